Source: an optimization exercise on an open RTL-to-GDS flow (aim: small area). Production flows keep margins and buffers that such runs may drop.
RTL that was checked went through simulation tests only; none was proved equivalent to the original.
Runs are listed by start time; runs that overlapped did not see each other's results, and the first one shown may already differ from the original design.
The series may have gaps, and a smaller design here may also do less where the tests do not look.
Function not checked in runs 1, 5, 8 and 14: the RTL went through the layout flow alone.
No activity file was given, so power comes from the tool's default toggle rates.

==> flow/run.sh <==
#!/bin/bash
# synth_recipe.tcl (not shown) runs the flow's synth.tcl, then flattens the netlist and writes it again
# the make line also repeats each setting of config.mk as NAME=value (left out here)
make -C /OpenROAD-flow-scripts/flow DESIGN_CONFIG=/design/flow/config.mk WORK_HOME=/design/flow/orfs CLKGATE_MAP_FILE= SYNTH_SCRIPT=/design/flow/synth_recipe.tcl finish
==> flow/config.mk <==
export PLATFORM = sky130hd
export DESIGN_NAME = crtc
export DESIGN_NICKNAME = crtc
export VERILOG_FILES = /design/flow/design.v
export SDC_FILE = /design/flow/constraint.sdc
export NUM_CORES = 4
export LEC_CHECK = 0
export CAP_MARGIN = 20
export CORE_MARGIN = 2
export CORE_UTILIZATION = 40
export SETUP_SLACK_MARGIN = 0.2
export SLEW_MARGIN = 20
==> flow/constraint.sdc <==
create_clock -name core_clock -period 5.0 [get_ports {clk}]
set_input_delay 1.0000 -clock core_clock [delete_from_list [all_inputs] [get_ports {clk}]]
set_output_delay 1.0000 -clock core_clock [all_outputs]
set_load 0.01 [all_outputs]
==> flow/design.v <==
module jtframe_frac_cen #(parameter W=2)(
    input         clk,
    input         rst,
    input         cen_in,
    input   [9:0] n,          
    input   [9:0] m,          
    output reg [W-1:0] cen,
    output reg [W-1:0] cenb  
);
wire [10:0] step={1'b0,n};
wire [10:0] lim ={1'b0,m};
wire [10:0] absmax = lim+step;
reg  [10:0] cencnt;
reg  [10:0] next;
reg  [10:0] next2;
always @(*) begin
    next  = cencnt+step;
    next2 = next-lim;
end
reg  half;
wire over    = next>=lim;
wire halfway = next >= (lim>>1)  && !half;
reg  [W-1:0] edgecnt;
wire [W-1:0] next_edgecnt = edgecnt + 1'b1;
wire [W-1:0] toggle = next_edgecnt & ~edgecnt;
always @(posedge clk) begin
    cen  <= {W{1'b0}};
    cenb <= {W{1'b0}};
    if (rst) begin
        cencnt  <= 11'd0;
        half    <= 1'b0;
        edgecnt <= {W{1'b0}};
    end else if (cen_in) begin
        if( cencnt >= absmax ) begin
            cencnt <= 11'd0;
        end else
        if( halfway ) begin
            half <= 1'b1;
            cenb[0] <= 1'b1;
        end
        if( over ) begin
            cencnt <= next2;
            half <= 1'b0;
            edgecnt <= next_edgecnt;
            cen <= { toggle[W-2:0], 1'b1 };
        end else begin
            cencnt <= next;
        end
    end
end
endmodule
module crtc(
    input clk,
    input reset,
    output ce_pixel,
    input [1:0] wr,
    input [4:0] address,
    input [15:0] din,
    output [15:0] dout,
    output hsync,
    output hblank,
    output [11:0] hcnt,
    output vsync,
    output vblank,
    output [11:0] vcnt,
    output [11:0] arx,
    output [11:0] ary,
	output [5:0] pll_addr,
	output [31:0] pll_value,
	output reg pll_write,
	input      pll_busy
);
reg [15:0] ctrl[32];
wire [9:0] ce_num = ctrl[0][9:0];
wire [9:0] ce_denom = ctrl[1][9:0];
wire [11:0] hact = ctrl[2][11:0];
wire [11:0] hfp = ctrl[3][11:0];
wire [11:0] hs = ctrl[4][11:0];
wire [11:0] hbp = ctrl[5][11:0];
wire [11:0] vact = ctrl[6][11:0];
wire [11:0] vfp = ctrl[7][11:0];
wire [11:0] vs = ctrl[8][11:0];
wire [11:0] vbp = ctrl[9][11:0];
assign arx = ctrl[10][11:0];
assign ary = ctrl[11][11:0];
assign pll_addr = ctrl[14][5:0];
assign pll_value = {ctrl[12], ctrl[13]};
localparam PLL_IO_REG = 15;
localparam HCNT_REG = 16;
localparam VCNT_REG = 17;
assign hcnt = ctrl[HCNT_REG][11:0];
assign vcnt = ctrl[VCNT_REG][11:0];
wire ce_pixel2;  
jtframe_frac_cen ce_pix_frac(
    .clk(clk),
    .rst(reset),
    .cen_in(1'b1),
    .n(ce_num),
    .m(ce_denom),
    .cen({ce_pixel2, ce_pixel}),
    .cenb()
);
reg [11:0] hb_start, vb_start;
reg [11:0] hs_start, vs_start;
reg [11:0] hs_end, vs_end;
assign hblank = hcnt >= hb_start || hcnt < hbp;
assign hsync = hcnt >= hs_start && hcnt < hs_end;
assign vblank = vcnt >= vb_start || vcnt < vbp;
assign vsync = vcnt >= vs_start && vcnt < vs_end;
assign dout = address == PLL_IO_REG ? {16{pll_busy}} : ctrl[address];
wire pll_io_req = wr[0] && address == PLL_IO_REG;
reg pll_io_req_prev;
integer i;
always_ff @(posedge clk) begin
    if (reset) begin
        for (i = 0; i < 32; i = i + 1) ctrl[i] <= 16'd0;
        pll_io_req_prev <= 1'b0;
        pll_write <= 1'b0;
        hb_start <= 12'd0;
        vb_start <= 12'd0;
        hs_start <= 12'd0;
        vs_start <= 12'd0;
        hs_end <= 12'd0;
        vs_end <= 12'd0;
    end else begin
    if (wr[0]) ctrl[address][7:0] <= din[7:0];
    if (wr[1]) ctrl[address][15:8] <= din[15:8];
    pll_io_req_prev <= pll_io_req;
    pll_write <= pll_io_req & ~pll_io_req_prev;
    hb_start <= hact + hbp;
    vb_start <= vact + vbp;
    hs_start <= hb_start + hfp;
    vs_start <= vb_start + vfp;
    hs_end <= hs_start + hs;
    vs_end <= vs_start + vs;
    if (ce_pixel) begin
        ctrl[HCNT_REG] <= hcnt + 12'd1;
        if (hcnt >= (hs_end - 1)) begin
            ctrl[HCNT_REG] <= 16'd0;
            ctrl[VCNT_REG] <= vcnt + 12'd1;
            if (vcnt >= (vs_end - 1)) begin
                ctrl[VCNT_REG] <= 16'd0;
            end
        end
    end
    end
end
endmodule
==> results of run 1 <==
cell usage in the layout (no fill, tap or decap), types with 31 or more instances in the layout:
| master | count |
|---|---|
| dfxtp_1 | 86 |
| a31oi_1 | 40 |
| mux4_2 | 117 |
| xor2_1 | 46 |
| xnor2_1 | 60 |
| nor3_1 | 487 |
| buf_4 | 126 |
| o21ai_0 | 125 |
| ha_1 | 208 |
| a21oi_1 | 58 |
| nand2_1 | 167 |
| nand3_1 | 31 |
| edfxtp_1 | 499 |
| inv_1 | 140 |
| clkbuf_16 | 68 |
| clkdlybuf4s50_1 | 130 |
| a21o_1 | 32 |
| nor2_1 | 136 |
worst max-delay path, cell delays in order:
cell and delay [ns]:
clkbuf_8 0.48, buf_4 0.33, mux4_2 0.22, mux2i_1 0.06, o21ai_0 0.42, o21ai_0 0.15, a31oi_1 0.41, clkdlybuf4s50_1 0.63
cell families (layout without fill, tap and decap cells):
kind of cell,after synthesis,after routing,share of synthesized area
AND/OR/NAND/NOR,988,988,0.147
multiplexers,145,145,0.0886
other,0,4,0
AO/OA/AOI/OAI,447,447,0.0896
buffers and inverters,383,529,0.0587
flip-flops,585,585,0.505
adder cells (fa/ha/maj),216,216,0.0835
XOR/XNOR,106,106,0.0281
routing by layer:
layer	part of all wire	up-vias	GRT usage
met4	0.039	6	0.110
met5	0.00034	-	0
met3	0.13	262	0.0778
li1	-	11000	-
met1	0.39	12600	0.375
met2	0.44	1730	0.424
sequential cells by signal (all words and copies together) (netlist names):
register	flops
hb_start	12
ctrl	499
vs_end	12
vs_start	12
pll_write	1
hs_start	12
ce_pix_frac.cencnt	11
ce_pix_frac.cen	1
hs_end	12
vb_start	12
pll_io_req_prev	1
stage by stage:
step	total power, uW	util
2_1_floorplan	8860	-
3_3_place_gp	10300	0.433
3_5_place_dp	10400	0.433
4_1_cts	15100	0.458
5_1_grt	15700	0.459
6_report	15100	0.459
what timing repair did:
| action | in CTS | in global routing |
|---|---|---|
| endpoints found under the setup margin | 1 | 12 |
| resized for setup | 1 | 4 |
| endpoints found under the hold margin | 0 | 0 |
worst min-delay path by stage:
stage                                           from                   end  cells after the start
after floorplan           pll_io_req_prev$_SDFF_PP0_  pll_write$_SDFF_PP0_                      1
after global placement    pll_io_req_prev$_SDFF_PP0_  pll_write$_SDFF_PP0_                      1
after detailed placement  pll_io_req_prev$_SDFF_PP0_  pll_write$_SDFF_PP0_                      1
after CTS                 pll_io_req_prev$_SDFF_PP0_  pll_write$_SDFF_PP0_                      1
after global routing      pll_io_req_prev$_SDFF_PP0_  pll_write$_SDFF_PP0_                      1
final                     pll_io_req_prev$_SDFF_PP0_  pll_write$_SDFF_PP0_                      1
report_power, final:
| group | total, uW | switching, uW | leakage, uW | internal, uW |
|---|---|---|---|---|
| Clock | 4710 | 2110 | 0.000982 | 2600 |
| Sequential | 6110 | 431 | 0.00586 | 5680 |
| Combinational | 4300 | 2570 | 0.00666 | 1730 |
cell type report:
class,count,area (um2),area share
Inverter,143,537,0.0143
Multi-Input combinational cell,1902,14500,0.386
Clock inverter,29,264,0.00702
Antenna cell,4,10.0,0.000266
Timing Repair Buffer,268,2470,0.0656
Sequential cell,585,16700,0.444
Tap cell,1070,1340,0.0356
Clock buffer,89,1790,0.0476
==> notes.md, run 1 <==
antenna viol nets, final=0; syn avg cell area=11.5 um2; Post-Route WL=120 mm; Buffers on Ports=133; first-pass GRT wire length=173 mm; RSZ-0062 raised after global routing=yes; critical path type=input port to output port; hold buffers post-CTS=0; synthesis-to-finish area growth=13.7%; Initial Utilization=0.404; Max Cap Violations=0; asr flop ratio synth=0; DIE WIDTH=292 um; Yosys warning count=2; Pins Over Slew Limit=0; largest net degree at the start of global routing=138; Fmax=0.209 GHz; placed cell area=35500 um2; cell taking the most area after synthesis=edfxtp_1; Hold Vio Cnt, Final=0; FP Rows=105; average wire per standard cell=29.3 um; pre-CTS WS=0.261 ns; Least-Margin Pin Slew=1.05 ns; R2R depth=13; fin area=37600 um2; CP Max Fanout=55; Seq/Total Area, Yosys=0.505; Tmin final=4.77 ns; Final setup viols=0; Chip Height=292 um; peak supply drop=0.229 mV; CTS Buf Count=67; Boundary Pins=134; Clock Pin Slew Worst Setup and Hold Paths=0.06 ns; required time of the critical path=4.00 ns; via count=25600; total grt overflow=0; synth top area cells=edfxtp_1, mux4_2, ha_1; setup TNS=0 ns; crit path to=dout[8]; clk_skew=0.0275 ns; PnR worst setup slack=0.227 ns; Layout Cells excl Fill=4090; H-tree depth=3; Worst-Skew Late Latency=0.62 ns; Placer Congestion=1.01; headroom to the max-slew limit=0.301; share of cells above drive strength 1=0.136; CTS tree=yes; 1st-pass router iterations=6; Final Net Count=3209; top cell type's share of synthesized area=0.453; Tcrit/Tclk final=0.955; placed insts=3967; Reg-to-Reg Start=hs_end[5]$_SDFF_PP0_; Critical Path AT=3.77 ns; detailed router's first-iteration violation count=3626; worst hold-check path type=flip-flop to flip-flop; core area=82000 um2; Synth Register Bits=585; Total Routing Usage GR=0.278; Crit. End Element=output port; Power Dens Cells=402 nW/um2; fillers=7556; status=no timing/DRC/antenna violations; Post-Syn Instances=2870; vias in the first global route=25000; HPWL after DPL=87.4 mm; Post-synth top cells=edfxtp_1, nor3_1, ha_1, nand2_1, inv_1; Leak=0.0135 uW; most common flop cell mapped by yosys=edfxtp_1; worst reg2reg endpoint=ctrl[14][0]$_SDFFCE_PN0P_; Fin Hold WS=0.422 ns; synth unique cells=75; Root Buffer=clkbuf_16; # Post-CTS Setup Buffers=0; die area=85000 um2; initial antenna violation count=11; Post-synth EDFFs=499; # clock sinks=585; most common cell in the netlist=edfxtp_1; mapped cell area=33100 um2; DRC errors left=0; Max Root-Sink Buffers=3; Vias/cell=6.26; CP Launch Type=input port; R2R setup slack=0.85 ns; CP startpoint=address[1]
==> run 2, diff against run 1 <==
==> flow/design.v (replaced) <==
module jtframe_frac_cen(
    input         clk,
    input         rst,
    input   [9:0] n,          
    input   [9:0] m,          
    output reg    cen
);
reg  [10:0] cencnt;
wire [10:0] next  = cencnt + {1'b0, n};
wire        over  = next >= {1'b0, m};
wire [10:0] next2 = next - {1'b0, m};
always @(posedge clk) begin
    if (rst) begin
        cencnt <= 11'd0;
        cen    <= 1'b0;
    end else begin
        cencnt <= over ? next2 : next;
        cen    <= over;
    end
end
endmodule
module crtc(
    input clk,
    input reset,
    output ce_pixel,
    input [1:0] wr,
    input [4:0] address,
    input [15:0] din,
    output [15:0] dout,
    output hsync,
    output hblank,
    output [11:0] hcnt,
    output vsync,
    output vblank,
    output [11:0] vcnt,
    output [11:0] arx,
    output [11:0] ary,
	output [5:0] pll_addr,
	output [31:0] pll_value,
	output reg pll_write,
	input      pll_busy
);
localparam PLL_IO_REG = 15;
localparam HCNT_REG = 16;
localparam VCNT_REG = 17;
wire [15:0] wd = din & {16{~reset}};
wire [31:0] sel = 32'd1 << address;
wire [15:0] ctrl [0:31];
genvar k;
generate
for (k = 0; k < 32; k = k + 1) begin : g_reg
    if (k == PLL_IO_REG) begin : g_io
        assign ctrl[k] = 16'd0;
    end else if (k != HCNT_REG && k != VCNT_REG) begin : g_plain
        reg [15:0] q;
        wire en_lo = reset | (wr[0] & sel[k]);
        wire en_hi = reset | (wr[1] & sel[k]);
        always @(posedge clk) begin
            if (en_lo) q[7:0] <= wd[7:0];
            if (en_hi) q[15:8] <= wd[15:8];
        end
        assign ctrl[k] = q;
    end
end
endgenerate
wire [9:0] ce_num = ctrl[0][9:0];
wire [9:0] ce_denom = ctrl[1][9:0];
wire [11:0] hact = ctrl[2][11:0];
wire [11:0] hfp = ctrl[3][11:0];
wire [11:0] hs = ctrl[4][11:0];
wire [11:0] hbp = ctrl[5][11:0];
wire [11:0] vact = ctrl[6][11:0];
wire [11:0] vfp = ctrl[7][11:0];
wire [11:0] vs = ctrl[8][11:0];
wire [11:0] vbp = ctrl[9][11:0];
assign arx = ctrl[10][11:0];
assign ary = ctrl[11][11:0];
assign pll_addr = ctrl[14][5:0];
assign pll_value = {ctrl[12], ctrl[13]};
jtframe_frac_cen ce_pix_frac(
    .clk(clk),
    .rst(reset),
    .n(ce_num),
    .m(ce_denom),
    .cen(ce_pixel)
);
reg [11:0] hb_start, vb_start;
reg [11:0] hs_start, vs_start;
reg [11:0] hs_end, vs_end;
always @(posedge clk) begin
    if (reset) begin
        hb_start <= 12'd0;
        vb_start <= 12'd0;
        hs_start <= 12'd0;
        vs_start <= 12'd0;
        hs_end <= 12'd0;
        vs_end <= 12'd0;
    end else begin
        hb_start <= hact + hbp;
        vb_start <= vact + vbp;
        hs_start <= hb_start + hfp;
        vs_start <= vb_start + vfp;
        hs_end <= hs_start + hs;
        vs_end <= vs_start + vs;
    end
end
reg [15:0] hreg, vreg;
assign hcnt = hreg[11:0];
assign vcnt = vreg[11:0];
assign ctrl[HCNT_REG] = hreg;
assign ctrl[VCNT_REG] = vreg;
wire hwrap = (hs_end != 12'd0) && ({1'b0, hcnt} + 13'd1 >= {1'b0, hs_end});
wire vwrap = (vs_end != 12'd0) && ({1'b0, vcnt} + 13'd1 >= {1'b0, vs_end});
always @(posedge clk) begin
    if (reset) begin
        hreg <= 16'd0;
    end else if (ce_pixel) begin
        hreg <= hwrap ? 16'd0 : {3'b000, {1'b0, hcnt} + 13'd1};
    end else begin
        if (wr[0] & sel[HCNT_REG]) hreg[7:0] <= din[7:0];
        if (wr[1] & sel[HCNT_REG]) hreg[15:8] <= din[15:8];
    end
end
always @(posedge clk) begin
    if (reset) begin
        vreg <= 16'd0;
    end else if (ce_pixel & hwrap) begin
        vreg <= vwrap ? 16'd0 : {3'b000, {1'b0, vcnt} + 13'd1};
    end else begin
        if (wr[0] & sel[VCNT_REG]) vreg[7:0] <= din[7:0];
        if (wr[1] & sel[VCNT_REG]) vreg[15:8] <= din[15:8];
    end
end
assign hblank = hcnt >= hb_start || hcnt < hbp;
assign hsync = hcnt >= hs_start && hcnt < hs_end;
assign vblank = vcnt >= vb_start || vcnt < vbp;
assign vsync = vcnt >= vs_start && vcnt < vs_end;
assign dout = address == PLL_IO_REG ? {16{pll_busy}} : ctrl[address];
wire pll_io_req = wr[0] && address == PLL_IO_REG;
reg pll_io_req_prev;
always @(posedge clk) begin
    if (reset) begin
        pll_io_req_prev <= 1'b0;
        pll_write <= 1'b0;
    end else begin
        pll_io_req_prev <= pll_io_req;
        pll_write <= pll_io_req & ~pll_io_req_prev;
    end
end
endmodule
==> run 2 against run 1 <==
Compared with the run above: clock-buffer cell count decreased by 16; synthesized cell count decreased by 19%; wire length decreased by 16%; maximum frequency increased by 1.1%; design area decreased by 11%; total power increased by 1.3%; critical path depth increased by 6; highest routed layer unchanged.
==> notes.md, run 2 <==
Max Root-Sink Buffers=3; FP Rows=97; Slowest cell on crit path=clkdlybuf4s50_1; Worst-Skew Late Latency=0.65 ns; Initial Utilization=0.404; largest register by flop count=g.genblk1.g_plain.q; max reg flops=464; total design power=15300 uW; Vias/cell=5.99; CTS tree=yes; average wire per standard cell=28.8 um; HPWL after DPL=72.8 mm; Tmin final=4.72 ns; most common cell after layout, fill and taps aside=edfxtp_1; asr flop ratio synth=0; status=no timing/DRC/antenna violations; synth top area cells=edfxtp_1, ha_1, dfxtp_1; most common flop cell mapped by yosys=edfxtp_1; Critical Path Stages=14; # clock sinks=582; ant diodes=0; Buffers on Ports=133; DIE WIDTH=270 um; headroom to the max-slew limit=0.267; mapped cell area=28300 um2; first-pass GRT wire length=144 mm; largest net degree at the start of global routing=89; Seq pwr share=0.415; initial antenna violation count=2; Placer Congestion=0.911; Gate power share=0.269; Final setup viols=0; Final Net Count=2747; RSZ-0062 raised after global routing=yes; required time of the critical path=4.00 ns; Total Routing Usage GR=0.271; synth unique cells=70; worst hold-check path type=flip-flop to flip-flop; total grt overflow=0; R2R depth=14; via count=21000; die area=73000 um2; Max Cap Violations=0; Hold Vio Cnt, Final=0; Yosys warning count=2; Post-synth EDFFs=464; syn avg cell area=12.1 um2; clk_skew=0.0322 ns; fin area=33600 um2; Routed met1 length=42.2 mm; 1st-pass router iterations=6; most frequent cells in the layout=edfxtp_1, ha_1, nor2_1, inv_1, clkdlybuf4s50_1; share of cells above drive strength 1=0.117; switching pwr=4840 uW; Seq/Total Area, Yosys=0.575; Chip Height=270 um; Leak=0.0130 uW; most common cell in the netlist=edfxtp_1; biggest regs=g.genblk1.g_plain.q (464), hreg (16), vreg (16); CP Max Fanout=18; Root Buffer=clkbuf_16; CP delay by family, top=buffers and inverters; critical path buffer and inverter count=6; vias in the first global route=20400; Post-synth top cells=edfxtp_1, ha_1, nor2_1, inv_1, dfxtp_1; Boundary Pins=134; Synth Register Bits=582; Tcrit/Tclk final=0.945; Top Layer Used=met5; Post-Syn Instances=2332; CTS Buf Count=61; cell taking the most area after synthesis=edfxtp_1; critical path type=input port to output port; Pins Over Slew Limit=0; WL met2=45.7 mm; detailed router's first-iteration violation count=2900; Sw Ratio=0.316; top cell type's share of synthesized area=0.492; Met3 Wirelength=10.1 mm; hold buffers post-CTS=0; core area=70000 um2; most used cell, CP=buf_4; setup TNS=0 ns; Clock Pin Slew Worst Setup and Hold Paths=0.06 ns; critical path, cell by cell=dlygate4sd2_1 -> buf_4 -> nor2_1 -> nand2_1 -> buf_4 -> nor2_1 -> buf_12 -> a22o_1 -> a221oi_2 -> nand4_1 -> nor3_1 -> buf_4 -> o21ai_1 -> clkdlybuf4s50_1; CP Launch Type=input port; Least-Margin Pin Slew=1.10 ns; Fmax=0.212 GHz; Clock power frac=0.316; antenna viol nets, final=0; DRC errors left=0; peak supply drop=0.305 mV; synthesis-to-finish area growth=18.5%; H-tree depth=2; Critical Path AT=3.72 ns; Post-Route WL=101 mm; Power Dens Cells=456 nW/um2; Pint=10500 uW; Crit. End Element=output port; placed cell area=31300 um2; worst hold stages=1; Crit path largest cell delay=0.52 ns
-- run 2: worst paths after layout --
path	end	from	slack, ns
worst max register to register	ce_pix_frac.cencnt[10]$_SDFF_PP0_	g_reg[0].genblk1.g_plain.q[4]$_DFFE_PP_	0.78
worst max-delay path	dout[5]	address[1]	0.28
worst min register to register	pll_write$_SDFF_PP0_	pll_io_req_prev$_SDFF_PP0_	0.40
worst min-delay path	pll_write$_SDFF_PP0_	pll_io_req_prev$_SDFF_PP0_	0.40
-- run 2: what timing repair did --
| item | 4_1_cts | 5_1_grt |
|---|---|---|
| buffers inserted | 0 | 3 |
| endpoints found under the setup margin | 16 | 9 |
| gates cloned | 0 | 0 |
| pin swaps | 2 | 1 |
| gates resized for setup | 31 | 6 |
| hold endpoints to repair | 0 | 0 |
-- run 2: cell type report --
class / instances / area [um2]
fill: 6208 / 36500
sequential: 582 / 16300
multi-input combinational: 1462 / 10900
timing repair buffer: 254 / 2470
clock buffer: 73 / 1620
tap: 940 / 1180
inverter: 146 / 548
clock inverter: 42 / 519
-- run 2: kinds of logic (layout without fill, tap and decap cells) --
logic type                 count (synthesis)  after routing  synth area share
AOI/OAI and AO/OA                        587            587             0.148
DFF                                      582            582             0.575
and+or+nand+nor                          534            534            0.0926
buffers and inverters                    288            515            0.0459
adders and majority gates                214            214            0.0967
xor gates and xnor gates                  87             87            0.0269
muxes                                     40             40            0.0144
-- run 2: per-stage QoR --
stage	util	hold slack, ns	worst slack [ns]	std cells
3_5_place_dp	0.447	0.393	-0.0791	3381
3_3_place_gp	0.447	0.391	-0.0780	3381
6_report	0.479	0.403	0.277	3499
4_1_cts	0.479	0.405	0.288	3496
5_1_grt	0.479	0.424	0.175	3499
2_1_floorplan	-	0.367	1.17	2332
-- run 2: power groups by stage --
| stage | Combinational [uW] | Clock, uW | Sequential, uW |
|---|---|---|---|
| 2_1_floorplan | 2880 | 0 | 6200 |
| 3_3_place_gp | 3970 | 0 | 6430 |
| 3_5_place_dp | 4070 | 0 | 6440 |
| 4_1_cts | 4110 | 4870 | 6340 |
| 5_1_grt | 4590 | 5060 | 6400 |
| 6_report | 4130 | 4840 | 6350 |
-- run 2: metal layers --
layer	vias up	global-route usage
li1	9140	-
met1	10400	0.379
met2	1201	0.429
met3	176	0.0523
met4	2	0.0754
met5	-	0
==> run 3, diff against run 2 <==
--- a/flow/design.v
+++ b/flow/design.v
@@ -6,18 +6,30 @@
     output reg    cen
 );
 reg  [10:0] cencnt;
-wire [10:0] next  = cencnt + {1'b0, n};
-wire        over  = next >= {1'b0, m};
-wire [10:0] next2 = next - {1'b0, m};
+wire [10:0] nxt;
+wire        over;
+jtframe_frac_step u_step(.acc(cencnt), .n(n), .m(m), .over(over), .nxt(nxt));
 always @(posedge clk) begin
     if (rst) begin
         cencnt <= 11'd0;
         cen    <= 1'b0;
     end else begin
-        cencnt <= over ? next2 : next;
+        cencnt <= nxt;
         cen    <= over;
     end
 end
+endmodule
+module jtframe_frac_step(
+    input  [10:0] acc,
+    input   [9:0] n,
+    input   [9:0] m,
+    output        over,
+    output [10:0] nxt
+);
+wire [10:0] next  = acc + {1'b0, n};
+wire [10:0] next2 = next - {1'b0, m};
+assign over = next >= {1'b0, m};
+assign nxt  = over ? next2 : next;
 endmodule
 module crtc(
     input clk,
@@ -87,6 +99,13 @@
 reg [11:0] hb_start, vb_start;
 reg [11:0] hs_start, vs_start;
 reg [11:0] hs_end, vs_end;
+wire [11:0] hb_sum, vb_sum, hss_sum, vss_sum, hse_sum, vse_sum;
+crtc_add12 u_hb (.a(hact), .b(hbp), .s(hb_sum));
+crtc_add12 u_vb (.a(vact), .b(vbp), .s(vb_sum));
+crtc_add12 u_hss(.a(hb_start), .b(hfp), .s(hss_sum));
+crtc_add12 u_vss(.a(vb_start), .b(vfp), .s(vss_sum));
+crtc_add12 u_hse(.a(hs_start), .b(hs), .s(hse_sum));
+crtc_add12 u_vse(.a(vs_start), .b(vs), .s(vse_sum));
 always @(posedge clk) begin
     if (reset) begin
         hb_start <= 12'd0;
@@ -96,12 +115,12 @@
         hs_end <= 12'd0;
         vs_end <= 12'd0;
     end else begin
-        hb_start <= hact + hbp;
-        vb_start <= vact + vbp;
-        hs_start <= hb_start + hfp;
-        vs_start <= vb_start + vfp;
-        hs_end <= hs_start + hs;
-        vs_end <= vs_start + vs;
+        hb_start <= hb_sum;
+        vb_start <= vb_sum;
+        hs_start <= hss_sum;
+        vs_start <= vss_sum;
+        hs_end <= hse_sum;
+        vs_end <= vse_sum;
     end
 end
 reg [15:0] hreg, vreg;
@@ -109,13 +128,17 @@
 assign vcnt = vreg[11:0];
 assign ctrl[HCNT_REG] = hreg;
 assign ctrl[VCNT_REG] = vreg;
-wire hwrap = (hs_end != 12'd0) && ({1'b0, hcnt} + 13'd1 >= {1'b0, hs_end});
-wire vwrap = (vs_end != 12'd0) && ({1'b0, vcnt} + 13'd1 >= {1'b0, vs_end});
+wire [12:0] hinc, vinc;
+wire hwrap, vwrap;
+crtc_inc12 u_hinc(.a(hcnt), .y(hinc));
+crtc_inc12 u_vinc(.a(vcnt), .y(vinc));
+crtc_wrap12 u_hwrap(.inc(hinc), .e(hs_end), .y(hwrap));
+crtc_wrap12 u_vwrap(.inc(vinc), .e(vs_end), .y(vwrap));
 always @(posedge clk) begin
     if (reset) begin
         hreg <= 16'd0;
     end else if (ce_pixel) begin
-        hreg <= hwrap ? 16'd0 : {3'b000, {1'b0, hcnt} + 13'd1};
+        hreg <= hwrap ? 16'd0 : {3'b000, hinc};
     end else begin
         if (wr[0] & sel[HCNT_REG]) hreg[7:0] <= din[7:0];
         if (wr[1] & sel[HCNT_REG]) hreg[15:8] <= din[15:8];
@@ -125,18 +148,55 @@
     if (reset) begin
         vreg <= 16'd0;
     end else if (ce_pixel & hwrap) begin
-        vreg <= vwrap ? 16'd0 : {3'b000, {1'b0, vcnt} + 13'd1};
+        vreg <= vwrap ? 16'd0 : {3'b000, vinc};
     end else begin
         if (wr[0] & sel[VCNT_REG]) vreg[7:0] <= din[7:0];
         if (wr[1] & sel[VCNT_REG]) vreg[15:8] <= din[15:8];
     end
 end
-assign hblank = hcnt >= hb_start || hcnt < hbp;
-assign hsync = hcnt >= hs_start && hcnt < hs_end;
-assign vblank = vcnt >= vb_start || vcnt < vbp;
-assign vsync = vcnt >= vs_start && vcnt < vs_end;
-assign dout = address == PLL_IO_REG ? {16{pll_busy}} : ctrl[address];
-wire pll_io_req = wr[0] && address == PLL_IO_REG;
+wire h_lt_bs_n, h_lt_bp, h_lt_ss_n, h_lt_se;
+wire v_lt_bs_n, v_lt_bp, v_lt_ss_n, v_lt_se;
+crtc_lt12 u_c0(.a(hcnt), .b(hb_start), .y(h_lt_bs_n));
+crtc_lt12 u_c1(.a(hcnt), .b(hbp), .y(h_lt_bp));
+crtc_lt12 u_c2(.a(hcnt), .b(hs_start), .y(h_lt_ss_n));
+crtc_lt12 u_c3(.a(hcnt), .b(hs_end), .y(h_lt_se));
+crtc_lt12 u_c4(.a(vcnt), .b(vb_start), .y(v_lt_bs_n));
+crtc_lt12 u_c5(.a(vcnt), .b(vbp), .y(v_lt_bp));
+crtc_lt12 u_c6(.a(vcnt), .b(vs_start), .y(v_lt_ss_n));
+crtc_lt12 u_c7(.a(vcnt), .b(vs_end), .y(v_lt_se));
+assign hblank = ~h_lt_bs_n | h_lt_bp;
+assign hsync = ~h_lt_ss_n & h_lt_se;
+assign vblank = ~v_lt_bs_n | v_lt_bp;
+assign vsync = ~v_lt_ss_n & v_lt_se;
+wire [15:0] rsrc [0:31];
+generate
+for (k = 0; k < 32; k = k + 1) begin : g_rsrc
+    if (k == PLL_IO_REG) begin : g_io
+        assign rsrc[k] = {16{pll_busy}};
+    end else begin : g_r
+        assign rsrc[k] = ctrl[k];
+    end
+end
+endgenerate
+genvar b, g;
+generate
+for (b = 0; b < 16; b = b + 1) begin : g_dout
+    wire [10:0] t;
+    for (g = 0; g < 10; g = g + 1) begin : g_grp
+        crtc_aoi222 u(
+            .a0(sel[3*g]),   .b0(rsrc[3*g][b]),
+            .a1(sel[3*g+1]), .b1(rsrc[3*g+1][b]),
+            .a2(sel[3*g+2]), .b2(rsrc[3*g+2][b]),
+            .y(t[g]));
+    end
+    crtc_aoi22 u_last(
+        .a0(sel[30]), .b0(rsrc[30][b]),
+        .a1(sel[31]), .b1(rsrc[31][b]),
+        .y(t[10]));
+    assign dout[b] = ~&t;
+end
+endgenerate
+wire pll_io_req = wr[0] && sel[PLL_IO_REG];
 reg pll_io_req_prev;
 always @(posedge clk) begin
     if (reset) begin
@@ -148,3 +208,67 @@
     end
 end
 endmodule
+module crtc_add12(
+    input  [11:0] a,
+    input  [11:0] b,
+    output [11:0] s
+);
+wire [12:0] c;
+assign c[0] = 1'b0;
+genvar i;
+generate
+for (i = 0; i < 12; i = i + 1) begin : g
+    assign s[i] = a[i] ^ b[i] ^ c[i];
+    assign c[i+1] = (a[i] & b[i]) | (a[i] & c[i]) | (b[i] & c[i]);
+end
+endgenerate
+endmodule
+module crtc_lt12(
+    input  [11:0] a,
+    input  [11:0] b,
+    output y
+);
+wire [12:0] c;
+assign c[0] = 1'b0;
+genvar i;
+generate
+for (i = 0; i < 12; i = i + 1) begin : g
+    assign c[i+1] = (~a[i] & b[i]) | (~a[i] & c[i]) | (b[i] & c[i]);
+end
+endgenerate
+assign y = c[12];
+endmodule
+module crtc_inc12(
+    input  [11:0] a,
+    output [12:0] y
+);
+assign y = {1'b0, a} + 13'd1;
+endmodule
+module crtc_wrap12(
+    input  [12:0] inc,
+    input  [11:0] e,
+    output y
+);
+wire [13:0] c;
+wire [12:0] ee = {1'b0, e};
+assign c[0] = 1'b0;
+genvar i;
+generate
+for (i = 0; i < 13; i = i + 1) begin : g
+    assign c[i+1] = (~inc[i] & ee[i]) | (~inc[i] & c[i]) | (ee[i] & c[i]);
+end
+endgenerate
+assign y = |e & ~c[13];
+endmodule
+module crtc_aoi222(
+    input a0, b0, a1, b1, a2, b2,
+    output y
+);
+assign y = ~((a0 & b0) | (a1 & b1) | (a2 & b2));
+endmodule
+module crtc_aoi22(
+    input a0, b0, a1, b1,
+    output y
+);
+assign y = ~((a0 & b0) | (a1 & b1));
+endmodule
--- a/flow/config.mk
+++ b/flow/config.mk
@@ -10,3 +10,5 @@
 export CORE_UTILIZATION = 40
 export SETUP_SLACK_MARGIN = 0.2
 export SLEW_MARGIN = 20
+export SYNTH_HIERARCHICAL = 1
+export SYNTH_MINIMUM_KEEP_SIZE = 0
==> run 3 against run 2 <==
Compared with the run above: still clean; final cell count is 14% lower; clock-buffer cell count is 1 lower; total power is 0.80% lower; sequential cell count stayed put; maximum frequency hardly changed; largest power group unchanged.
==> notes.md, run 3 <==
status=no timing/DRC/antenna violations; Power Dens Cells=484 nW/um2; mapped cell area=26200 um2; Yosys warning count=8; Post-synth EDFFs=464; Initial Utilization=0.406; synthesis-to-finish area growth=19.9%; Max Cap Violations=0; Final Net Count=2227; required time of the critical path=4.00 ns; Post-Syn Instances=1868; Chip Height=260 um; Tmin final=4.73 ns; Boundary Pins=134; FP Rows=93; Slowest cell on crit path=clkdlybuf4s50_1; asr flop ratio synth=0; initial antenna violation count=2; antenna viol nets, final=0; biggest regs=g.genblk1.g_plain.q (464), hreg (16), vreg (16); Vias/cell=6.00; Total Routing Usage GR=0.229; worst hold-check path type=flip-flop to flip-flop; hold buffers post-CTS=0; most common flop cell mapped by yosys=edfxtp_1; Worst-Skew Late Latency=0.64 ns; PnR worst setup slack=0.274 ns; most common cell after layout, fill and taps aside=edfxtp_1; most common cell in the netlist=edfxtp_1; Leak=0.0113 uW; largest net degree at the start of global routing=100; average wire per standard cell=25.9 um; total design power=15200 uW; share of cells above drive strength 1=0.177; headroom to the max-slew limit=0.276; Max Root-Sink Buffers=3; Crit path largest cell delay=0.40 ns; pre-CTS WS=-0.194 ns; Tcrit/Tclk final=0.945; most frequent cells in the layout=edfxtp_1, a222oi_1, buf_4, inv_1, dfxtp_1; critical path type=input port to output port; Clock Pin Slew Worst Setup and Hold Paths=0.06 ns; Buffers on Ports=133; largest register by flop count=g.genblk1.g_plain.q; cell taking the most area after synthesis=edfxtp_1; die area=67600 um2; CP Max Fanout=10; Post-synth top cells=edfxtp_1, a222oi_1, inv_1, dfxtp_1, nor2b_1; Fin Hold WS=0.460 ns; Critical Path AT=3.73 ns; Synth Register Bits=582; top cell type's share of synthesized area=0.532; CP Launch Type=input port; DIE WIDTH=260 um; vias in the first global route=17900; total grt overflow=0; first-pass GRT wire length=115 mm; Pins Over Slew Limit=0; synth unique cells=79; Seq/Total Area, Yosys=0.622; setup TNS=0 ns; core area=64600 um2; Placer Congestion=0.884; Crit. End Element=output port; RSZ-0062 raised after global routing=yes; Least-Margin Pin Slew=1.08 ns; peak supply drop=0.319 mV; synth top area cells=edfxtp_1, dfxtp_1, a222oi_1; most used cell, CP=buf_4; Final setup viols=0; via count=18100; Root Buffer=clkbuf_16; DRC errors left=0; critical path buffer and inverter count=7; fillers=5493; # clock sinks=582; CTS Buf Count=59; H-tree depth=2; 1st-pass router iterations=10; CTS tree=yes; detailed router's first-iteration violation count=2673; Fmax=0.212 GHz; critical path, cell by cell=clkdlybuf4s50_1 -> buf_4 -> buf_4 -> nand3b_1 -> nor2_1 -> buf_4 -> buf_12 -> a222oi_1 -> nand4_1 -> buf_4 -> nor2_1 -> nand4_1 -> dlygate4sd2_1; clk_skew=0.0325 ns; Hold Vio Cnt, Final=0; syn avg cell area=14.0 um2; ant diodes=0; max reg flops=464; Post-Route WL=78.1 mm; CP delay by family, top=buffers and inverters; HPWL after DPL=53.5 mm
## run 3: worst paths after layout
check / startpoint / end / slack, ns / cells past startpoint
max: address[2] / dout[8] / 0.27 / 13
min: pll_io_req_prev$_SDFF_PP0_ / pll_write$_SDFF_PP0_ / 0.46 / 1
max reg2reg: g_reg[7].genblk1.g_plain.q[0]$_DFFE_PP_ / vs_start[11]$_SDFF_PP0_ / 0.33 / 13
min reg2reg: pll_io_req_prev$_SDFF_PP0_ / pll_write$_SDFF_PP0_ / 0.46 / 1
## run 3: per-stage QoR
| stage | util | instances | cell area, um2 |
|---|---|---|---|
| 2_1_floorplan | - | 1868 | 26200 |
| 6_report | 0.486 | 3016 | 31400 |
| 3_3_place_gp | 0.453 | 2897 | 29300 |
| 3_5_place_dp | 0.453 | 2897 | 29300 |
| 4_1_cts | 0.485 | 3012 | 31400 |
| 5_1_grt | 0.486 | 3016 | 31400 |
## run 3: area by class of cell
cell class	instances	area (um2)	share of cell area
Multi-Input combinational cell	1044	8930	0.284
Clock buffer	72	1540	0.0489
Clock inverter	39	450	0.0143
Inverter	135	507	0.0161
Sequential cell	582	16300	0.519
Tap cell	855	1070	0.0341
Timing Repair Buffer	289	2620	0.0834
## run 3: repair_timing
item                       CTS  global route
resized for setup           55            38
gates cloned                 0             0
hold endpoints to repair     0             0
pin swaps                   21            26
setup endpoints to repair   28            21
setup buffers                4             4
## run 3: cells by family (layout without fill, tap and decap cells)
group,count (synthesis),count (layout),synth area share
buffers and inverters,242,535,0.0448
XOR/XNOR,39,39,0.0165
adder cells (fa/ha/maj),108,108,0.0678
multiplexers,9,9,0.00482
flip-flops,582,582,0.622
AO/OA/AOI/OAI,495,495,0.157
AND/OR/NAND/NOR,393,393,0.0870
## run 3: modules after synthesis, one instance, submodules excluded
| module | cell area, um2 | flip-flops and latches |
|---|---|---|
| crtc | 19100 | 570 |
| crtc_add12 | 236 | 0 |
| crtc_aoi22 | 12.5 | 0 |
| crtc_aoi222 | 10.0 | 0 |
| crtc_inc12 | 209 | 0 |
| crtc_lt12 | 181 | 0 |
| crtc_wrap12 | 253 | 0 |
| jtframe_frac_cen | 367 | 12 |
| jtframe_frac_step | 1100 | 0 |
## run 3: worst register-to-register path: cells and delay by family (launching register included)
family | cells | cell delay, ns
flops | 1 | 0.39
fa+ha+maj | 11 | 3.81
xor+xnor | 1 | 0.19
simple gates | 1 | 0.14
## run 3: power by group
part | switching (uW) | total [uW] | leakage, uW | internal, uW
Combinational | 2010 | 3990 | 0.00483 | 1980
Clock | 1870 | 4520 | 0.000964 | 2650
Sequential | 816 | 6690 | 0.00546 | 5870
## run 3: metal layers
| layer | routed length (um) | vias to the layer above | track usage |
|---|---|---|---|
| met5 | 10 | - | 0 |
| met4 | 2960 | 2 | 0.0875 |
| met3 | 7380 | 166 | 0.0407 |
| met2 | 35500 | 995 | 0.355 |
| met1 | 32300 | 9028 | 0.320 |
| li1 | - | 7912 | - |
==> run 4, diff against run 3 <==
--- a/flow/config.mk
+++ b/flow/config.mk
@@ -7,7 +7,8 @@
 export LEC_CHECK = 0
 export CAP_MARGIN = 20
 export CORE_MARGIN = 2
-export CORE_UTILIZATION = 40
+export CORE_UTILIZATION = 55
+export CTS_BUF_LIST = sky130_fd_sc_hd__clkbuf_8
 export SETUP_SLACK_MARGIN = 0.2
 export SLEW_MARGIN = 20
 export SYNTH_HIERARCHICAL = 1
==> run 4 against run 3 <==
Compared with the run above: sequential cell count did not move; synthesized cell count did not move; clock-buffer cell count rose by 32; highest routed layer is now met4; via count rose by 2.2%; clock power fell by 13%; critical endpoint is now dout[11]; register-to-register slack barely moved; sequential share of layout area rose by 0.72 points; largest power group unchanged; final cell count fell by 5.9%; largest cell class unchanged.
==> notes.md, run 4 <==
Seq pwr share=0.457; asr flop ratio synth=0; Post-Route WL=77.0 mm; die area=49400 um2; most common cell after layout, fill and taps aside=edfxtp_1; 1st-pass router iterations=12; Gate power share=0.274; Synth Register Bits=582; average wire per standard cell=27.1 um; Power Dens Cells=472 nW/um2; Total Routing Usage GR=0.311; HPWL after DPL=51.4 mm; # clock sinks=582; largest family of logic cells by synthesized area=compound AO/OA/AOI/OAI gates; Pins Over Slew Limit=0; clk_skew=0.0243 ns; H-tree depth=3; CTS Buf Count=95; ant diodes=0; synth top area cells=edfxtp_1, dfxtp_1, a222oi_1; required time of the critical path=4.00 ns; Pint=9850 uW; RSZ-0062 raised after global routing=yes; biggest regs=g.genblk1.g_plain.q (464), hreg (16), vreg (16); Hold Vio Cnt, Final=0; Boundary Pins=134; Least-Margin Pin Slew=1.00 ns; initial antenna violation count=0; antenna viol nets, final=0; Vias/cell=6.52; Buffers on Ports=133; pre-CTS WS=-0.123 ns; DRC errors left=0; Max Root-Sink Buffers=3; headroom to the max-slew limit=0.331; Yosys warning count=8; Placer Congestion=0.872; Post-Synth Adder-Cell Area=0.0678; Tcrit/Tclk final=0.963; vias in the first global route=18300; Clock Pin Slew Worst Setup and Hold Paths=0.07 ns; status=no timing/DRC/antenna violations; Post-synth EDFFs=464; critical path type=input port to output port; mapped cell area=26200 um2; Crit. End Element=output port; most frequent cells in the layout=edfxtp_1, a222oi_1, inv_1, buf_4, dfxtp_1; max reg flops=464; Chip Height=222 um; total grt overflow=0; XOR/XNOR share of the synthesized area=0.0165; detailed router's first-iteration violation count=2953; most common flop cell mapped by yosys=edfxtp_1; Critical Path AT=3.81 ns; synth unique cells=79; Worst-Skew Late Latency=0.70 ns; fin util=0.663; Clock power frac=0.269; most used cell, CP=buf_4; Compound-Gate Fraction of Synth Area=0.157; Final Net Count=2266; Post-Syn Instances=1868; via count=18500; FP Rows=79; Sw Ratio=0.326; share of cells above drive strength 1=0.190; largest register by flop count=g.genblk1.g_plain.q; Post-synth top cells=edfxtp_1, a222oi_1, inv_1, dfxtp_1, nor2b_1; cell taking the most area after synthesis=edfxtp_1; critical path, cell by cell=clkdlybuf4s50_1 -> buf_4 -> or3b_1 -> buf_4 -> nor2_1 -> buf_4 -> a222oi_1 -> nand4_1 -> nor2_2 -> nand4_1 -> clkdlybuf4s50_1; Root Buffer=clkbuf_8; DIE WIDTH=222 um; CP Max Fanout=11; first-pass GRT wire length=114 mm; mux contribution to synthesized area=0.00482; Crit path largest cell delay=0.53 ns; CTS tree=yes; core area=46800 um2; Leak=0.0114 uW; worst hold-check path type=flip-flop to flip-flop; switching pwr=4770 uW; largest net degree at the start of global routing=81; most common cell in the netlist=edfxtp_1; Initial Utilization=0.560; peak supply drop=0.347 mV; Final setup viols=0; PnR worst setup slack=0.186 ns; Max Cap Violations=0; syn avg cell area=14.0 um2; Tmin final=4.81 ns; synthesis-to-finish area growth=18.3%; top cell type's share of synthesized area=0.532; Fin Hold WS=0.393 ns; R2R setup slack=0.32 ns; CP Launch Type=input port; total design power=14600 uW; Seq/Total Area, Yosys=0.622; Fmax=0.208 GHz; simple-gate portion of the synthesized area=0.0870; Slowest cell on crit path=clkdlybuf4s50_1; placed cell area=28900 um2; fin area=31000 um2
[run 4: cell counts after synthesis]
Identical to the previous run, type by type.
[run 4: cell families after synthesis]
kind of cell             count (synthesis)
AO/OA/AOI/OAI                          495
XOR/XNOR                                39
adder cells (fa/ha/maj)                108
buffers and inverters                  242
flip-flops                             582
multiplexers                             9
AND/OR/NAND/NOR                        393
[run 4: per-layer routing]
metal,part of all wire,up-vias,GRT usage
met3,0.10,155,0.0674
met4,0.036,0,0.112
met2,0.45,1105,0.478
li1,-,8013,-
met1,0.41,9228,0.440
met5,0,-,0
[run 4: final timing paths]
kind	from	to	cells past startpoint
setup / recovery	address[3]	dout[11]	11
hold / removal	pll_io_req_prev$_SDFF_PP0_	pll_write$_SDFF_PP0_	1
setup reg to reg	g_reg[2].genblk1.g_plain.q[0]$_DFFE_PP_	hb_start[11]$_SDFF_PP0_	13
hold reg to reg	pll_io_req_prev$_SDFF_PP0_	pll_write$_SDFF_PP0_	1
[run 4: cell type report]
type                    instances  area [um2]
clock buffers                 104        1430
clock inverters                73         368
fillers                      3483       15800
inverters                     135         507
multi-input cells            1044        8940
flip-flops and latches        582       16300
well taps                     607         759
repair buffers                292        2680
[run 4: critical path: cells and delay by family]
kind | cells | cell delay [ns]
AO/OA/AOI/OAI | 1 | 0.50
buffers and inverters | 5 | 1.44
AND/OR/NAND/NOR | 5 | 0.84
[run 4: power groups by stage]
stage / Clock, uW / Combinational, uW / Sequential [uW]
4_1_cts: 3970 / 3980 / 6650
2_1_floorplan: 0 / 2950 / 6400
3_3_place_gp: 0 / 3860 / 6730
6_report: 3930 / 4010 / 6680
3_5_place_dp: 0 / 3950 / 6740
5_1_grt: 4200 / 4430 / 6730
[run 4: stage by stage]
step / setup TNS [ns] / std cells
final: 0 / 2837
after global routing: 0 / 2837
after CTS: 0 / 2832
after detailed placement: -0.716 / 2648
after global placement: -0.390 / 2648
after floorplan: 0 / 1868
[run 4: per-module statistics from Yosys, one instance, submodules excluded]
module,times used,cells,area [um2]
crtc_add12,6,12,236
crtc_inc12,2,32,209
crtc,1,1069,19100
jtframe_frac_step,1,140,1100
crtc_aoi22,16,1,12.5
crtc_wrap12,2,37,253
jtframe_frac_cen,1,25,367
crtc_aoi222,160,1,10.0
crtc_lt12,8,31,181
[run 4: what timing repair did]
| action | 4_1_cts | 5_1_grt |
|---|---|---|
| cloned | 0 | 0 |
| gates resized for setup | 46 | 37 |
| buffers inserted | 7 | 5 |
| hold buffers | 0 | 0 |
| setup endpoints to repair | 28 | 23 |
| pin swaps | 14 | 23 |
==> run 5, diff against run 4 <==
--- a/flow/design.v
+++ b/flow/design.v
@@ -26,10 +26,59 @@
     output        over,
     output [10:0] nxt
 );
-wire [10:0] next  = acc + {1'b0, n};
-wire [10:0] next2 = next - {1'b0, m};
-assign over = next >= {1'b0, m};
-assign nxt  = over ? next2 : next;
+wire [10:0] c, p, bo;
+jtframe_frac_carry  u_c(.a(acc), .b({1'b0, n}), .c(c));
+jtframe_frac_xor3   u_p(.a(acc), .b({1'b0, n}), .c(c), .y(p));
+jtframe_frac_borrow u_b(.p(p), .m(m), .bo(bo), .over(over));
+jtframe_frac_sel    u_s(.over(over), .p(p), .m(m), .bo(bo), .y(nxt));
+endmodule
+module jtframe_frac_carry(
+    input  [10:0] a,
+    input  [10:0] b,
+    output [10:0] c
+);
+assign c[0] = 1'b0;
+genvar i;
+generate
+for (i = 1; i < 11; i = i + 1) begin : g
+    assign c[i] = (a[i-1] & b[i-1]) | (a[i-1] & c[i-1]) | (b[i-1] & c[i-1]);
+end
+endgenerate
+endmodule
+module jtframe_frac_xor3(
+    input  [10:0] a,
+    input  [10:0] b,
+    input  [10:0] c,
+    output [10:0] y
+);
+assign y = a ^ b ^ c;
+endmodule
+module jtframe_frac_borrow(
+    input  [10:0] p,
+    input   [9:0] m,
+    output [10:0] bo,
+    output        over
+);
+wire [11:0] c;
+wire [10:0] mm = {1'b0, m};
+assign c[0] = 1'b0;
+genvar i;
+generate
+for (i = 0; i < 11; i = i + 1) begin : g
+    assign c[i+1] = (~p[i] & mm[i]) | (~p[i] & c[i]) | (mm[i] & c[i]);
+end
+endgenerate
+assign bo = c[10:0];
+assign over = ~c[11];
+endmodule
+module jtframe_frac_sel(
+    input         over,
+    input  [10:0] p,
+    input   [9:0] m,
+    input  [10:0] bo,
+    output [10:0] y
+);
+assign y = over ? (p ^ {1'b0, m} ^ bo) : p;
 endmodule
 module crtc(
     input clk,
@@ -128,12 +177,16 @@
 assign vcnt = vreg[11:0];
 assign ctrl[HCNT_REG] = hreg;
 assign ctrl[VCNT_REG] = vreg;
+wire h_lt_bs_n, h_lt_bp, h_lt_ss_n, h_lt_se;
+wire v_lt_bs_n, v_lt_bp, v_lt_ss_n, v_lt_se;
 wire [12:0] hinc, vinc;
-wire hwrap, vwrap;
+wire h_eq_se, v_eq_se;
 crtc_inc12 u_hinc(.a(hcnt), .y(hinc));
 crtc_inc12 u_vinc(.a(vcnt), .y(vinc));
-crtc_wrap12 u_hwrap(.inc(hinc), .e(hs_end), .y(hwrap));
-crtc_wrap12 u_vwrap(.inc(vinc), .e(vs_end), .y(vwrap));
+crtc_eq12 u_heq(.a(hinc[11:0]), .b(hs_end), .y(h_eq_se));
+crtc_eq12 u_veq(.a(vinc[11:0]), .b(vs_end), .y(v_eq_se));
+wire hwrap = (|hs_end) & (~h_lt_se | h_eq_se);
+wire vwrap = (|vs_end) & (~v_lt_se | v_eq_se);
 always @(posedge clk) begin
     if (reset) begin
         hreg <= 16'd0;
@@ -154,8 +207,6 @@
         if (wr[1] & sel[VCNT_REG]) vreg[15:8] <= din[15:8];
     end
 end
-wire h_lt_bs_n, h_lt_bp, h_lt_ss_n, h_lt_se;
-wire v_lt_bs_n, v_lt_bp, v_lt_ss_n, v_lt_se;
 crtc_lt12 u_c0(.a(hcnt), .b(hb_start), .y(h_lt_bs_n));
 crtc_lt12 u_c1(.a(hcnt), .b(hbp), .y(h_lt_bp));
 crtc_lt12 u_c2(.a(hcnt), .b(hs_start), .y(h_lt_ss_n));
@@ -242,23 +293,23 @@
     input  [11:0] a,
     output [12:0] y
 );
-assign y = {1'b0, a} + 13'd1;
-endmodule
-module crtc_wrap12(
-    input  [12:0] inc,
-    input  [11:0] e,
+wire [12:0] c;
+assign c[0] = 1'b1;
+genvar i;
+generate
+for (i = 0; i < 12; i = i + 1) begin : g
+    assign y[i] = a[i] ^ c[i];
+    assign c[i+1] = a[i] & c[i];
+end
+endgenerate
+assign y[12] = c[12];
+endmodule
+module crtc_eq12(
+    input  [11:0] a,
+    input  [11:0] b,
     output y
 );
-wire [13:0] c;
-wire [12:0] ee = {1'b0, e};
-assign c[0] = 1'b0;
-genvar i;
-generate
-for (i = 0; i < 13; i = i + 1) begin : g
-    assign c[i+1] = (~inc[i] & ee[i]) | (~inc[i] & c[i]) | (ee[i] & c[i]);
-end
-endgenerate
-assign y = |e & ~c[13];
+assign y = a == b;
 endmodule
 module crtc_aoi222(
     input a0, b0, a1, b1, a2, b2,
==> flow/flow/run.sh (new file) <==
#!/bin/bash
set -o pipefail
export BUFFER_PORTS_ARGS="-buffer_cell sky130_fd_sc_hd__buf_1"
bash standard.sh > standard.log 2>&1
==> flow/standard.sh (new file) <==
#!/bin/bash
# synth_recipe.tcl (not shown) runs the flow's synth.tcl, then flattens the netlist and writes it again
# the make line also repeats each setting of config.mk as NAME=value (left out here)
make -C /OpenROAD-flow-scripts/flow DESIGN_CONFIG=/design/flow/config.mk WORK_HOME=/design/flow/orfs CLKGATE_MAP_FILE= SYNTH_SCRIPT=/design/flow/synth_recipe.tcl "${@:-finish}"
==> flow/config.mk (replaced) <==
export PLATFORM = sky130hd
export DESIGN_NAME = crtc
export DESIGN_NICKNAME = crtc
export VERILOG_FILES = /design/flow/design.v
export SDC_FILE = /design/flow/constraint.sdc
export NUM_CORES = 4
export LEC_CHECK = 0
export CAP_MARGIN = 10
export CORE_MARGIN = 2
export CORE_UTILIZATION = 40
export CTS_CLUSTER_DIAMETER = 150
export CTS_CLUSTER_SIZE = 25
export GPL_TIMING_DRIVEN = 0
export SETUP_SLACK_MARGIN = 0.05
export SLEW_MARGIN = 10
export SYNTH_HIERARCHICAL = 1
export SYNTH_MINIMUM_KEEP_SIZE = 0
removed: flow/run.sh
==> run 5 against run 4 <==
Compared with the run above: critical path depth fell by 2; still clean; maximum frequency fell by 2.5%; highest routed layer is now met5; core utilization is 21 points lower; first-iteration DRC count fell by 10%; critical path type unchanged; via count shrank 8.1%; die area is 34% higher; sequential share of layout area up 4.0 points; hold slack better by 0.0019 ns; non-clock buffer count fell by 26.
==> notes.md, run 5 <==
status=no timing/DRC/antenna violations; Vias/cell=6.05; most common flop cell mapped by yosys=edfxtp_1; cell taking the most area after synthesis=edfxtp_1; core area=63300 um2; HPWL after DPL=54.1 mm; Hold Vio Cnt, Final=0; Crit. End Element=output port; Leak=0.0101 uW; Tmin final=4.94 ns; worst reg2reg endpoint=hs_end[11]$_SDFF_PP0_; critical path type=input port to output port; most common cell in the netlist=edfxtp_1; WHS Endpoint=pll_write$_SDFF_PP0_; Fmax=0.202 GHz; Reg-to-Reg Start=g_reg[4].genblk1.g_plain.q[0]$_DFFE_PP_; DIE WIDTH=258 um; hold buffers post-CTS=0; Post-Route WL=75.4 mm; Buffers on Ports=132; peak supply drop=0.285 mV; Seq/Total Area, Yosys=0.633; Chip Height=258 um; largest net degree at the start of global routing=30; asr flop ratio synth=0; Total Routing Usage GR=0.220; Pins Over Slew Limit=0; synth unique cells=72; 1st-pass router iterations=11; Post-synth EDFFs=464; Yosys warning count=8; placed insts=2761; Final Net Count=2068; Layout Cells excl Fill=2812; H-tree depth=1; headroom to the max-slew limit=0.107; share of cells above drive strength 1=0.146; clk_skew=0.0154 ns; CP startpoint=address[0]; Tcrit/Tclk final=0.988; most frequent cells in the layout=edfxtp_1, a222oi_1, buf_1, dfxtp_1, inv_1; Placer Congestion=0.883; R2R depth=13; mapped cell area=25700 um2; synthesis-to-finish area growth=11.9%; Synth Register Bits=582; Critical Path AT=3.94 ns; detailed router's first-iteration violation count=2654; CP Max Fanout=18; average wire per standard cell=26.8 um; Power Dens Cells=452 nW/um2; syn avg cell area=14.6 um2; FP Rows=92; via count=17000; Clock Pin Slew Worst Setup and Hold Paths=0.11 ns; Root Buffer=clkbuf_16; Worst-Skew Late Latency=0.63 ns; # clock sinks=582; worst hold-check path type=flip-flop to flip-flop; Fin Hold WS=0.395 ns; worst hold stages=1; CP Launch Type=input port; Max Cap Violations=0; Max Root-Sink Buffers=3; CTS tree=yes; total grt overflow=0; Post-Syn Instances=1760; first-pass GRT wire length=109 mm; synth top area cells=edfxtp_1, dfxtp_1, a222oi_1; top cell type's share of synthesized area=0.541; required time of the critical path=4.00 ns; Final setup viols=0; R2R setup slack=0.15 ns; Boundary Pins=134; antenna viol nets, final=0; Initial Utilization=0.407; Least-Margin Pin Slew=1.33 ns; most common cell after layout, fill and taps aside=edfxtp_1; biggest regs=g.genblk1.g_plain.q (464), hreg (16), vreg (16); largest register by flop count=g.genblk1.g_plain.q; DRC errors left=0; initial antenna violation count=2; CTS Buf Count=27; max reg flops=464; Post-synth top cells=edfxtp_1, a222oi_1, dfxtp_1, nor2b_1, inv_1; die area=66400 um2; vias in the first global route=16400; RSZ-0062 raised after global routing=yes; HP Start=pll_io_req_prev$_SDFF_PP0_
## run 5: cell families (layout without fill, tap and decap cells)
logic type	Yosys count	in the layout	synth area share
multiplexers	14	14	0.00544
XOR/XNOR	62	62	0.0310
other	3	5	0.000438
buffers and inverters	206	410	0.0394
flip-flops	582	582	0.633
AND/OR/NAND/NOR	371	371	0.0812
AO/OA/AOI/OAI	415	415	0.141
adder cells (fa/ha/maj)	107	107	0.0680
## run 5: where the power goes
part | switching, uW | internal [uW]
Combinational | 1940 | 1820
Sequential | 823 | 5870
Clock | 1490 | 1060
Total | 4260 | 8760
## run 5: through the flow
step	utilization	setup TNS (ns)	instance area [um2]	power (uW)	setup WS, ns
floorplan	-	0	25700	9260	0.0636
CTS	0.454	0	28700	13000	0.0179
finish	0.455	0	28800	13000	0.0610
global route	0.455	0	28800	13700	0.00288
global placement	0.431	-37.69	27300	10400	-1.94
detailed placement	0.439	-2.26	27800	10500	-0.277
## run 5: routing by layer
| layer | GRT usage | wire length [um] | vias up |
|---|---|---|---|
| met1 | 0.317 | 31300 | 8598 |
| met3 | 0.0313 | 7370 | 108 |
| met4 | 0.0511 | 1890 | 4 |
| met5 | 0 | 20 | - |
| met2 | 0.355 | 34800 | 944 |
| li1 | - | - | 7352 |
## run 5: what timing repair did
item | 4_1_cts | 5_1_grt
setup endpoints to repair | 24 | 18
setup buffers | 7 | 4
gates resized for setup | 38 | 23
endpoints found under the hold margin | 0 | 0
pin swaps | 6 | 5
gates cloned | 0 | 0
## run 5: how the worst max path moves through the flow
stage / endpoint / cells past startpoint
floorplan: vb_start[11]$_SDFF_PP0_ / 13
detailed placement: hb_start[11]$_SDFF_PP0_ / 13
global route: hs_end[11]$_SDFF_PP0_ / 13
CTS: hb_start[11]$_SDFF_PP0_ / 13
finish: dout[11] / 9
global placement: dout[10] / 8
## run 5: critical path, cell delays in order
cell and delay (ns):
buf_1 0.38, clkbuf_2 0.32, or3_1 0.23, nor2_2 0.20
a222oi_1 0.71, nand4_1 0.40, nor2_1 0.29, nand4_1 0.19
buf_1 0.19
## run 5: layout make-up
class                      instances  area [um2]
fill                            5593       34500
sequential                       582       16300
multi-input combinational        972        8770
tap                              846        1060
timing repair buffer             166         880
clock buffer                      36         709
buffer                           100         618
inverter                         105         394
clock inverter                     3        66.3
antenna                            2        5.00
## run 5: modules after synthesis, one instance, submodules excluded, a selection
module | times used | flops+latches
crtc_add12 | 6 | 0
jtframe_frac_borrow | 1 | 0
jtframe_frac_sel | 1 | 0
jtframe_frac_xor3 | 1 | 0
crtc_aoi22 | 16 | 0
jtframe_frac_cen | 1 | 12
crtc_inc12 | 2 | 0
crtc_eq12 | 2 | 0
crtc | 1 | 570
jtframe_frac_step | 1 | 0
crtc_lt12 | 8 | 0
jtframe_frac_carry | 1 | 0
==> run 6, diff against run 5 <==
--- a/flow/design.v
+++ b/flow/design.v
@@ -207,14 +207,16 @@
         if (wr[1] & sel[VCNT_REG]) vreg[15:8] <= din[15:8];
     end
 end
-crtc_lt12 u_c0(.a(hcnt), .b(hb_start), .y(h_lt_bs_n));
-crtc_lt12 u_c1(.a(hcnt), .b(hbp), .y(h_lt_bp));
-crtc_lt12 u_c2(.a(hcnt), .b(hs_start), .y(h_lt_ss_n));
-crtc_lt12 u_c3(.a(hcnt), .b(hs_end), .y(h_lt_se));
-crtc_lt12 u_c4(.a(vcnt), .b(vb_start), .y(v_lt_bs_n));
-crtc_lt12 u_c5(.a(vcnt), .b(vbp), .y(v_lt_bp));
-crtc_lt12 u_c6(.a(vcnt), .b(vs_start), .y(v_lt_ss_n));
-crtc_lt12 u_c7(.a(vcnt), .b(vs_end), .y(v_lt_se));
+wire [11:0] hcnt_n = ~hcnt;
+wire [11:0] vcnt_n = ~vcnt;
+crtc_lt12 u_c0(.an(hcnt_n), .b(hb_start), .y(h_lt_bs_n));
+crtc_lt12 u_c1(.an(hcnt_n), .b(hbp), .y(h_lt_bp));
+crtc_lt12 u_c2(.an(hcnt_n), .b(hs_start), .y(h_lt_ss_n));
+crtc_lt12 u_c3(.an(hcnt_n), .b(hs_end), .y(h_lt_se));
+crtc_lt12 u_c4(.an(vcnt_n), .b(vb_start), .y(v_lt_bs_n));
+crtc_lt12 u_c5(.an(vcnt_n), .b(vbp), .y(v_lt_bp));
+crtc_lt12 u_c6(.an(vcnt_n), .b(vs_start), .y(v_lt_ss_n));
+crtc_lt12 u_c7(.an(vcnt_n), .b(vs_end), .y(v_lt_se));
 assign hblank = ~h_lt_bs_n | h_lt_bp;
 assign hsync = ~h_lt_ss_n & h_lt_se;
 assign vblank = ~v_lt_bs_n | v_lt_bp;
@@ -275,7 +277,7 @@
 endgenerate
 endmodule
 module crtc_lt12(
-    input  [11:0] a,
+    input  [11:0] an,
     input  [11:0] b,
     output y
 );
@@ -284,7 +286,7 @@
 genvar i;
 generate
 for (i = 0; i < 12; i = i + 1) begin : g
-    assign c[i+1] = (~a[i] & b[i]) | (~a[i] & c[i]) | (b[i] & c[i]);
+    assign c[i+1] = (an[i] & b[i]) | (an[i] & c[i]) | (b[i] & c[i]);
 end
 endgenerate
 assign y = c[12];
==> run 6 against run 5 <==
Compared with the run above: the layout now fails its checks (setup timing); sequential power is 3.0% lower; register-to-register slack worse by 0.02 ns; synthesized area is 0.75% lower; via count is 1.4% lower; die area is 0.74% lower; final cell count is 2.0% lower; first-iteration DRC count is 13% lower; synthesized cell count is 4.1% lower; maximum frequency is 2.8% lower.
==> notes.md, run 6 <==
Post-Syn Instances=1688; Synth Register Bits=582; mapped cell area=25500 um2; Tcrit/Tclk final=1.02; largest register by flop count=g.genblk1.g_plain.q; M3 GR Usage=0.0356; worst hold stages=1; headroom to the max-slew limit=0.280; required time of the critical path=4.00 ns; 1st-pass router iterations=14; Root Buffer=clkbuf_16; Final Net Count=2003; Vias/cell=6.08; total design power=13000 uW; first-pass GRT wire length=109 mm; core area=63100 um2; antenna viol nets, final=0; grt peak-use layer=met2; pre-CTS WS=-0.748 ns; Yosys warning count=8; Initial Utilization=0.405; GR met2 Demand/Resource=0.366; placed insts=2695; Post-Route WL=74.5 mm; most frequent cells in the layout=edfxtp_1, a222oi_1, buf_1, dfxtp_1, nor2b_1; share of cells above drive strength 1=0.173; DIE WIDTH=257 um; fin util=0.455; most common cell after layout, fill and taps aside=edfxtp_1; largest family of logic cells by synthesized area=compound AO/OA/AOI/OAI gates; Total Routing Usage GR=0.220; top cell type's share of synthesized area=0.545; cell taking the most area after synthesis=edfxtp_1; CTS Buf Count=27; asr flop ratio synth=0; status=complete, but fails checks; Critical Path AT=4.08 ns; biggest regs=g.genblk1.g_plain.q (464), hreg (16), vreg (16); die area=65900 um2; simple-gate portion of the synthesized area=0.0738; XOR/XNOR share of the synthesized area=0.0313; worst hold-check path type=flip-flop to flip-flop; DRC errors left=0; SO Faults=setup timing; Power Dens Cells=454 nW/um2; mux contribution to synthesized area=0.00549; synth top area cells=edfxtp_1, dfxtp_1, a222oi_1; Clock Pin Slew Worst Setup and Hold Paths=0.11 ns; CP Launch Type=input port; Boundary Pins=134; CTS tree=yes; critical path type=input port to output port; Crit. End Element=output port; RSZ-0062 raised after global routing=yes; max reg flops=464; Layout Cells excl Fill=2757; Pins Over Slew Limit=0; syn avg cell area=15.1 um2; HPWL after DPL=55.2 mm; Seq/Total Area, Yosys=0.638; hold buffers post-CTS=0; largest net degree at the start of global routing=30; FP Rows=92; H-tree depth=1; Placer Congestion=0.946; Final setup viols=2; Worst-Skew Late Latency=0.63 ns; Tmin final=5.08 ns; Least-Margin Pin Slew=1.08 ns; placed cell area=27600 um2; average wire per standard cell=27.0 um; Fmax=0.197 GHz; most common cell in the netlist=edfxtp_1; fin area=28700 um2; GRT met1 Usage=0.298; synth unique cells=73; Post-synth top cells=edfxtp_1, a222oi_1, dfxtp_1, nor2b_1, nor2_1; Max Root-Sink Buffers=3; detailed router's first-iteration violation count=2297; Post-synth EDFFs=464; CP Max Fanout=18; Hold Vio Cnt, Final=0; initial antenna violation count=7; peak supply drop=0.257 mV; Leak=0.00985 uW; PnR worst setup slack=-0.0819 ns; via count=16800; R2R depth=13; synthesis-to-finish area growth=12.3%; clk_skew=0.0222 ns; total grt overflow=0; vias in the first global route=16400; Chip Height=257 um; Buffers on Ports=132; most common flop cell mapped by yosys=edfxtp_1; Max Cap Violations=0; Post-Synth Adder-Cell Area=0.0654; # clock sinks=582; Compound-Gate Fraction of Synth Area=0.155
-- run 6: cell types whose count changed after synthesis, moves of 16 or more --
cell and delta:
inv_1 -65, o22a_1 +24, a222oi_1 -16, a31oi_1 +16
nor2b_1 -16, o21bai_1 -16
-- run 6: per-layer routing --
layer	share of wire	wire length, um	up-vias
met5	0.00093	69	-
met4	0.033	2430	10
met1	0.41	30400	8656
met2	0.48	36100	712
li1	-	-	7258
met3	0.073	5470	126
-- run 6: layout make-up --
class | count | area, um2
antenna | 1 | 2.50
clock inverter | 3 | 45.0
inverter | 40 | 150
multi-input combinational | 964 | 8820
clock buffer | 47 | 751
fill | 5652 | 34400
tap | 846 | 1060
timing repair buffer | 172 | 925
sequential | 582 | 16300
buffer | 102 | 653
-- run 6: worst paths after layout --
kind                                                 from                 endpoint  slack (ns)
hold / removal                 pll_io_req_prev$_SDFF_PP0_     pll_write$_SDFF_PP0_        0.40
setup reg to reg  g_reg[2].genblk1.g_plain.q[0]$_DFFE_PP_  hb_start[11]$_SDFF_PP0_        0.13
hold reg to reg                pll_io_req_prev$_SDFF_PP0_     pll_write$_SDFF_PP0_        0.40
setup / recovery                               address[3]                  dout[2]       -0.08
-- run 6: per-module statistics from Yosys (local to each module, per instance), a selection --
module               times used  cell area (um2)
jtframe_frac_xor3             1              262
jtframe_frac_carry            1              233
crtc_lt12                     8              149
crtc_add12                    6              236
jtframe_frac_step             1             3.75
crtc_eq12                     2              134
jtframe_frac_borrow           1              259
crtc                          1            19200
crtc_aoi22                   16             12.5
-- run 6: worst max-delay path: stages --
cell and delay (ns):
buf_1 0.20, clkbuf_2 0.31, or3_1 0.23, nor2_2 0.19, a222oi_1 0.88, nand4_1 0.50
nor2_2 0.29, nand4_1 0.24, buf_2 0.23
-- run 6: power by group --
part	internal [uW]	switching [uW]
Combinational	1800	2160
Clock	1050	1520
Sequential	5870	624
Total	8720	4300
-- run 6: metrics by stage --
stage | TNS [ns] | hold WS [ns]
2_1_floorplan | 0 | 0.367
3_3_place_gp | -34.31 | 0.378
3_5_place_dp | -7.62 | 0.388
4_1_cts | 0 | 0.403
5_1_grt | 0 | 0.423
6_report | -0.0940 | 0.399
-- run 6: kinds of logic (layout without fill, tap and decap cells) --
family                     after synthesis  in the layout
muxes                                   14             14
DFF                                    582            582
other                                    3              4
and+or+nand+nor                        332            332
xor gates and xnor gates                62             62
adders and majority gates               99             99
buffers and inverters                  142            364
AOI/OAI and AO/OA                      454            454
-- run 6: what timing repair did --
action / CTS / global route
endpoints found under the setup margin: 23 / 8
hold endpoints to repair: 0 / 0
gates resized for setup: 50 / 24
gates cloned: 0 / 0
setup buffers: 3 / 8
pin swaps: 12 / 16
==> run 7, diff against run 6 <==
==> flow/flow/run.sh (replaced) <==
#!/bin/bash
set -o pipefail
export BUFFER_PORTS_ARGS="-buffer_cell sky130_fd_sc_hd__buf_1"
export CTS_ARGS="-sink_clustering_enable -repair_clock_nets -sink_clustering_size 25 -sink_clustering_max_diameter 150 -dont_use_dummy_load"
bash standard.sh > standard.log 2>&1
--- a/flow/config.mk
+++ b/flow/config.mk
@@ -7,7 +7,7 @@
 export LEC_CHECK = 0
 export CAP_MARGIN = 10
 export CORE_MARGIN = 2
-export CORE_UTILIZATION = 40
+export CORE_UTILIZATION = 50
 export CTS_CLUSTER_DIAMETER = 150
 export CTS_CLUSTER_SIZE = 25
 export GPL_TIMING_DRIVEN = 0
==> run 7 against run 6 <==
Compared with the run above: global-route usage grew 4.5 points; now clean on timing, DRC and antenna; largest cell class unchanged; critical endpoint is now dout[0]; clock skew increased by 0.024 ns; synthesized cell count unchanged; combinational power fell by 2%; wire length decreased by 4.9%; sequential share of layout area grew 0.81 points.
==> notes.md, run 7 <==
initial antenna violation count=2; Fmax=0.204 GHz; total grt overflow=0; Max Root-Sink Buffers=3; FP Rows=82; DRC errors left=0; Max Cap Violations=0; required time of the critical path=4.00 ns; headroom to the max-slew limit=0.150; detailed router's first-iteration violation count=2543; CTS Buf Count=27; PnR worst setup slack=0.108 ns; Boundary Pins=134; Critical Path AT=3.89 ns; synth unique cells=73; average wire per standard cell=27.7 um; most frequent cells in the layout=edfxtp_1, a222oi_1, buf_1, dfxtp_1, buf_4; Post-synth top cells=edfxtp_1, a222oi_1, dfxtp_1, nor2b_1, nor2_1; Power Dens Cells=449 nW/um2; most common cell in the netlist=edfxtp_1; peak supply drop=0.298 mV; largest register by flop count=g.genblk1.g_plain.q; Post-Syn Instances=1688; Post-Route WL=70.8 mm; CTS tree=yes; CP Max Fanout=18; Hold Vio Cnt, Final=0; 1st-pass router iterations=7; Vias/cell=6.38; Clock Pin Slew Worst Setup and Hold Paths=0.10 ns; top cell type's share of synthesized area=0.545; die area=52900 um2; Post-Synth Adder-Cell Area=0.0654; first-pass GRT wire length=104 mm; setup TNS=0 ns; Pins Over Slew Limit=0; syn avg cell area=15.1 um2; pre-CTS WS=-0.330 ns; Yosys warning count=8; Worst-Skew Late Latency=0.62 ns; Least-Margin Pin Slew=1.26 ns; synth top area cells=edfxtp_1, dfxtp_1, a222oi_1; biggest regs=g.genblk1.g_plain.q (464), hreg (16), vreg (16); mapped cell area=25500 um2; status=no timing/DRC/antenna violations; synthesis-to-finish area growth=10.8%; Post-synth EDFFs=464; Final setup viols=0; worst hold-check path type=flip-flop to flip-flop; antenna viol nets, final=0; via count=16300; most common flop cell mapped by yosys=edfxtp_1; CP Launch Type=input port; simple-gate portion of the synthesized area=0.0738; RSZ-0062 raised after global routing=no; hold buffers post-CTS=0; Leak=0.00981 uW; largest net degree at the start of global routing=30; Initial Utilization=0.508; core area=50300 um2; asr flop ratio synth=0; most common cell after layout, fill and taps aside=edfxtp_1; mux contribution to synthesized area=0.00549; ant diodes=0; Tmin final=4.89 ns; share of cells above drive strength 1=0.169; Tcrit/Tclk final=0.978; H-tree depth=1; Synth Register Bits=582; cell taking the most area after synthesis=edfxtp_1; Seq/Total Area, Yosys=0.638; largest family of logic cells by synthesized area=compound AO/OA/AOI/OAI gates; Total Routing Usage GR=0.265; HPWL after DPL=52.3 mm; max reg flops=464; XOR/XNOR share of the synthesized area=0.0313; # clock sinks=582; Placer Congestion=0.922; DIE WIDTH=230 um; Crit. End Element=output port; Root Buffer=clkbuf_16; Compound-Gate Fraction of Synth Area=0.155; clk_skew=0.0459 ns; Chip Height=230 um; critical path type=input port to output port; vias in the first global route=15900; Final Net Count=2002; Buffers on Ports=132
-- run 7: per-module statistics from Yosys (local to each module, per instance), a selection --
module / area [um2] / flops+latches
jtframe_frac_cen: 367 / 12
jtframe_frac_borrow: 259 / 0
crtc_add12: 236 / 0
crtc_lt12: 149 / 0
crtc_eq12: 134 / 0
crtc_aoi222: 10.0 / 0
-- run 7: routing by layer --
metal | track usage | up-vias | wire (um)
met5 | 0 | - | 13
met4 | 0.0724 | 2 | 2030
met3 | 0.0346 | 88 | 5700
met2 | 0.424 | 742 | 33000
met1 | 0.383 | 8260 | 30000
li1 | - | 7220 | -
-- run 7: cell families after synthesis --
family	count (synthesis)
other cells	3
mux	14
flops	582
buf+inv	142
fa+ha+maj	99
simple gates	332
xor+xnor	62
compound gates	454
-- run 7: path summary, 6_finish.rpt --
check	cells past startpoint	slack (ns)	to	startpoint
setup / recovery	9	0.11	dout[0]	address[2]
hold reg to reg	1	0.39	pll_write$_SDFF_PP0_	pll_io_req_prev$_SDFF_PP0_
hold / removal	1	0.39	pll_write$_SDFF_PP0_	pll_io_req_prev$_SDFF_PP0_
setup reg to reg	13	0.19	vs_start[11]$_SDFF_PP0_	g_reg[7].genblk1.g_plain.q[0]$_DFFE_PP_
-- run 7: report_power, final --
part | internal, uW | switching (uW)
clock network | 964 | 1410
registers | 5870 | 584
logic | 1790 | 2080
total | 8620 | 4080
-- run 7: critical path, cell delays in order --
cell and delay (ns):
buf_1 0.15, clkbuf_2 0.24, nand2_1 0.37, nor2_2 0.28
a222oi_1 0.89, nand4_1 0.42, nor2_1 0.23, nand4_1 0.14
buf_1 0.16
-- run 7: cell type report --
type	instances	area [um2]
sequential	582	16300
tap	672	841
multi-input combinational	964	8810
buffer	101	628
clock buffer	27	676
timing repair buffer	172	898
inverter	40	150
fill	4081	22000
-- run 7: timing repair --
item	4_1_cts	5_1_grt
endpoints found under the setup margin	23	18
gates cloned	0	0
setup buffers	8	5
pin swaps	1	6
resized for setup	36	23
-- run 7: metrics by stage --
stage | power (uW) | instances | util | hold WS (ns) | area (um2)
global placement | 10300 | 2492 | 0.535 | 0.372 | 26900
floorplan | 9300 | 1688 | - | 0.367 | 25600
finish | 12700 | 2558 | 0.563 | 0.392 | 28300
detailed placement | 10400 | 2519 | 0.545 | 0.379 | 27400
global route | 13400 | 2558 | 0.563 | 0.399 | 28300
CTS | 12700 | 2553 | 0.561 | 0.394 | 28200
==> run 8, diff against run 7 <==
--- a/flow/design.v
+++ b/flow/design.v
@@ -28,7 +28,15 @@
 );
 wire [10:0] c, p, bo;
 jtframe_frac_carry  u_c(.a(acc), .b({1'b0, n}), .c(c));
-jtframe_frac_xor3   u_p(.a(acc), .b({1'b0, n}), .c(c), .y(p));
+genvar i;
+generate
+for (i = 0; i < 10; i = i + 1) begin : g_p
+    wire t;
+    jtframe_frac_xor2 u_x0(.a(acc[i]), .b(n[i]), .y(t));
+    jtframe_frac_xor2 u_x1(.a(t), .b(c[i]), .y(p[i]));
+end
+endgenerate
+jtframe_frac_xor2 u_p10(.a(acc[10]), .b(c[10]), .y(p[10]));
 jtframe_frac_borrow u_b(.p(p), .m(m), .bo(bo), .over(over));
 jtframe_frac_sel    u_s(.over(over), .p(p), .m(m), .bo(bo), .y(nxt));
 endmodule
@@ -45,13 +53,12 @@
 end
 endgenerate
 endmodule
-module jtframe_frac_xor3(
-    input  [10:0] a,
-    input  [10:0] b,
-    input  [10:0] c,
-    output [10:0] y
+module jtframe_frac_xor2(
+    input  a,
+    input  b,
+    output y
 );
-assign y = a ^ b ^ c;
+assign y = a ^ b;
 endmodule
 module jtframe_frac_borrow(
     input  [10:0] p,
@@ -187,25 +194,23 @@
 crtc_eq12 u_veq(.a(vinc[11:0]), .b(vs_end), .y(v_eq_se));
 wire hwrap = (|hs_end) & (~h_lt_se | h_eq_se);
 wire vwrap = (|vs_end) & (~v_lt_se | v_eq_se);
+wire hstep = ce_pixel;
+wire vstep = ce_pixel & hwrap;
+wire hclr = hwrap | reset;
+wire vclr = vwrap | reset;
+wire [15:0] hval = {3'b000, hinc & {13{~hclr}}};
+wire [15:0] vval = {3'b000, vinc & {13{~vclr}}};
+wire [15:0] hd = hstep ? hval : wd;
+wire [15:0] vd = vstep ? vval : wd;
+wire hen_lo = reset | hstep | (wr[0] & sel[HCNT_REG]);
+wire hen_hi = reset | hstep | (wr[1] & sel[HCNT_REG]);
+wire ven_lo = reset | vstep | (wr[0] & sel[VCNT_REG]);
+wire ven_hi = reset | vstep | (wr[1] & sel[VCNT_REG]);
 always @(posedge clk) begin
-    if (reset) begin
-        hreg <= 16'd0;
-    end else if (ce_pixel) begin
-        hreg <= hwrap ? 16'd0 : {3'b000, hinc};
-    end else begin
-        if (wr[0] & sel[HCNT_REG]) hreg[7:0] <= din[7:0];
-        if (wr[1] & sel[HCNT_REG]) hreg[15:8] <= din[15:8];
-    end
-end
-always @(posedge clk) begin
-    if (reset) begin
-        vreg <= 16'd0;
-    end else if (ce_pixel & hwrap) begin
-        vreg <= vwrap ? 16'd0 : {3'b000, vinc};
-    end else begin
-        if (wr[0] & sel[VCNT_REG]) vreg[7:0] <= din[7:0];
-        if (wr[1] & sel[VCNT_REG]) vreg[15:8] <= din[15:8];
-    end
+    if (hen_lo) hreg[7:0] <= hd[7:0];
+    if (hen_hi) hreg[15:8] <= hd[15:8];
+    if (ven_lo) vreg[7:0] <= vd[7:0];
+    if (ven_hi) vreg[15:8] <= vd[15:8];
 end
 wire [11:0] hcnt_n = ~hcnt;
 wire [11:0] vcnt_n = ~vcnt;
--- a/flow/config.mk
+++ b/flow/config.mk
@@ -7,11 +7,11 @@
 export LEC_CHECK = 0
 export CAP_MARGIN = 10
 export CORE_MARGIN = 2
-export CORE_UTILIZATION = 50
+export CORE_UTILIZATION = 55
 export CTS_CLUSTER_DIAMETER = 150
 export CTS_CLUSTER_SIZE = 25
 export GPL_TIMING_DRIVEN = 0
-export SETUP_SLACK_MARGIN = 0.05
+export SETUP_SLACK_MARGIN = 0.2
 export SLEW_MARGIN = 10
 export SYNTH_HIERARCHICAL = 1
 export SYNTH_MINIMUM_KEEP_SIZE = 0
==> run 8 against run 7 <==
Compared with the run above: sequential power is 1% higher; still clean; maximum frequency hardly changed; clock power hardly changed; total power is 1.2% lower; largest cell class unchanged; critical path depth is 4 higher; register-to-register slack worse by 0.08 ns; critical endpoint is now vb_start[11]$_SDFF_PP0_; highest routed layer unchanged; design area is 0.44% lower; wire length is 2.6% lower; sequential cell count stayed put.
==> notes.md, run 8 <==
Pins Over Slew Limit=0; share of cells above drive strength 1=0.178; biggest regs=g.genblk1.g_plain.q (464), hreg (16), vreg (16); R2R depth=13; antenna viol nets, final=0; total grt overflow=0; Sequential Area=16600 um2; Fmax=0.205 GHz; Max Root-Sink Buffers=3; Max Cap Violations=0; average wire per standard cell=28.5 um; setup TNS=0 ns; # clock sinks=582; H-tree depth=1; worst hold-check path type=flip-flop to flip-flop; Tcrit/Tclk final=0.978; Leak=0.00981 uW; RSZ-0062 raised after global routing=yes; CP Max Fanout=2; die area=47900 um2; Post-Syn Instances=1623; Power Dens Cells=445 nW/um2; Worst-Skew Late Latency=0.62 ns; CTS tree=yes; Hold Vio Cnt, Final=0; CTS Buf Count=27; via count=15800; Chip Height=219 um; Critical Path AT=5.35 ns; DRC errors left=0; critical path type=flip-flop to flip-flop; mapped cell area=25400 um2; most common cell after layout, fill and taps aside=edfxtp_1; detailed router's first-iteration violation count=2303; Boundary Pins=134; first-pass GRT wire length=100 mm; headroom to the max-slew limit=0.291; Post-Route WL=69.0 mm; largest register by flop count=g.genblk1.g_plain.q; required time of the critical path=5.47 ns; 1st-pass router iterations=8; peak supply drop=0.290 mV; Least-Margin Pin Slew=1.06 ns; clk_skew=0.0463 ns; placed insts=2386; DIE WIDTH=219 um; PnR worst setup slack=0.111 ns; Layout Cells excl Fill=2422; status=no timing/DRC/antenna violations; largest net degree at the start of global routing=32; Yosys warning count=8; CP Launch Type=flip-flop; worst hold stages=1; hold buffers post-CTS=0; max reg flops=464; fin util=0.619; Initial Utilization=0.558; R2R setup slack=0.11 ns; Root Buffer=clkbuf_16; most frequent cells in the layout=edfxtp_1, a222oi_1, buf_1, nor2b_1, dfxtp_1; Placer Congestion=0.926; core area=45500 um2; area of the multi-input gates=8360 um2; Final Net Count=1937; pre-CTS WS=-0.184 ns; initial antenna violation count=3; Crit. End Element=flip-flop; synthesis-to-finish area growth=11.0%; fillers=3533; Buffers on Ports=133; Clock Pin Slew Worst Setup and Hold Paths=0.09 ns; Total Routing Usage GR=0.286; FP Rows=78; Tmin final=4.89 ns; vias in the first global route=15400; syn avg cell area=15.6 um2; Vias/cell=6.54; Final setup viols=0; HPWL after DPL=51.0 mm
==> run 8: repair_timing <==
item,CTS,global route
pin swaps,8,6
endpoints found under the setup margin,15,19
setup buffers,6,3
gates resized for setup,31,10
==> run 8: critical path: stages (launching register included) <==
cell      delay, ns
edfxtp_1       0.43
ha_2           0.20
fa_1           0.38
fa_1           0.39
fa_2           0.36
fa_2           0.36
fa_2           0.35
fa_2           0.36
fa_2           0.36
fa_2           0.37
fa_2           0.35
fa_1           0.38
xor3_1         0.36
nor2b_1        0.13
==> run 8: stage by stage <==
stage / hold slack [ns] / cell area (um2) / total power, uW
after floorplan: 0.367 / 25400 / 9130
after global placement: 0.379 / 26700 / 10100
after detailed placement: 0.377 / 27300 / 10200
after CTS: 0.391 / 28100 / 12600
after global routing: 0.408 / 28200 / 13200
final: 0.388 / 28200 / 12500
==> run 8: power by group <==
| group | internal, uW | switching, uW |
|---|---|---|
| Clock | 965 | 1410 |
| Combinational | 1650 | 1980 |
| Sequential | 5970 | 570 |
==> run 8: path summary, 6_finish.rpt <==
path                                                         startpoint                       to
worst min-delay path                         pll_io_req_prev$_SDFF_PP0_     pll_write$_SDFF_PP0_
worst max register to register  g_reg[9].genblk1.g_plain.q[0]$_DFFE_PP_  vb_start[11]$_SDFF_PP0_
worst min register to register               pll_io_req_prev$_SDFF_PP0_     pll_write$_SDFF_PP0_
worst max-delay path            g_reg[9].genblk1.g_plain.q[0]$_DFFE_PP_  vb_start[11]$_SDFF_PP0_
==> run 8: final cells by class <==
class,count,share of cell area
buffer,89,0.0213
timing repair buffer,172,0.0367
inverter,34,0.00453
tap,600,0.0266
multi-input combinational,917,0.297
clock buffer,27,0.0240
sequential,582,0.590
antenna,1,0.0000888
==> run 8: layer usage <==
| metal | GRT usage | vias up | share of wire |
|---|---|---|---|
| li1 | - | 6953 | - |
| met1 | 0.408 | 8113 | 0.42 |
| met2 | 0.471 | 674 | 0.48 |
| met3 | 0.0381 | 84 | 0.073 |
| met4 | 0.0691 | 4 | 0.024 |
| met5 | 0 | - | 0.00044 |
==> run 9, diff against run 8 <==
--- a/flow/design.v
+++ b/flow/design.v
@@ -271,15 +271,20 @@
     input  [11:0] b,
     output [11:0] s
 );
-wire [12:0] c;
+wire [10:0] c;
 assign c[0] = 1'b0;
 genvar i;
 generate
-for (i = 0; i < 12; i = i + 1) begin : g
+for (i = 0; i < 10; i = i + 1) begin : g
     assign s[i] = a[i] ^ b[i] ^ c[i];
     assign c[i+1] = (a[i] & b[i]) | (a[i] & c[i]) | (b[i] & c[i]);
 end
 endgenerate
+wire u0 = a[10] ^ b[10];
+wire k0 = a[10] & b[10];
+wire u1 = a[11] ^ b[11] ^ k0;
+assign s[10] = u0 ^ c[10];
+assign s[11] = u1 ^ (c[10] & u0);
 endmodule
 module crtc_lt12(
     input  [11:0] an,
==> run 9 against run 8 <==
Compared with the run above: non-clock buffer count down 1; clock skew down 0.0018 ns; sequential cell count unchanged; design area about the same; total power up 0.53%; clock-buffer cell count unchanged; final cell count up 0.66%; synthesized area up 0.18%; first-iteration DRC count down 8.1%; critical path depth up 1; critical path type unchanged; largest cell class unchanged; largest power group unchanged; highest routed layer unchanged.
==> notes.md, run 9 <==
RSZ-0062 raised after global routing=yes; Gate power share=0.290; total grt overflow=0; placed insts=2404; Pint=8590 uW; Critical Path AT=5.25 ns; HPWL after DPL=51.0 mm; Placer Congestion=0.921; HP Start=pll_io_req_prev$_SDFF_PP0_; Root Buffer=clkbuf_16; die area=48000 um2; grt peak-use layer=met2; Seq pwr share=0.520; switching pwr=4020 uW; biggest regs=g.genblk1.g_plain.q (464), hreg (16), vreg (16); Yosys warning count=8; clk_skew=0.0445 ns; detailed router's first-iteration violation count=2116; GR met2 Demand/Resource=0.461; Buffers on Ports=133; first-pass GRT wire length=102 mm; DRC errors left=0; CTS tree=yes; R2R setup slack=0.22 ns; antenna viol nets, final=0; max reg flops=464; via count=16000; Fmax=0.209 GHz; worst reg2reg endpoint=vs_end[11]$_SDFF_PP0_; most frequent cells in the layout=edfxtp_1, a222oi_1, buf_1, nor2b_1, dfxtp_1; H-tree depth=1; Worst-Skew Late Latency=0.62 ns; Tmin final=4.78 ns; fillers=3556; Least-Margin Pin Slew=1.04 ns; GRT met1 Usage=0.404; Chip Height=219 um; mapped cell area=25400 um2; Hold Vio Cnt, Final=0; Reg-to-Reg Start=g_reg[8].genblk1.g_plain.q[0]$_DFFE_PP_; Post-Syn Instances=1641; largest net degree at the start of global routing=32; Vias/cell=6.54; R2R depth=14; 1st-pass router iterations=9; CTS Buf Count=27; total design power=12600 uW; Max Root-Sink Buffers=3; # clock sinks=582; synthesis-to-finish area growth=10.7%; status=no timing/DRC/antenna violations; fin area=28200 um2; largest register by flop count=g.genblk1.g_plain.q; worst hold-check path type=flip-flop to flip-flop; CP Max Fanout=2; required time of the critical path=5.47 ns; Fin Hold WS=0.399 ns; average wire per standard cell=28.5 um; Sw Ratio=0.319; Layout Cells excl Fill=2438; vias in the first global route=15700; Crit. End Element=flip-flop; Leak=0.00989 uW; initial antenna violation count=2; Final setup viols=0; CP Launch Type=flip-flop; Tcrit/Tclk final=0.955; Total Routing Usage GR=0.290; ant diodes=0; worst hold stages=1; M3 GR Usage=0.0520; critical path type=flip-flop to flip-flop; Final Net Count=1960; Max Cap Violations=0; syn avg cell area=15.5 um2; headroom to the max-slew limit=0.304; Boundary Pins=134; core area=45500 um2; placed cell area=27300 um2; Clock power frac=0.190; Pins Over Slew Limit=0; WHS Endpoint=pll_write$_SDFF_PP0_; Initial Utilization=0.559; share of cells above drive strength 1=0.161; most common cell after layout, fill and taps aside=edfxtp_1; DIE WIDTH=219 um; peak supply drop=0.407 mV; Post-Route WL=69.5 mm; Clock Pin Slew Worst Setup and Hold Paths=0.10 ns; Power Dens Cells=448 nW/um2; FP Rows=78
==> run 9: critical path: stages, from the launching register on <==
cell      delay [ns]
edfxtp_1        0.45
ha_1            0.22
fa_1            0.38
fa_2            0.36
fa_1            0.39
fa_1            0.39
fa_1            0.39
fa_2            0.36
fa_2            0.35
fa_1            0.39
fa_1            0.38
ha_1            0.20
xor2_1          0.17
xnor2_1         0.12
nor2b_1         0.13
==> run 9: through the flow <==
stage	util	TNS, ns	setup slack [ns]
after floorplan	-	0	0.323
after global placement	0.587	-3.54	-0.399
after detailed placement	0.601	-0.216	-0.0689
after CTS	0.617	0	0.201
after global routing	0.619	0	0.0398
final	0.619	0	0.224
==> run 9: worst max-delay path by stage <==
stage / from / endpoint
after floorplan: g_reg[9].genblk1.g_plain.q[0]$_DFFE_PP_ / vb_start[11]$_SDFF_PP0_
after global placement: address[4] / dout[1]
after detailed placement: address[4] / dout[0]
after CTS: g_reg[2].genblk1.g_plain.q[0]$_DFFE_PP_ / hb_start[11]$_SDFF_PP0_
after global routing: g_reg[8].genblk1.g_plain.q[0]$_DFFE_PP_ / vs_end[11]$_SDFF_PP0_
final: g_reg[8].genblk1.g_plain.q[0]$_DFFE_PP_ / vs_end[11]$_SDFF_PP0_
==> run 9: area by class of cell <==
cell class / count / area, um2 / area share
tap: 600 / 751 / 0.0267
clock buffer: 27 / 676 / 0.0240
buffer: 89 / 603 / 0.0214
sequential: 582 / 16600 / 0.590
timing repair buffer: 171 / 1040 / 0.0371
inverter: 34 / 128 / 0.00453
multi-input combinational: 935 / 8340 / 0.296
==> run 9: what timing repair did <==
item	in CTS	in global routing
pin swaps	8	7
gates resized for setup	18	22
setup buffers	4	4
endpoints found under the setup margin	16	28
hold buffers	0	0
==> run 9: per-layer routing <==
layer / routed length, um / up-vias
met3: 5400 / 115
met4: 2790 / 4
li1: - / 7022
met2: 32600 / 702
met5: 148 / -
met1: 28600 / 8108
==> run 9: power by group through the flow <==
stage                     Combinational, uW  Clock (uW)  Sequential [uW]
after floorplan                        2700           0             6450
after global placement                 3510           0             6640
after detailed placement               3600           0             6660
after CTS                              3640        2450             6550
after global routing                   4020        2580             6640
final                                  3660        2390             6560
==> run 10, diff against run 9 <==
--- a/flow/config.mk
+++ b/flow/config.mk
@@ -7,10 +7,11 @@
 export LEC_CHECK = 0
 export CAP_MARGIN = 10
 export CORE_MARGIN = 2
-export CORE_UTILIZATION = 55
+export CORE_UTILIZATION = 70
 export CTS_CLUSTER_DIAMETER = 150
 export CTS_CLUSTER_SIZE = 25
 export GPL_TIMING_DRIVEN = 0
+export PLACE_DENSITY = 0.78
 export SETUP_SLACK_MARGIN = 0.2
 export SLEW_MARGIN = 10
 export SYNTH_HIERARCHICAL = 1
==> run 10 against run 9 <==
Compared with the run above: design area decreased by 0.64%; wire length decreased by 1.5%; total power decreased by 0.10%; setup slack got worse by 0.017 ns; sequential share of layout area increased by 0.38 points; die area decreased by 21%; combinational power about the same; via count increased by 4.3%; critical path type is now input port to output port; largest cell class unchanged.
==> notes.md, run 10 <==
Placer Congestion=0.960; vias in the first global route=16100; Max Root-Sink Buffers=3; DRC errors left=0; CTS Buf Count=27; Clock Pin Slew Worst Setup and Hold Paths=0.10 ns; Hold Vio Cnt, Final=0; headroom to the max-slew limit=0.294; most frequent cells in the layout=edfxtp_1, a222oi_1, buf_1, nor2b_1, dfxtp_1; largest register by flop count=g.genblk1.g_plain.q; first-pass GRT wire length=101 mm; share of cells above drive strength 1=0.163; Boundary Pins=134; Tcrit/Tclk final=0.959; HPWL after DPL=48.9 mm; peak supply drop=0.382 mV; Power Dens Cells=450 nW/um2; H-tree depth=1; Critical Path AT=3.79 ns; Yosys warning count=8; biggest regs=g.genblk1.g_plain.q (464), hreg (16), vreg (16); CP delay by family, top=simple AND/OR/NAND/NOR gates; Vias/cell=7.24; Tmin final=4.79 ns; CP Launch Type=input port; HP Start=pll_io_req_prev$_SDFF_PP0_; Least-Margin Pin Slew=1.06 ns; total grt overflow=0; Root Buffer=clkbuf_16; RSZ-0062 raised after global routing=no; die area=37900 um2; Buffers on Ports=133; critical path, cell by cell=buf_1 -> or3_1 -> nor2_2 -> a222oi_1 -> nand4_1 -> nor2_1 -> nand4_1 -> buf_1; antenna viol nets, final=0; CP Max Fanout=18; clk_skew=0.0314 ns; mapped cell area=25400 um2; Max Cap Violations=0; Total Routing Usage GR=0.361; FP Rows=69; critical path buffer and inverter count=2; via count=16600; average wire per standard cell=29.8 um; Slowest cell on crit path=a222oi_1; Reg-to-Reg Start=g_reg[2].genblk1.g_plain.q[0]$_DFFE_PP_; total design power=12600 uW; CTS tree=yes; Crit path largest cell delay=0.99 ns; Final setup viols=0; pre-CTS WS=-0.0513 ns; Fin Hold WS=0.395 ns; CP startpoint=address[0]; Post-Route WL=68.4 mm; worst hold-check path type=flip-flop to flip-flop; # clock sinks=582; most common cell after layout, fill and taps aside=edfxtp_1; Initial Utilization=0.713; placed insts=2261; required time of the critical path=4.00 ns; critical path type=input port to output port; Final Net Count=1956; hold buffers post-CTS=0; status=no timing/DRC/antenna violations; 1st-pass router iterations=9; Post-Syn Instances=1641; core area=35700 um2; PnR worst setup slack=0.207 ns; Chip Height=195 um; max reg flops=464; Pins Over Slew Limit=0; Fmax=0.209 GHz; Crit. End Element=output port; detailed router's first-iteration violation count=2908; largest net degree at the start of global routing=32; Worst-Skew Late Latency=0.60 ns; DIE WIDTH=195 um; synthesis-to-finish area growth=10.0%; initial antenna violation count=2; syn avg cell area=15.5 um2; Layout Cells excl Fill=2296; Leak=0.00985 uW
## run 10: final cells by class
type / count / area [um2]
well taps: 461 / 577
flip-flops and latches: 582 / 16600
fillers: 2043 / 7680
clock buffers: 27 / 676
diodes: 1 / 2.50
multi-input cells: 935 / 8360
repair buffers: 167 / 1020
inverters: 34 / 128
plain buffers: 89 / 601
## run 10: repair_timing
| item | in CTS | in global routing |
|---|---|---|
| gates resized for setup | 18 | 22 |
| pin swaps | 3 | 5 |
| endpoints found under the setup margin | 7 | 31 |
| buffers inserted | 4 | 4 |
## run 10: per-layer routing
metal  wire length (um)  track usage  vias up
met5                 13            0        -
met3               8440       0.0600      159
met2              32900        0.589     1203
li1                   -            -     7016
met4               2620        0.130        2
met1              24400        0.498     8251
## run 10: path summary, 6_finish.rpt
path                            cells past startpoint                 endpoint  slack [ns]
worst max-delay path                                8                  dout[4]        0.21
worst min-delay path                                1     pll_write$_SDFF_PP0_        0.40
worst max register to register                     14  hb_start[11]$_SDFF_PP0_        0.30
worst min register to register                      1     pll_write$_SDFF_PP0_        0.40
## run 10: stage by stage
step           cell area, um2  setup TNS, ns  utilization
3_3_place_gp            26500        -0.0332        0.743
6_report                28000              0        0.785
5_1_grt                 28000              0        0.785
2_1_floorplan           25400              0            -
4_1_cts                 27900              0        0.782
3_5_place_dp            27100        -0.0513        0.761
## run 10: power breakdown
part	leakage [uW]	switching [uW]	internal (uW)	total, uW
registers	0.00554	609	5980	6580
logic	0.00397	2010	1650	3660
clock network	0.000333	1390	964	2350
total	0.00985	4000	8590	12600
==> run 11, diff against run 10 <==
==> flow/flow/run.sh (replaced) <==
#!/bin/bash
set -o pipefail
export BUFFER_PORTS_ARGS="-buffer_cell sky130_fd_sc_hd__buf_1"
export REMOVE_ABC_BUFFERS=1
export CTS_ARGS="-sink_clustering_enable -repair_clock_nets -sink_clustering_size 25 -sink_clustering_max_diameter 150 -dont_use_dummy_load"
bash standard.sh > standard.log 2>&1
--- a/flow/config.mk
+++ b/flow/config.mk
@@ -7,11 +7,10 @@
 export LEC_CHECK = 0
 export CAP_MARGIN = 10
 export CORE_MARGIN = 2
-export CORE_UTILIZATION = 70
+export CORE_UTILIZATION = 55
 export CTS_CLUSTER_DIAMETER = 150
 export CTS_CLUSTER_SIZE = 25
 export GPL_TIMING_DRIVEN = 0
-export PLACE_DENSITY = 0.78
 export SETUP_SLACK_MARGIN = 0.2
 export SLEW_MARGIN = 10
 export SYNTH_HIERARCHICAL = 1
==> run 11 against run 10 <==
Compared with the run above: clock-buffer cell count unchanged; critical path depth up 1; still clean; sequential share of layout area up 0.77 points; highest routed layer is now met4; maximum frequency up 1.7%; sequential power about the same; non-clock buffer count down 89; combinational power down 2%.
==> notes.md, run 11 <==
status=no timing/DRC/antenna violations; Pins Over Slew Limit=0; Tmin final=4.71 ns; max reg flops=464; Crit. End Element=output port; FP Rows=78; CP Launch Type=input port; Max Cap Violations=0; RSZ-0062 raised after global routing=yes; critical path buffer and inverter count=3; H-tree depth=1; die area=48000 um2; HPWL after DPL=48.6 mm; Crit path largest cell delay=0.59 ns; initial antenna violation count=2; required time of the critical path=4.00 ns; largest register by flop count=g.genblk1.g_plain.q; Tcrit/Tclk final=0.943; CP delay by family, top=simple AND/OR/NAND/NOR gates; Final Net Count=1867; first-pass GRT wire length=99.2 mm; largest net degree at the start of global routing=40; Fmax=0.212 GHz; Yosys warning count=8; biggest regs=g.genblk1.g_plain.q (464), hreg (16), vreg (16); CTS tree=yes; worst hold-check path type=flip-flop to flip-flop; Least-Margin Pin Slew=1.07 ns; clk_skew=0.0401 ns; Total Routing Usage GR=0.283; fillers=3567; Clock Pin Slew Worst Setup and Hold Paths=0.09 ns; Final setup viols=0; vias in the first global route=15200; Chip Height=219 um; critical path type=input port to output port; syn avg cell area=15.5 um2; synthesis-to-finish area growth=8.61%; Post-Syn Instances=1641; critical path, cell by cell=buf_1 -> nand2b_1 -> nor2_1 -> buf_4 -> a222oi_1 -> nand4_1 -> nor2_1 -> nand4_1 -> buf_1; R2R depth=14; Max Root-Sink Buffers=3; headroom to the max-slew limit=0.284; Critical Path AT=3.71 ns; Power Dens Cells=453 nW/um2; Post-Route WL=67.9 mm; most frequent cells in the layout=edfxtp_1, a222oi_1, buf_1, nor2b_1, dfxtp_1; peak supply drop=0.389 mV; total design power=12500 uW; mapped cell area=25400 um2; Routed met1 length=29.4 mm; share of cells above drive strength 1=0.131; Met3 Wirelength=5.38 mm; Hold Vio Cnt, Final=0; CTS Buf Count=27; Worst-Skew Late Latency=0.61 ns; DIE WIDTH=219 um; total grt overflow=0; Top Layer Used=met4; HP Start=pll_io_req_prev$_SDFF_PP0_; Buffers on Ports=133; # clock sinks=582; via count=15500; antenna viol nets, final=0; Vias/cell=6.62; ant diodes=0; Boundary Pins=134; setup TNS=0 ns; DRC errors left=0; Placer Congestion=0.857; Slowest cell on crit path=a222oi_1; CP Max Fanout=12; most common cell after layout, fill and taps aside=edfxtp_1; worst hold stages=1; 1st-pass router iterations=10; Reg-to-Reg Start=g_reg[8].genblk1.g_plain.q[0]$_DFFE_PP_; detailed router's first-iteration violation count=2382; Leak=0.00951 uW; average wire per standard cell=29.0 um; core area=45500 um2; CP startpoint=address[1]; Critical Path Stages=9; Initial Utilization=0.559; Root Buffer=clkbuf_16; WL met2=31.6 mm
run 11: worst register-to-register path, stage by stage (launching register included):
cell      delay [ns]
edfxtp_1        0.43
ha_1            0.21
fa_1            0.39
fa_2            0.36
fa_1            0.39
fa_1            0.39
fa_1            0.39
fa_2            0.35
fa_2            0.35
fa_2            0.35
fa_1            0.38
ha_1            0.20
xor2_1          0.15
xnor2_1         0.12
nor2b_1         0.12
run 11: per-layer routing:
layer / track usage / up-vias
li1: - / 6830
met1: 0.417 / 7949
met3: 0.0468 / 71
met2: 0.447 / 681
met4: 0.0592 / 0
met5: 0 / -
run 11: final cells by class:
cell class | instances | area (um2) | share of cell area
clock buffer | 27 | 676 | 0.0245
inverter | 34 | 128 | 0.00462
multi-input combinational | 935 | 8370 | 0.303
sequential | 582 | 16600 | 0.602
tap | 600 | 751 | 0.0272
timing repair buffer | 167 | 1070 | 0.0389
run 11: worst paths after layout:
path                                         endpoint  slack, ns
worst max register to register  vs_end[11]$_SDFF_PP0_       0.32
worst min-delay path             pll_write$_SDFF_PP0_       0.39
worst max-delay path                          dout[2]       0.29
worst min register to register   pll_write$_SDFF_PP0_       0.39
run 11: timing repair:
| item | in CTS | in global routing |
|---|---|---|
| gates resized for setup | 16 | 28 |
| pin swaps | 3 | 7 |
| setup buffers | 6 | 3 |
| hold buffers | 0 | 0 |
| endpoints found under the setup margin | 36 | 32 |
run 11: where the power goes:
group          switching, uW  internal (uW)  leakage (uW)
sequential               598           5970       0.00554
combinational           2020           1550       0.00364
clock                   1410            964      0.000333
total                   4030           8490       0.00951
run 11: stage by stage:
| step | area (um2) | worst slack (ns) | cells | util | hold slack, ns |
|---|---|---|---|---|---|
| floorplan | 24800 | -0.424 | 1551 | - | 0.367 |
| global route | 27600 | 0.158 | 2345 | 0.607 | 0.402 |
| finish | 27600 | 0.285 | 2345 | 0.607 | 0.392 |
| global placement | 26100 | -8.41 | 2284 | 0.573 | 0.379 |
| detailed placement | 26800 | -0.0597 | 2309 | 0.588 | 0.379 |
| CTS | 27500 | 0.203 | 2342 | 0.605 | 0.394 |
==> run 12, diff against run 11 <==
==> flow/flow/run.sh (replaced) <==
#!/bin/bash
set -o pipefail
export BUFFER_PORTS_ARGS="-buffer_cell sky130_fd_sc_hd__buf_1"
export REMOVE_ABC_BUFFERS=1
export CTS_ARGS="-sink_clustering_enable -repair_clock_nets -sink_clustering_size 16 -sink_clustering_max_diameter 100 -buf_list sky130_fd_sc_hd__clkbuf_8 -dont_use_dummy_load"
bash standard.sh > standard.log 2>&1
--- a/flow/config.mk
+++ b/flow/config.mk
@@ -8,10 +8,11 @@
 export CAP_MARGIN = 10
 export CORE_MARGIN = 2
 export CORE_UTILIZATION = 55
-export CTS_CLUSTER_DIAMETER = 150
-export CTS_CLUSTER_SIZE = 25
+export CTS_BUF_LIST = sky130_fd_sc_hd__clkbuf_8
+export CTS_CLUSTER_DIAMETER = 100
+export CTS_CLUSTER_SIZE = 16
 export GPL_TIMING_DRIVEN = 0
-export SETUP_SLACK_MARGIN = 0.2
+export SETUP_SLACK_MARGIN = 0.1
 export SLEW_MARGIN = 10
 export SYNTH_HIERARCHICAL = 1
 export SYNTH_MINIMUM_KEEP_SIZE = 0
==> run 12 against run 11 <==
Compared with the run above: sequential cell count is the same; sequential share of layout area increased by 0.33 points; setup slack worse by 0.11 ns; largest cell class unchanged.
==> notes.md, run 12 <==
Sequential Area=16600 um2; ant diodes=0; required time of the critical path=4.00 ns; via count=15600; largest net degree at the start of global routing=40; placed insts=2309; grt peak-use layer=met2; DRC errors left=0; Crit. End Element=output port; initial antenna violation count=3; Boundary Pins=134; Hold Vio Cnt, Final=0; Total Routing Usage GR=0.286; area of the multi-input gates=8330 um2; most frequent cells in the layout=edfxtp_1, a222oi_1, buf_1, nor2b_1, dfxtp_1; detailed router's first-iteration violation count=2300; biggest regs=g.genblk1.g_plain.q (464), hreg (16), vreg (16); status=no timing/DRC/antenna violations; Seq pwr share=0.533; clk_skew=0.0414 ns; syn avg cell area=15.5 um2; CTS Buf Count=42; Max Cap Violations=0; Critical Path AT=3.82 ns; GR met2 Demand/Resource=0.445; Sw Ratio=0.329; Chip Height=219 um; Pint=8270 uW; fin util=0.604; Pins Over Slew Limit=0; Initial Utilization=0.559; Worst-Skew Late Latency=0.64 ns; fillers=3579; Slowest cell on crit path=a222oi_1; Root Buffer=clkbuf_8; H-tree depth=2; worst hold-check path type=flip-flop to flip-flop; Least-Margin Pin Slew=1.19 ns; critical path, cell by cell=buf_1 -> nor2_1 -> nand2_1 -> nor2_2 -> a222oi_1 -> nand4_1 -> nor2_1 -> nand4_1 -> buf_1; core area=45500 um2; Final setup viols=0; Placer Congestion=0.857; mapped cell area=25400 um2; die area=48000 um2; critical path type=input port to output port; vias in the first global route=15400; Power Dens Cells=449 nW/um2; Layout Cells excl Fill=2359; antenna viol nets, final=0; placed cell area=26800 um2; hold buffers post-CTS=0; first-pass GRT wire length=99.8 mm; largest register by flop count=g.genblk1.g_plain.q; Vias/cell=6.62; 1st-pass router iterations=8; total grt overflow=0; GRT met1 Usage=0.416; Buffers on Ports=133; CP Max Fanout=18; Yosys warning count=8; Clock power frac=0.179; Gate power share=0.288; Post-Syn Instances=1641; share of cells above drive strength 1=0.129; Clock Pin Slew Worst Setup and Hold Paths=0.09 ns; HPWL after DPL=48.6 mm; synthesis-to-finish area growth=8.01%; average wire per standard cell=28.8 um; RSZ-0062 raised after global routing=yes; M3 GR Usage=0.0543; DIE WIDTH=219 um; fin area=27500 um2; Max Root-Sink Buffers=3; max reg flops=464; FP Rows=78; Post-Route WL=68.0 mm; Tcrit/Tclk final=0.964; Tmin final=4.82 ns; Leak=0.00948 uW; Final Net Count=1881; headroom to the max-slew limit=0.210; CP Launch Type=input port; switching pwr=4060 uW; most common cell after layout, fill and taps aside=edfxtp_1; Fmax=0.207 GHz; CTS tree=yes; peak supply drop=0.328 mV; # clock sinks=582; Crit path largest cell delay=1.07 ns; setup TNS=0 ns; total design power=12300 uW
[run 12: area by class of cell]
| type | instances | share of cell area |
|---|---|---|
| repair buffers | 166 | 0.0388 |
| multi-input cells | 935 | 0.303 |
| well taps | 600 | 0.0273 |
| flip-flops and latches | 582 | 0.605 |
| clock buffers | 42 | 0.0210 |
| inverters | 34 | 0.00465 |
[run 12: routing by layer]
| metal | share of wire | routed length, um | vias to the layer above |
|---|---|---|---|
| li1 | - | - | 6847 |
| met4 | 0.026 | 1770 | 2 |
| met5 | 0.00019 | 13 | - |
| met2 | 0.46 | 31300 | 687 |
| met1 | 0.43 | 29100 | 7984 |
| met3 | 0.085 | 5770 | 92 |
[run 12: power by group through the flow]
| stage | Combinational, uW | Sequential [uW] | Clock, uW |
|---|---|---|---|
| 2_1_floorplan | 2430 | 6510 | 0 |
| 3_3_place_gp | 3360 | 6700 | 0 |
| 3_5_place_dp | 3450 | 6690 | 0 |
| 4_1_cts | 3520 | 6580 | 2260 |
| 5_1_grt | 3900 | 6650 | 2400 |
| 6_report | 3550 | 6570 | 2210 |
[run 12: through the flow]
step | hold slack (ns) | setup WS, ns
6_report | 0.393 | 0.179
3_5_place_dp | 0.379 | -0.0597
5_1_grt | 0.401 | 0.0414
4_1_cts | 0.393 | 0.107
3_3_place_gp | 0.379 | -8.41
2_1_floorplan | 0.367 | -0.424
[run 12: path summary, 6_finish.rpt]
path                            depth (start not counted)                                     from  slack (ns)                     to
worst min register to register                          1               pll_io_req_prev$_SDFF_PP0_        0.39   pll_write$_SDFF_PP0_
worst max-delay path                                    9                               address[3]        0.18                dout[1]
worst max register to register                         14  g_reg[8].genblk1.g_plain.q[0]$_DFFE_PP_        0.23  vs_end[11]$_SDFF_PP0_
worst min-delay path                                    1               pll_io_req_prev$_SDFF_PP0_        0.39   pll_write$_SDFF_PP0_
[run 12: critical path, delay by kind of cell]
| family | cells | cell delay (ns) |
|---|---|---|
| compound gates | 1 | 1.07 |
| simple gates | 6 | 1.29 |
| buf+inv | 2 | 0.44 |
[run 12: repair_timing]
item,in CTS,in global routing
endpoints found under the setup margin,28,20
pin swaps,1,9
resized for setup,2,24
hold endpoints to repair,0,0
setup buffers,5,3
==> run 13, diff against run 12 <==
==> flow/flow/run.sh (replaced) <==
#!/bin/bash
set -o pipefail
export BUFFER_PORTS_ARGS="-buffer_cell sky130_fd_sc_hd__buf_1"
export REMOVE_ABC_BUFFERS=1
export CTS_ARGS="-sink_clustering_enable -repair_clock_nets -sink_clustering_size 16 -sink_clustering_max_diameter 100 -buf_list sky130_fd_sc_hd__clkbuf_8 -dont_use_dummy_load"
export PRE_FLOORPLAN_TCL="$PWD/flow/downsize.tcl"
bash standard.sh > standard.log 2>&1
==> flow/flow/downsize.tcl (new file) <==
# Pre-floorplan hook: set every logic cell that synthesis mapped to a larger
# drive strength to the smallest drive of the same function (same pins).
# Flip-flops, buffers and tie cells are left alone; repair_design and
# repair_timing later upsize whatever the layout needs.
set db [ord::get_db]
set block [ord::get_db_block]
set masters {}
foreach lib [$db getLibs] {
  foreach m [$lib getMasters] { dict set masters [$m getName] $m }
}
set dont_use {}
if { [info exists ::env(DONT_USE_CELLS)] } { set dont_use $::env(DONT_USE_CELLS) }
set n 0
set saved 0.0
foreach inst [$block getInsts] {
  set m [$inst getMaster]
  set name [$m getName]
  if { ![regexp {^(sky130_fd_sc_hd__([a-z0-9]+))_([0-9]+)$} $name -> base fn drive] } { continue }
  if { [regexp {^(df|edf|sdf|dl|sdl|buf|clk|conb|tap|fill|decap|diode|probe|lpflow|bufinv|einv|ebuf)} $fn] } { continue }
  set best $m
  set bestarea [expr {[$m getWidth] * [$m getHeight]}]
  foreach d {0 1 2} {
    set cand "${base}_$d"
    if { $cand eq $name || ![dict exists $masters $cand] || [lsearch -exact $dont_use $cand] >= 0 } { continue }
    set cm [dict get $masters $cand]
    set a [expr {[$cm getWidth] * [$cm getHeight]}]
    if { $a < $bestarea } { set best $cm; set bestarea $a }
  }
  if { $best ne $m } {
    set saved [expr {$saved + ([$m getWidth] * [$m getHeight] - $bestarea) / 1e6}]
    $inst swapMaster $best
    incr n
  }
}
puts "downsize: swapped $n instances, [format %.1f $saved] um2"
==> run 13 against run 12 <==
Compared with the run above: still clean on timing, DRC and antenna; non-clock buffer count is the same; sequential power is essentially flat; final cell count is the same; clock skew shrank 0.0045 ns; hold slack gained 0.020 ns; clock-buffer cell count is the same; largest cell class unchanged; setup slack lost 0.023 ns; highest routed layer unchanged; register-to-register slack is essentially flat; critical path depth shrank 1.
==> notes.md, run 13 <==
status=no timing/DRC/antenna violations; synthesis-to-finish area growth=8.33%; RSZ-0062 raised after global routing=yes; most common cell after layout, fill and taps aside=edfxtp_1; Root Buffer=clkbuf_8; mapped cell area=25100 um2; CTS tree=yes; DRC errors left=0; Leak=0.00942 uW; HPWL after DPL=48.5 mm; initial antenna violation count=2; # clock sinks=582; Vias/cell=6.63; CP delay by family, top=simple AND/OR/NAND/NOR gates; Worst-Skew Late Latency=0.66 ns; biggest regs=g.genblk1.g_plain.q (464), hreg (16), vreg (16); critical path type=input port to output port; Reg-to-Reg Start=g_reg[7].genblk1.g_plain.q[0]$_DFFE_PP_; Buffers on Ports=133; most frequent cells in the layout=edfxtp_1, a222oi_1, buf_1, nor2b_1, dfxtp_1; worst hold-check path type=flip-flop to flip-flop; peak supply drop=0.250 mV; detailed router's first-iteration violation count=2225; antenna viol nets, final=0; Final Net Count=1881; Max Cap Violations=0; headroom to the max-slew limit=0.141; 1st-pass router iterations=9; largest net degree at the start of global routing=39; Clock Pin Slew Worst Setup and Hold Paths=0.10 ns; critical path, cell by cell=buf_1 -> or2_4 -> nor2_2 -> a222oi_1 -> nand4_1 -> nor2_1 -> nand4_1 -> buf_1; Power Dens Cells=443 nW/um2; Post-Syn Instances=1641; clk_skew=0.0369 ns; Fin Hold WS=0.412 ns; Critical Path AT=3.84 ns; Hold Vio Cnt, Final=0; syn avg cell area=15.3 um2; via count=15700; setup TNS=0 ns; Tmin final=4.84 ns; HP Start=pll_io_req_prev$_SDFF_PP0_; max reg flops=464; total grt overflow=0; vias in the first global route=15200; FP Rows=78; Total Routing Usage GR=0.286; required time of the critical path=4.00 ns; Tcrit/Tclk final=0.969; ant diodes=0; Slowest cell on crit path=a222oi_1; Post-Route WL=67.4 mm; H-tree depth=2; largest register by flop count=g.genblk1.g_plain.q; Boundary Pins=134; Final setup viols=0; Fmax=0.206 GHz; DIE WIDTH=218 um; Max Root-Sink Buffers=3; CP Max Fanout=18; Crit path largest cell delay=1.12 ns; Initial Utilization=0.555; average wire per standard cell=28.6 um; die area=47300 um2; Yosys warning count=8; CP startpoint=address[1]; Placer Congestion=0.840; share of cells above drive strength 1=0.0870; CP Launch Type=input port; Least-Margin Pin Slew=1.29 ns; Chip Height=218 um; Crit. End Element=output port; CTS Buf Count=42; core area=45200 um2; Pins Over Slew Limit=0; critical path buffer and inverter count=2; first-pass GRT wire length=98.7 mm
## run 13: what timing repair did
action	in CTS	in global routing
gates resized for setup	2	23
endpoints found under the setup margin	12	18
setup buffers	2	5
pin swaps	1	4
hold buffers	0	0
## run 13: layout make-up
| type | instances | area [um2] |
|---|---|---|
| sequential | 582 | 16600 |
| inverter | 34 | 128 |
| fill | 3493 | 18000 |
| tap | 600 | 751 |
| timing repair buffer | 166 | 1100 |
| multi-input combinational | 935 | 8000 |
| clock buffer | 42 | 578 |
## run 13: metrics by stage
stage | instances | cell area [um2] | utilization | total power (uW) | setup slack (ns)
floorplan | 1551 | 24500 | - | 8700 | -0.429
global placement | 2284 | 25700 | 0.569 | 9780 | -8.18
detailed placement | 2310 | 26500 | 0.586 | 9870 | -0.0395
CTS | 2354 | 27100 | 0.599 | 12100 | 0.103
global route | 2359 | 27200 | 0.601 | 12600 | 0.00198
finish | 2359 | 27200 | 0.601 | 12000 | 0.156
## run 13: final timing paths
check	to	slack, ns	cells after the start
worst max register to register	vs_start[11]$_SDFF_PP0_	0.24	14
worst min register to register	pll_write$_SDFF_PP0_	0.41	1
worst min-delay path	pll_write$_SDFF_PP0_	0.41	1
worst max-delay path	dout[1]	0.16	8
## run 13: power by group
| group | internal [uW] | switching, uW |
|---|---|---|
| clock network | 757 | 1440 |
| logic | 1390 | 1890 |
| registers | 5970 | 597 |
| total | 8120 | 3920 |
## run 13: layer usage
layer  wire (um)  share of wire  GRT usage
met4        1850          0.027     0.0872
met3        6300          0.093     0.0626
met5          21        0.00031          0
met2       30800           0.46      0.434
met1       28400           0.42      0.415
==> run 14, diff against run 13 <==
--- a/flow/design.v
+++ b/flow/design.v
@@ -111,10 +111,16 @@
 localparam PLL_IO_REG = 15;
 localparam HCNT_REG = 16;
 localparam VCNT_REG = 17;
-wire [15:0] wd = din & {16{~reset}};
+wire [15:0] wdg [0:3];
+genvar k;
+generate
+for (k = 0; k < 4; k = k + 1) begin : g_wd
+    crtc_wdgate u(.d(din), .r(reset), .y(wdg[k]));
+end
+endgenerate
+wire [15:0] wd = wdg[2];
 wire [31:0] sel = 32'd1 << address;
 wire [15:0] ctrl [0:31];
-genvar k;
 generate
 for (k = 0; k < 32; k = k + 1) begin : g_reg
     if (k == PLL_IO_REG) begin : g_io
@@ -124,8 +130,8 @@
         wire en_lo = reset | (wr[0] & sel[k]);
         wire en_hi = reset | (wr[1] & sel[k]);
         always @(posedge clk) begin
-            if (en_lo) q[7:0] <= wd[7:0];
-            if (en_hi) q[15:8] <= wd[15:8];
+            if (en_lo) q[7:0] <= wdg[k/8][7:0];
+            if (en_hi) q[15:8] <= wdg[k/8][15:8];
         end
         assign ctrl[k] = q;
     end
@@ -335,3 +341,10 @@
 );
 assign y = ~((a0 & b0) | (a1 & b1));
 endmodule
+module crtc_wdgate(
+    input  [15:0] d,
+    input         r,
+    output [15:0] y
+);
+assign y = d & {16{~r}};
+endmodule
==> run 14 against run 13 <==
Compared with the run above: non-clock buffer count shrank 3; setup slack gained 0.042 ns; sequential share of layout area is essentially flat; critical path type is now flip-flop to flip-flop; critical endpoint is now hs_end[11]$_SDFF_PP0_; largest cell class unchanged; largest power group unchanged; highest routed layer unchanged.
==> notes.md, run 14 <==
status=no timing/DRC/antenna violations; antenna viol nets, final=0; Post-Syn Instances=1698; core area=45500 um2; most frequent cells in the layout=edfxtp_1, a222oi_1, nor2b_1, buf_1, dfxtp_1; Root Buffer=clkbuf_8; total grt overflow=0; Buffers on Ports=133; vias in the first global route=15900; Final setup viols=0; Total Routing Usage GR=0.289; Worst-Skew Late Latency=0.67 ns; Vias/cell=6.64; Power Dens Cells=442 nW/um2; required time of the critical path=5.55 ns; headroom to the max-slew limit=0.168; die area=47900 um2; detailed router's first-iteration violation count=1963; Final Net Count=1933; peak supply drop=0.299 mV; 1st-pass router iterations=8; critical path type=flip-flop to flip-flop; first-pass GRT wire length=101 mm; CP Launch Type=flip-flop; Crit. End Element=flip-flop; total design power=12000 uW; mapped cell area=25400 um2; Critical Path AT=5.35 ns; Least-Margin Pin Slew=1.24 ns; Fmax=0.208 GHz; HPWL after DPL=50.4 mm; Leak=0.00943 uW; Tcrit/Tclk final=0.960; fillers=3593; Gate power share=0.272; syn avg cell area=15.0 um2; CTS tree=yes; via count=16000; FP Rows=78; most common cell after layout, fill and taps aside=edfxtp_1; CP Max Fanout=2; Fin Hold WS=0.403 ns; Sw Ratio=0.327; clk_skew=0.0418 ns; Seq pwr share=0.546; Pint=8080 uW; Pins Over Slew Limit=0; CTS Buf Count=42; Clock power frac=0.182; Placer Congestion=0.916; Initial Utilization=0.559; DRC errors left=0; Max Root-Sink Buffers=3; Clock Pin Slew Worst Setup and Hold Paths=0.11 ns; initial antenna violation count=2; average wire per standard cell=28.4 um; share of cells above drive strength 1=0.0784; Post-Route WL=68.6 mm; Hold Vio Cnt, Final=0; # clock sinks=582; DIE WIDTH=219 um; H-tree depth=2; Boundary Pins=134; biggest regs=g.genblk1.g_plain.q (464), hreg (16), vreg (16); RSZ-0062 raised after global routing=yes; Max Cap Violations=0; largest register by flop count=g.genblk1.g_plain.q; largest net degree at the start of global routing=42; max reg flops=464; worst hold-check path type=flip-flop to flip-flop; switching pwr=3920 uW; Tmin final=4.80 ns; Chip Height=219 um; Yosys warning count=8; synthesis-to-finish area growth=6.88%
run 14: worst max-delay path, stage by stage, from the launching register on:
cell and delay, ns:
edfxtp_1 0.41, ha_1 0.21, fa_1 0.40, fa_1 0.40, fa_2 0.36, fa_2 0.36
fa_1 0.41, fa_1 0.41, fa_2 0.37, fa_1 0.39, fa_1 0.38, ha_1 0.20
xor2_1 0.17, xnor2_1 0.12, nor2b_2 0.15
run 14: path summary, 6_finish.rpt:
path	start	endpoint	slack (ns)	depth (start not counted)
worst max-delay path	g_reg[4].genblk1.g_plain.q[0]$_DFFE_PP_	hs_end[11]$_SDFF_PP0_	0.20	14
worst min-delay path	pll_io_req_prev$_SDFF_PP0_	pll_write$_SDFF_PP0_	0.40	1
worst max register to register	g_reg[4].genblk1.g_plain.q[0]$_DFFE_PP_	hs_end[11]$_SDFF_PP0_	0.20	14
worst min register to register	pll_io_req_prev$_SDFF_PP0_	pll_write$_SDFF_PP0_	0.40	1
run 14: per-layer routing:
metal	routed length, um	vias up	GRT usage
li1	-	7021	-
met4	1600	4	0.0764
met3	5190	94	0.0396
met5	23	-	0
met1	28100	8241	0.404
met2	33700	658	0.480
run 14: cell type report:
class	instances	area, um2	share of cell area
Multi-Input combinational cell	977	8180	0.301
Inverter	47	176	0.00650
Clock buffer	42	578	0.0213
Antenna cell	1	2.50	0.0000921
Sequential cell	582	16600	0.612
Tap cell	600	751	0.0276
Timing Repair Buffer	163	858	0.0316
run 14: metrics by stage:
| stage | cell area, um2 | utilization | setup slack (ns) | cells | TNS (ns) |
|---|---|---|---|---|---|
| detailed placement | 26400 | 0.581 | -0.0879 | 2361 | -0.153 |
| floorplan | 24800 | - | 0.326 | 1606 | 0 |
| CTS | 27100 | 0.595 | 0.0689 | 2407 | 0 |
| global placement | 26100 | 0.573 | -6.15 | 2339 | -4678.47 |
| finish | 27200 | 0.597 | 0.198 | 2412 | 0 |
| global route | 27200 | 0.597 | 0.00747 | 2411 | 0 |
run 14: power by group through the flow:
stage	Sequential (uW)	Combinational [uW]	Clock, uW
global placement	6650	3160	0
CTS	6540	3230	2240
global route	6630	3600	2410
floorplan	6490	2220	0
detailed placement	6650	3200	0
finish	6560	3260	2190
run 14: timing repair:
action,CTS,global route
hold buffers,0,0
pin swaps,1,3
setup buffers,4,3
endpoints found under the setup margin,8,15
endpoints found under the hold margin,0,0
gates resized for setup,12,20

[afterwards: timing with drivers on the ports]
In the flow no input, the clock included, has a driving cell. The finished layouts below were timed again as built, in two steps.
Step 1, drivers: a clkbuf_16 drives clk and a buf_2 each remaining input, both assumed.
Step 2 times the ports against the registers' clock, not the clock port: input delays grow and output delays shrink by t, the midpoint of the rising clock arrivals with the driver on.
Three values: ideal, step 1, step 2; two values: the first two.
run | shift t [ns] | setup WS [ns] | clock arrival spread, ns
run 1 | 0.676 | 0.227 / 0.192 / 0.192 | 0.027 / 0.027
run 2 | 0.700 | 0.277 / 0.235 / 0.235 | 0.037 / 0.037
run 3 | 0.685 | 0.274 / 0.244 / 0.244 | 0.036 / 0.036
run 4 | 0.748 | 0.186 / 0.133 / 0.133 | 0.030 / 0.031
run 5 | 0.676 | 0.061 / 0.031 / 0.031 | 0.019 / 0.020
run 6 | 0.673 | -0.082 / -0.170 / -0.170 | 0.026 / 0.025
run 7 | 0.657 | 0.108 / 0.048 / 0.048 | 0.053 / 0.054
run 8 | 0.647 | 0.111 / 0.111 / 0.111 | 0.061 / 0.061
run 9 | 0.647 | 0.224 / 0.184 / 0.184 | 0.057 / 0.057
run 10 | 0.625 | 0.207 / 0.134 / 0.134 | 0.075 / 0.075
run 11 | 0.648 | 0.285 / 0.218 / 0.218 | 0.047 / 0.048
run 12 | 0.685 | 0.179 / 0.111 / 0.111 | 0.058 / 0.058
run 13 | 0.676 | 0.156 / 0.134 / 0.134 | 0.069 / 0.069
run 14 | 0.707 | 0.198 / 0.198 / 0.198 | 0.049 / 0.049
For run 6, which loses most, drivers alone change the setup slack by -0.088 ns; drivers and shift together by -0.088 ns.
